What follows belongs to an exercise in optimizing a design on an open flow for small area, a short achievable clock period and few clock cycles; a production flow would make more cautious choices.
At most, simulation tests tie the RTL to the original design; equivalence was not proved.
Runs are listed by start time; runs that overlapped did not see each other's results, and the first one shown may already differ from the original design.
The series may have gaps, and a smaller design here may also do less where the tests do not look.
Only the layout flow was run in runs 2 and 3; the RTL was not checked for function there.
Power is estimated from default activity; no workload was simulated.

File: design/flow/constraint.sdc
create_clock -name core_clock -period 28.0 [get_ports {clk}]
set_input_delay 5.6000 -clock core_clock [delete_from_list [all_inputs] [get_ports {clk}]]
set_output_delay 5.6000 -clock core_clock [all_outputs]
set_load 0.01 [all_outputs]
File: design/flow/run.sh
#!/bin/bash
# synth_recipe.tcl (not shown) runs the flow's synth.tcl, then flattens the netlist and writes it again
# the make line also repeats each setting of config.mk as NAME=value (left out here)
make -C /OpenROAD-flow-scripts/flow DESIGN_CONFIG=/design/flow/config.mk WORK_HOME=/design/flow/orfs CLKGATE_MAP_FILE= SYNTH_SCRIPT=/design/flow/synth_recipe.tcl finish
File: design/flow/design.v
`timescale 1ns/1ps
module full_adder 
  (
   i_bit1,
   i_bit2,
   i_carry,
   o_sum,
   o_carry
   );
  input  i_bit1;
  input  i_bit2;
  input  i_carry;
  output o_sum;
  output o_carry;
  wire   w_WIRE_1;
  wire   w_WIRE_2;
  wire   w_WIRE_3;
  assign w_WIRE_1 = i_bit1 ^ i_bit2;
  assign w_WIRE_2 = w_WIRE_1 & i_carry;
  assign w_WIRE_3 = i_bit1 & i_bit2;
  assign o_sum   = w_WIRE_1 ^ i_carry;
  assign o_carry = w_WIRE_2 | w_WIRE_3;
endmodule
module carry_lookahead_adder
  #(parameter WIDTH=32)
  (
   input [WIDTH-1:0] i_add1,
   input [WIDTH-1:0] i_add2,
   output [WIDTH:0]  o_result
   );
  wire [WIDTH:0]     w_C;
  wire [WIDTH-1:0]   w_G, w_P, w_SUM;
  genvar             ii;
  generate
    for (ii=0; ii<WIDTH; ii=ii+1) 
      begin
        full_adder full_adder_inst
            ( 
              .i_bit1(i_add1[ii]),
              .i_bit2(i_add2[ii]),
              .i_carry(w_C[ii]),
              .o_sum(w_SUM[ii]),
              .o_carry()
              );
      end
  endgenerate
  genvar             jj;
  generate
    for (jj=0; jj<WIDTH; jj=jj+1) 
      begin
        assign w_G[jj]   = i_add1[jj] & i_add2[jj];
        assign w_P[jj]   = i_add1[jj] | i_add2[jj];
        assign w_C[jj+1] = w_G[jj] | (w_P[jj] & w_C[jj]);
      end
  endgenerate
  assign w_C[0] = 1'b0;  
  assign o_result = {w_C[WIDTH], w_SUM};    
endmodule  
`timescale 1ns/1ps
module alu (
    input wire[4:0] i_alu_operator,
    input  wire[31:0] i_alu_operand_1,
    input  wire[31:0] i_alu_operand_2,
    output wire[31:0] o_alu_output,
    output wire o_alu_br_cond
);
wire [32:0] r_adder_out;
wire [32:0] r_substract_out;
wire [31:0] i_alu_operand_2_comp;
carry_lookahead_adder uut1
                (
                .i_add1(i_alu_operand_1),
                .i_add2(i_alu_operand_2),
                .o_result(r_adder_out)
                );
assign i_alu_operand_2_comp=((~i_alu_operand_2)+1);
carry_lookahead_adder  uut2
                (
                .i_add1(i_alu_operand_1),
                .i_add2(i_alu_operand_2_comp),
                .o_result(r_substract_out)
                );
wire[31:0] lsl_val;
wire[31:0] lru_val;
wire[31:0] lra_val;
wire[31:0] add_val;
wire[31:0] sub_val;
wire[31:0] and_val;
wire[31:0] or_val;
wire[31:0] xor_val;
wire[31:0] sltu_val;
wire[31:0] slt_val;
assign lsl_val = i_alu_operand_1 << i_alu_operand_2[4:0];
assign lru_val = i_alu_operand_1 >> i_alu_operand_2[4:0];
assign lra_val = $signed(i_alu_operand_1) >>> $signed(i_alu_operand_2[4:0]);
assign add_val = r_adder_out[31:0];
assign sub_val = r_substract_out[31:0];
assign and_val = i_alu_operand_1 & i_alu_operand_2;
assign or_val = i_alu_operand_1 | i_alu_operand_2;
assign xor_val = i_alu_operand_1 ^ i_alu_operand_2;
assign sltu_val = i_alu_operand_1 < i_alu_operand_2;
assign slt_val = $signed(i_alu_operand_1) < $signed(i_alu_operand_2);
assign o_alu_output = i_alu_operator == 5'b00000 ? i_alu_operand_1 :
                      i_alu_operator == 5'b00001             ? lsl_val         :
                      i_alu_operator == 5'b00010      ? lru_val         :
                      i_alu_operator == 5'b00011        ? lra_val         :
                      i_alu_operator == 5'b00100             ? add_val         :
                      i_alu_operator == 5'b00101             ? sub_val         :
                      i_alu_operator == 5'b00110             ? and_val         :
                      i_alu_operator == 5'b00111              ? or_val          :
                      i_alu_operator == 5'b01000             ? xor_val         :
                      i_alu_operator == 5'b01001      ? sltu_val         :
                      i_alu_operator == 5'b01010        ? slt_val        :
                      i_alu_operator == 5'b01011 ? i_alu_operand_2 :
                      32'b0;
assign o_alu_br_cond = i_alu_operator == 5'b01100 && sub_val==32'b0   ?  1'b1 :
                       i_alu_operator == 5'b01101 && sub_val!=32'b0   ?  1'b1 :
                       i_alu_operator == 5'b01110 && slt_val==32'b1  ?  1'b1 :
                       i_alu_operator == 5'b01111 && sltu_val==32'b1 ?  1'b1 :
                       i_alu_operator == 5'b10000 && slt_val==32'b0  ?  1'b1 :
                       i_alu_operator == 5'b10001 && sltu_val==32'b0 ?  1'b1 :
                       1'b0;
endmodule
`timescale 1ns / 1ps
module branch(
input wire i_branch_cond,
input wire[31:0] i_jump_br_addr,
input wire[1:0] i_br_type,
output wire o_is_branching,
output wire[31:0] o_branch_addr
);
wire[31:0] jalr_jump_addr;
assign jalr_jump_addr = {i_jump_br_addr[31:1],1'b0};
assign o_is_branching = i_br_type== 2'b00 ? 1'b0 :  
                                            i_br_type== 2'b01 ? 1'b1 : 
                                                               i_br_type== 2'b10 ?  1'b1 :  
                                                                                    i_br_type==2'b11 && i_branch_cond==1'b1 ? 1'b1:
                                                                                                                            1'b0;
assign o_branch_addr = 
                        i_br_type== 2'b01 ? i_jump_br_addr : 
                                            i_br_type== 2'b10 ? jalr_jump_addr :  
                                                                i_br_type==2'b11 && i_branch_cond==1 ?   i_jump_br_addr: 32'b0  ;
endmodule
`timescale 1ns / 1ps
module control(
input wire[31:0] instr_in,
output wire[4:0] ALU_OP,
output wire REG_write_en,
output wire[1:0] BR_type,
output wire RAM_write_en ,
output wire RAM_read_en ,
output wire[3:0] RAM_ram_type ,
output wire RAM_sign,
output wire MUX_op1_select,
output wire MUX_op2_select,
output wire MUX_br_ret_addr_select,
output wire MUX_br_Addr_sel,
output wire[1:0] MUX_writeback 
    );
    wire is_branch;
    wire is_jal;
    wire is_jalr;
    wire is_auipc;
    wire is_lui;
    wire is_load;
    wire is_store;
    wire is_system;
    wire is_op;
    wire is_op_imm;
    assign is_branch = instr_in[6] & instr_in[5] & ~instr_in[4] & ~instr_in[3] & ~instr_in[2] & instr_in[1] & instr_in[0];
    assign is_jal = instr_in[6] & instr_in[5] & ~instr_in[4] & instr_in[3] & instr_in[2]  & instr_in[1] & instr_in[0];
    assign is_jalr = instr_in[6] & instr_in[5] & ~instr_in[4] & ~instr_in[3] & instr_in[2]  & instr_in[1] & instr_in[0];
    assign is_auipc = ~instr_in[6] & ~instr_in[5] & instr_in[4] & ~instr_in[3] & instr_in[2]  & instr_in[1] & instr_in[0];
    assign is_lui = ~instr_in[6] & instr_in[5] & instr_in[4] & ~instr_in[3] & instr_in[2]  & instr_in[1] & instr_in[0];
    assign is_op = ~instr_in[6] & instr_in[5] & instr_in[4] & ~instr_in[3] & ~instr_in[2]  & instr_in[1] & instr_in[0];
    assign is_op_imm = ~instr_in[6] & ~instr_in[5] & instr_in[4] & ~instr_in[3] & ~instr_in[2]  & instr_in[1] & instr_in[0];
    assign is_load = ~instr_in[6] & ~instr_in[5] & ~instr_in[4] & ~instr_in[3] & ~instr_in[2]  & instr_in[1] & instr_in[0];
    assign is_store = ~instr_in[6] & instr_in[5] & ~instr_in[4] & ~instr_in[3] & ~instr_in[2]  & instr_in[1] & instr_in[0];
    wire[2:0] FN3;
    wire FN7_BIT30;
    assign FN3 =  instr_in[14:12];
    assign FN7_BIT30=instr_in[30];
    assign ALU_OP = is_load || is_store || is_auipc || is_jal || is_jalr || (is_op && FN3==3'b000 && FN7_BIT30==0) || (is_op_imm && FN3==3'b000) ? 5'b00100 :
                      is_op && FN3==3'b000 && FN7_BIT30==1                                                                                             ? 5'b00101 :
                      ( is_op && FN3==3'b001 ) || (is_op_imm && FN3==3'b001)                                                                             ? 5'b00001 :
                      (is_op && FN3==3'b010) || (is_op_imm && FN3==3'b010)                                                                               ? 5'b01010 :
                      (is_op && FN3==3'b011) || (is_op_imm && FN3==3'b011)                                                                             ? 5'b01001 :
                      (is_op && FN3==3'b100) || (is_op_imm && FN3==3'b100)                                                                               ? 5'b01000 :
                      (is_op && FN3==3'b110) || (is_op_imm && FN3==3'b110)                                                                                 ? 5'b00111 :
                      (is_op && FN3==3'b111) || (is_op_imm && FN3==3'b111)                                                                               ? 5'b00110 :
                      (is_op && FN3==3'b101 && FN7_BIT30==0)|| (is_op_imm && FN3==3'b101 && FN7_BIT30==0)                                        ? 5'b00010 :
                      (is_op && FN3==3'b101 && FN7_BIT30==1)|| (is_op_imm && FN3==3'b101 && FN7_BIT30==1)                                        ? 5'b00011 :
                       is_lui == 1                                                                                                                           ? 5'b01011:
                       is_branch && FN3==3'b000                                                                                                            ? 5'b01100 :
                       is_branch && FN3==3'b001                                                                                                            ? 5'b01101 :
                       is_branch && FN3==3'b100                                                                                                            ? 5'b01110 :
                       is_branch && FN3==3'b101                                                                                                            ? 5'b10000 :
                       is_branch && FN3==3'b110                                                                                                           ? 5'b01111 :
                       is_branch && FN3==3'b111                                                                                                           ? 5'b10001 :
                      5'b00000;
    assign REG_write_en = is_op || is_op_imm || is_lui || is_auipc || is_jal || is_jalr || is_load   ? 1'b1 :
                          1'b0 ;
    assign BR_type       =  is_jal      ?  2'b01 :
                            is_jalr     ?  2'b10:
                            is_branch   ?  2'b11  :
                            2'b00 ;
    assign RAM_write_en  = is_store ? 1'b1 :
                           1'b0 ;
    assign RAM_read_en  = is_load ? 1'b1 :
                           1'b0 ;
    assign RAM_ram_type = (is_load && FN3==3'b000)|| (is_load && FN3==3'b100) || (is_store && FN3==3'b000)  ?  4'b0001 :
                          (is_load && FN3==3'b001)|| (is_load && FN3==3'b101) || (is_store && FN3==3'b001)  ?  4'b0011 :
                          (is_load && FN3==3'b010)  || (is_store && FN3==3'b010)                         ?  4'b1111 :
                          4'b0000 ; 
    assign RAM_sign    = (is_load && FN3==3'b100) || (is_load && FN3==3'b101) ? 1'b0 : 
                          1'b1 ;
    assign MUX_op1_select = is_auipc || is_jal ?  1'b0 :
                            1'b1 ;
    assign MUX_op2_select = is_op || is_branch ? 1'b1 :
                            1'b0 ;
    assign MUX_br_ret_addr_select =  is_branch  ? 1'b1 :
                                     1'b0 ;
    assign MUX_br_Addr_sel =         is_branch  ? 1'b1 :
                                     1'b0 ;
    assign MUX_writeback = is_jal || is_jalr                         ? 2'b01:
                           is_op || is_op_imm ||  is_lui || is_auipc ? 2'b10 :
                           is_load                                   ?  2'b11 :
                                                                         2'b00 ;  
endmodule
`timescale 1ns / 1ps
`timescale 1ns / 1ps
module IMM_OP (
    input  [31:0] INSTR,
    output [31:0] IMM_OP
    );
    wire [31:0] i_type;
    wire [31:0] s_type;
    wire [31:0] b_type;
    wire [31:0] u_type;
    wire [31:0] j_type;
    wire [31:0] csr_type;
    wire is_branch;
    wire is_jal;
    wire is_jalr;
    wire is_auipc;
    wire is_lui;
    wire is_load;
    wire is_store;
    wire is_system;
    wire is_op;
    wire is_op_imm;
    wire [2:0] IMM_TYPE;
    assign is_branch = INSTR[6] & INSTR[5] & ~INSTR[4] & ~INSTR[3] & ~INSTR[2];
    assign is_jal = INSTR[6] & INSTR[5] & ~INSTR[4] & INSTR[3] & INSTR[2];
    assign is_jalr = INSTR[6] & INSTR[5] & ~INSTR[4] & ~INSTR[3] & INSTR[2];
    assign is_auipc = ~INSTR[6] & ~INSTR[5] & INSTR[4] & ~INSTR[3] & INSTR[2];
    assign is_lui = ~INSTR[6] & INSTR[5] & INSTR[4] & ~INSTR[3] & INSTR[2];
    assign is_op = ~INSTR[6] & INSTR[5] & INSTR[4] & ~INSTR[3] & ~INSTR[2];
    assign is_op_imm = ~INSTR[6] & ~INSTR[5] & INSTR[4] & ~INSTR[3] & ~INSTR[2];
    assign is_load = ~INSTR[6] & ~INSTR[5] & ~INSTR[4] & ~INSTR[3] & ~INSTR[2];
    assign is_store = ~INSTR[6] & INSTR[5] & ~INSTR[4] & ~INSTR[3] & ~INSTR[2];
    assign i_type = { {20{INSTR[31]}}, INSTR[31:20] };
    assign s_type = { {20{INSTR[31]}}, INSTR[31:25], INSTR[11:7] };
    assign b_type = { {19{INSTR[31]}}, INSTR[31], INSTR[7], INSTR[30:25], INSTR[11:8], 1'b0 };
    assign u_type = { INSTR[31:12], 12'h000 };
    assign j_type = { {11{INSTR[31]}}, INSTR[31], INSTR[19:12], INSTR[20], INSTR[30:21], 1'b0 };
    assign csr_type = { 27'b0, INSTR[19:15] };
    assign IMM_TYPE = {is_lui | is_auipc | is_jal , is_store | is_branch , is_op_imm | is_load | is_jalr | is_branch | is_jal } ;
assign IMM_OP = 3'b010 == IMM_TYPE ? s_type :
                3'b011 == IMM_TYPE ? b_type :
                3'b100 == IMM_TYPE ? u_type :
                3'b101 == IMM_TYPE ? j_type : 
                i_type ;  
endmodule
`timescale 1ns / 1ps
module pc(
input wire i_clk,
input wire i_rst_n,
input wire[2:0] trap,
input wire i_is_branch_true,
input wire[31:0] i_branch_addr,
output reg[31:0] o_r_pc
);
reg branch_address_misaligned;
always @(*)
begin
if (i_is_branch_true==1'b1 && i_branch_addr[1:0]!=2'b00)
    branch_address_misaligned <= 1'b1;
else
    branch_address_misaligned <= 1'b0;
end
wire[32:0] pc_plus4_addr;
wire[31:0] pc_nxt;
carry_lookahead_adder uut(.i_add1(o_r_pc),.i_add2(4),.o_result(pc_plus4_addr));
always@(posedge i_clk)
begin
if (i_rst_n == 0)
    o_r_pc<=32'b0;
else 
    o_r_pc<=pc_nxt;
end
assign pc_nxt = branch_address_misaligned==0 && i_is_branch_true==1 ?   i_branch_addr :
                branch_address_misaligned==1 ? 1020:
                trap==2'b001 ?  2050 :
                trap==2'b010 ?  2051 :
                trap==2'b011 ?  2052 :
                trap==3'b100 ? o_r_pc:
                pc_plus4_addr[31:0] ;
endmodule
`timescale 1ns / 1ps
module regs(
input i_clk,
input wire i_rst_n,
input wire[4:0] i_rs1_addr,
input wire[4:0] i_rs2_addr,
input wire[4:0] i_rd_addr,
input wire[31:0] i_rd_data,
input wire i_write_en,
output wire[31:0] o_rs1_data,
output wire[31:0] o_rs2_data
    );
    wire is_i_rs1_addr_zero;
    wire is_i_rs2_addr_zero;
    wire is_rd_fwd_rs1;
    wire is_rd_fwd_rs2;
    reg[31:0] reg_x[31:1];
    integer i;
    always@(posedge i_clk)
    begin
    if(i_rst_n==0)
    begin
    for(i=1;i<32;i=i+1)
                reg_x[i]<=32'b0;  
    end
    else if(i_write_en==1'b1 &&  i_rd_addr != 5'b00000)
    begin
            reg_x[i_rd_addr]<=i_rd_data;
    end        
    end
    assign is_i_rs1_addr_zero= i_rs1_addr==5'b00000;
    assign is_i_rs2_addr_zero= i_rs2_addr==5'b00000;
    assign o_rs1_data = is_i_rs1_addr_zero==1 ? 32'b0 :  reg_x[i_rs1_addr];
    assign o_rs2_data = is_i_rs2_addr_zero==1 ? 32'b0 : reg_x[i_rs2_addr];
endmodule
`timescale 1ns / 1ps
module ram_2 #(
    parameter w=32,
    parameter h=8,
    parameter l=4
    )(
    clk,
    ram_wdat,
    ram_we,
    ram_type,
    sign,
    ram_addr,
    ram_re,
    data_reg,
    o_memory_address_misaligned,
    wea,
    dina,
    bram_addr,
    data_read
    );
    input   wire          clk;
    input   wire   [w-1:0]  ram_wdat;
    input   wire          ram_we;
    input   wire  [l-1:0]   ram_type;
    input wire sign;
    input   wire   [w-1:0]  ram_addr;
    input   wire            ram_re;
    output  wire     [w-1:0] data_reg;
    output  wire o_memory_address_misaligned;
wire[31:0] ram_word_aligned_addr;
wire[1:0] ram_word__position;
assign ram_word_aligned_addr = {2'b00,ram_addr[31:2]};
assign ram_word__position=ram_addr[1:0];
output wire [3 : 0] wea;
output wire [31 : 0] dina; 
output wire [31:0] bram_addr;
input wire [31:0] data_read ;
assign bram_addr = ram_word_aligned_addr;
reg memory_address_misaligned ;
always @(*)
begin
if (    (ram_type==4'b0011 && ram_addr[0] != 1'b0 ) || (ram_type==4'b1111 && ram_addr[1:0] != 2'b00) ) 
        memory_address_misaligned<= 1'b1;
else 
        memory_address_misaligned<= 1'b0;
end
assign o_memory_address_misaligned = memory_address_misaligned ;
assign wea = memory_address_misaligned==1'b0 && ram_we && ram_type==4'b1111 ? 4'b1111 :
              memory_address_misaligned==1'b0 &&  ram_we && ram_type==4'b0011 && ram_word__position==2'b00 ? 4'b0011 :
             memory_address_misaligned==1'b0 &&  ram_we && ram_type==4'b0011 && ram_word__position==2'b10 ? 4'b1100 :
              memory_address_misaligned==1'b0 &&  ram_we &&  ram_type==4'b0001 && ram_word__position==2'b00 ? 4'b0001 : 
              memory_address_misaligned==1'b0 &&  ram_we &&  ram_type==4'b0001 && ram_word__position==2'b01 ? 4'b0010 :
              memory_address_misaligned==1'b0 &&  ram_we &&  ram_type==4'b0001 && ram_word__position==2'b10 ? 4'b0100 :
              memory_address_misaligned==1'b0 &&  ram_we &&  ram_type==4'b0001 && ram_word__position==2'b11 ? 4'b1000 : 4'b0000;
assign dina =memory_address_misaligned==1'b0 &&  ram_we && ram_type==4'b1111 ? ram_wdat :
              memory_address_misaligned==1'b0 &&  ram_we && ram_type==4'b0011 && ram_word__position==2'b00 ? ram_wdat :
              memory_address_misaligned==1'b0 &&  ram_we && ram_type==4'b0011 && ram_word__position==2'b10 ? {ram_wdat[2*h-1:0],16'b0} :
              memory_address_misaligned==1'b0 &&  ram_we &&  ram_type==4'b0001 && ram_word__position==2'b00 ? {24'b0,ram_wdat[h-1:0]} : 
              memory_address_misaligned==1'b0 &&  ram_we &&  ram_type==4'b0001 && ram_word__position==2'b01 ? {16'b0,ram_wdat[h-1:0],8'b0} :
              memory_address_misaligned==1'b0 &&  ram_we &&  ram_type==4'b0001 && ram_word__position==2'b10 ?{8'b0,ram_wdat[h-1:0],16'b0} :
              memory_address_misaligned==1'b0 &&  ram_we &&  ram_type==4'b0001 && ram_word__position==2'b11 ? {ram_wdat[h-1:0],24'b0} : 32'b0000;             
wire[h-1:0] data1;
wire[h-1:0] data2;
wire[h-1:0] data3;
wire[h-1:0] data4;
assign data1 = ram_type==4'b1111 || (ram_type==4'b0011 && ram_word__position==2'b00) || (ram_type==4'b0001 && ram_word__position==2'b00)  ? data_read[h-1:0] :
               ram_type==4'b0001 && ram_word__position==2'b01 ? data_read[2*h-1:h] :
               ram_type==4'b0011 && ram_word__position==2'b10 || (ram_type==4'b0001 && ram_word__position==2'b10)? data_read[3*h-1:2*h] :
               ram_type==4'b0001 && ram_word__position==2'b11 ? data_read[4*h-1:3*h]: 8'b00000000;
assign data2 =  ram_type==4'b1111 || (ram_type==4'b0011 && ram_word__position==2'b00)  ? data_read[2*h-1:h] :
                ram_type==4'b0011 && ram_word__position==2'b10  ? data_read[4*h-1:3*h] :  8'b00000000;
assign data3 =ram_type==4'b1111 ? data_read[3*h-1:2*h]:8'b00000000;
assign data4 =ram_type==4'b1111 ? data_read[4*h-1:3*h]:8'b00000000;
wire [w-1:0]signedbyte;
wire [w-1:0]unsignedbyte;
wire [w-1:0]signedhalfword;
wire [w-1:0]unsignedhalfword;
wire [w-1:0]signedthreequaters;
wire [w-1:0]unsignedthreequaters;
wire [w-1:0]fullword;
assign signedbyte={{24{data1[7]}},data1};
assign unsignedbyte={24'b0,data1};
assign signedhalfword={{16{data2[7]}},data2,data1};
assign unsignedhalfword={16'b0,data2,data1};
assign signedthreequaters={{8{data3[7]}},data3,data2,data1};
assign unsignedthreequaters={8'b0,data3,data2,data1};
assign fullword={data4,data3,data2,data1};
assign data_reg=(memory_address_misaligned==1'b0 && sign==1 && ram_type==4'b0001 && ram_re==1 )?signedbyte:
                (memory_address_misaligned==1'b0 && sign==0 && ram_type==4'b0001 && ram_re==1)?unsignedbyte:
                (memory_address_misaligned==1'b0 && sign==1 && ram_type==4'b0011 && ram_re==1)?signedhalfword:
                (memory_address_misaligned==1'b0 && sign==0 && ram_type==4'b0011 && ram_re==1)?unsignedhalfword:
                (memory_address_misaligned==1'b0 && ram_type==4'b1111 && ram_re==1)?fullword:
                 32'b0;
endmodule
`timescale 1ns / 1ps
module s_core(
input wire clk ,
input wire rst_n,
output wire[31:0] o_imem_addr,
input wire[31:0] i_imem_data,
output wire[31:0] o_dmem_addr,
output wire[3:0] o_dmem_we,
output wire[31:0] o_dmem_wdata,
input wire[31:0] i_dmem_rdata
);
wire[2:0] trap;
wire o_memory_address_misaligned;             
wire i_pc_is_branch_true; 
wire[31:0] i_pc_branch_addr;
wire[31:0] pc_out;
wire o_branch_address_misaligned;
pc uut_pc (clk,
        rst_n,
        trap,
        i_pc_is_branch_true,
        i_pc_branch_addr,
        pc_out
);
wire instrom_write_en; 
wire[31:0] instrom_pc_in;
wire[31:0] inst_mem_addr;
wire[31:0] inst_mem_data;
wire[31:0] inst_rom_out;
assign instrom_write_en=0;
assign inst_mem_data =0;
assign inst_mem_addr=0;
assign inst_rom_out = i_imem_data;
assign o_imem_addr = instrom_pc_in;
reg reg_load_handle;
wire wire_load_handle;
assign wire_load_handle = inst_rom_out[6:2] == 5'b00000 && reg_load_handle==0 ? 1'b1:0;
always @(posedge clk)
begin 
if(rst_n==0) 
        reg_load_handle<=0;
else
        reg_load_handle<=wire_load_handle;
end
assign trap = o_memory_address_misaligned==1 ? 2'b011:
              inst_rom_out[6:2] == 5'b11100 && inst_rom_out[14:12]==3'b000 && inst_rom_out[31:20]==12'b000000000000 ?2'b001 :
              inst_rom_out[6:2] == 5'b11100 && inst_rom_out[14:12]==3'b000 && inst_rom_out[31:20]==12'b000000000001 ?2'b010 :
               wire_load_handle==1 ? 3'b100 :3'b000;
wire[4:0] rs1_addr;
wire[4:0] rs2_addr;
wire[4:0]  rd_addr;
wire[31:0] rd_data;
wire reg_write_en; 
wire[31:0] rs1_data;
wire[31:0] rs2_data;
regs uut_reg (clk,
            rst_n,
            rs1_addr,
            rs2_addr,
            rd_addr,
            rd_data,
            reg_write_en & ~wire_load_handle,  
            rs1_data,
            rs2_data);
wire reg_rd_ctrl; 
wire [31:0 ] ALU_input_1;
wire [31:0 ] ALU_input_2;
wire[4:0] ALU_operator;
wire[31:0] ALU_out;
wire ALU_br_cond;
alu uut_alu(.i_alu_operator(ALU_operator),.i_alu_operand_1(ALU_input_1),.i_alu_operand_2(ALU_input_2),.o_alu_output(ALU_out),.o_alu_br_cond(ALU_br_cond));
wire[31:0] imm_out;
IMM_OP uut_imm_gen (inst_rom_out,imm_out);
wire[31:0] adder_in_1;
wire[32:0] cla_adder_out;
carry_lookahead_adder uut_adder(.i_add1(adder_in_1),.i_add2(pc_out),.o_result(cla_adder_out));
wire[31:0] adder_out;
assign adder_out=cla_adder_out[31:0];
wire[31:0] br_jump_addr ;
wire br_cond_in ;
wire[1:0] br_type ;   
wire br_is_branching ;
wire[31:0] br_addr ; 
branch uut_branch (br_cond_in , br_jump_addr , br_type ,br_is_branching, br_addr) ;
wire[31:0] ram_write_data_in;
wire ram_write_en ;  
wire[3:0] ram_type ; 
wire[31:0] ram_addr ;
wire ram_read_en ; 
wire[31:0] ram_data_out ;
wire ram_sign ; 
ram_2 uut_ram(
    clk,
    ram_write_data_in,
    ram_write_en,
    ram_type,
    ram_sign,
    ram_addr,
    ram_read_en,
    ram_data_out ,
    o_memory_address_misaligned,
    o_dmem_we,
    o_dmem_wdata,
    o_dmem_addr,
    i_dmem_rdata
    );
wire op1_select;
assign ALU_input_1 = op1_select==1 ? rs1_data : pc_out ;
wire op2_select;
assign ALU_input_2 = op2_select==1 ? rs2_data : imm_out ;
wire BR_OR_RETURN_select;
assign adder_in_1 = BR_OR_RETURN_select==1 ? imm_out : 32'h00000004 ; 
wire addr_sel;
assign br_jump_addr = addr_sel==1 ? adder_out : ALU_out;
wire[1:0] writeback_sel;
wire[31:0] rd_writeback;
assign rd_writeback = writeback_sel == 2'b01 ? adder_out    :
                      writeback_sel == 2'b10  ? ALU_out      :
                      writeback_sel == 2'b11 ? ram_data_out : 32'b0 ;
control uut_ctrl ( 
inst_rom_out,
ALU_operator,
reg_write_en,
br_type,
ram_write_en ,
ram_read_en ,
ram_type,
ram_sign,
op1_select,
op2_select,
BR_OR_RETURN_select,
addr_sel,
writeback_sel
 );
assign instrom_pc_in=pc_out;
assign rs1_addr=inst_rom_out[19:15];
assign rs2_addr=inst_rom_out[24:20];
assign rd_addr=inst_rom_out[11:7];  
assign rd_data =rd_writeback;  
assign br_cond_in = ALU_br_cond;
assign i_pc_is_branch_true = br_is_branching;
assign i_pc_branch_addr = br_addr; 
assign ram_write_data_in = rs2_data ; 
assign ram_addr = ALU_out ;
endmodule
File: design/flow/config.mk
export PLATFORM = sky130hd
export DESIGN_NAME = s_core
export DESIGN_NICKNAME = s_core
export VERILOG_FILES = /design/flow/design.v
export SDC_FILE = /design/flow/constraint.sdc
export NUM_CORES = 4
export LEC_CHECK = 0
export CAP_MARGIN = 20
export CORE_MARGIN = 2
export CORE_UTILIZATION = 40
export PLACE_DENSITY = 0.6
export SLEW_MARGIN = 20
==> reports/summary.txt, run 1 <==
Via density - 7.05
status - timing/DRC/antenna clean
final WL - 367000 um
DR WL/cell - 41.5 um
DR pass1 iterations - 7
mean area per synthesized cell - 11.2 um2
Clock Power Share - 34.4%
net load switching power - 0.00135 W
Die W - 422 um
total number of vias - 62500
WHS - 456 ps
Cell Pwr Density - 53.5 nW/um2
leak pwr - 28.7 nW
setup TNS - 0 ps
number of I/O pins - 166
Clock Tree Root - clkbuf_16
Post-synth EDFFs - 1024
Net Sw Frac - 31.6%
layout cell share with drive strength beyond 1 - 21.3%
WS Path Type - input port to output pin
crit path capture type - output pin
most used cell, CP - fa_2
area grow syn2layout - 14.8%
CP max stage delay - 540 ps
FILL cells - 16000
measured slew at the worst slew-check pin - 1410 ps
CP required - 22400 ps
crit path launch type - input port
flop-to-flop setup slack - 10070 ps
DP Area - 76100 um2
Max transition margin - 5.29%
Finished Layout Cells - 8853
ys async rst share - 0%
share of power burned in registers - 42.5%
clock latency on the worst-skew pair - 790 ps
Worst VDD drop - 0.0000532 V
initial antenna violation count - 33
RSZ-0062 raised after global routing - false
final period utilization - 97.9%
Routed Antenna Nets - 0
total of max-cap violations - 0
Clock Sinks - 1057
Pwr Total - 0.00428 W
Comb power frac - 23.1%
Most used DFF post-synth - edfxtp_1
flops & latches, synth - 1057
Remaining DRCs - 0
Detailed Place HPWL - 250000 um
IO Port Bufs - 163
GRT overflow - 0
final setup vio count - 0
# rows - 153
Post-layout nets - 6707
CTS Buffer Depth - 3
yosys warns - 4
GRT Util Overall - 40.2%
design area - 80000 um2
vias in the first global route - 59100
gate count after technology mapping - 6240
count of cell types in the netlist - 103
final hold vios - 0
Int Power - 0.00293 W
Worst Clk Skew - 63.8 ps
RD Place Congestion - 1.08
sequential fraction of the synthesis area - 45.0%
DR iter-0 viols - 10800
CP max FO - 6
H-Tree Depth - 3
Core Region - 174000 um2
first-pass GRT wire length - 494000 um
CTS tree - built
Cells after DPL - 8625
max-slew violation total from the final report - 0
Die Ht - 422 um
crit path time final - 27410 ps
fmax - 36.5 MHz
Initial Util - 40.2%
total CTS buffers - 110
Post-Syn Area - 69800 um2
Crit path max-delay family - adder cells
die area - 178000 um2
worst-path cell with the longest stage delay - a21oi_1
Hold Crit Class - flop to flop
arrival time worst endpoint - 21810 ps
worst path bufs/invs - 10
pin count of the biggest net entering global routing - 79
CTS clk-pin slew, worst paths - 90 ps
## cell usage after synthesis, types with 17 or more instances
library cell / count / area, um2
a21oi_1: 464 / 2320
a32oi_1: 17 / 149
edfxtp_1: 1024 / 30700
clkbuf_1: 386 / 1450
or2_2: 20 / 125
xnor2_1: 32 / 280
a221oi_1: 44 / 385
nor3_1: 168 / 841
inv_1: 123 / 462
o31ai_1: 18 / 135
and2_1: 26 / 163
o21ai_0: 210 / 1050
nand3_1: 74 / 370
mux2i_1: 378 / 3780
fa_1: 90 / 1800
a31oi_1: 45 / 282
nand4_1: 46 / 288
o21a_1: 21 / 158
mux2_2: 70 / 788
a22o_1: 55 / 482
o22ai_1: 60 / 375
o221ai_1: 40 / 350
dfxtp_1: 33 / 661
buf_4: 77 / 578
and3_1: 39 / 244
a221o_1: 27 / 270
nand2b_1: 25 / 156
nor2b_1: 24 / 150
o211ai_1: 82 / 616
inv_2: 21 / 78.8
nand2_1: 328 / 1230
nor4_1: 24 / 150
buf_2: 132 / 661
mux4_2: 349 / 7860
a211oi_1: 61 / 458
buf_6: 27 / 304
buf_1: 40 / 150
a211o_1: 24 / 210
a21o_1: 37 / 278
nor2_1: 909 / 3410
a22oi_1: 146 / 1100
ha_1: 127 / 1590
## routing by layer
metal,wire length (um),vias up,GRT usage (%)
met3,52600,1522,14.3
met4,36700,24,32.3
li1,-,24300,-
met2,156000,5556,58.9
met1,122000,31100,47.6
met5,159,-,0
## cell type report
class	count	area, um2	share of cell area (%)
antenna	12	30.0	0.0375
clock buffer	136	2870	3.59
clock inverter	68	606	0.757
inverter	148	558	0.697
multi-input combinational	4407	35700	44.6
sequential	1057	31400	39.2
tap	2325	2910	3.63
timing repair buffer	700	5950	7.43
## cell families after synthesis
| family | after synthesis | synth area share, % |
|---|---|---|
| DFF | 1057 | 45.0 |
| and+or+nand+nor | 1767 | 11.2 |
| xor gates and xnor gates | 36 | 0.452 |
| muxes | 797 | 17.8 |
| other | 1 | 0.00538 |
| adders and majority gates | 217 | 4.86 |
| buffers and inverters | 810 | 5.30 |
| AOI/OAI and AO/OA | 1555 | 15.3 |
## timing repair
item | in CTS | in global routing
resized for setup | 43 | 30
hold buffers | 0 | 0
setup endpoints to repair | 4 | 3
endpoints found under the hold margin | 0 | 0
setup buffers | 0 | 3
pin swaps | 6 | 11
## final timing paths
| kind | from | to | depth (start not counted) |
|---|---|---|---|
| worst min register to register | reg_load_handle | reg_load_handle | 1 |
| worst min-delay path | reg_load_handle | reg_load_handle | 1 |
| worst max-delay path | i_imem_data[24] | o_dmem_addr[29] | 51 |
| worst max register to register | uut_reg.reg_x[12][1] | uut_pc.o_r_pc[5] | 51 |
## registers in the layout, indices dropped and copies added (netlist names)
name,flops
uut_pc.o_r_pc,32
reg_load_handle,1
uut_reg.reg_x,1024
## through the flow
step | setup WS, ps | utilization (%)
3_3_place_gp | -1570 | 43.8
5_1_grt | 198 | 46.1
6_report | 594 | 46.1
2_1_floorplan | 30.6 | -
4_1_cts | 5.40 | 45.9
3_5_place_dp | -1510 | 43.8
## power groups by stage
stage	clock network, W	registers [W]	logic [W]
floorplan	0	0.00183	0.000500
global placement	0	0.00185	0.000927
detailed placement	0	0.00185	0.000927
CTS	0.00147	0.00182	0.000936
global route	0.00153	0.00182	0.00101
finish	0.00147	0.00182	0.000991
## cells in the final DEF (no fill, tap or decap), types with 25 or more instances in the layout
cell type / n
ha_1: 127
dfxtp_1: 33
fa_2: 35
clkbuf_1: 25
edfxtp_1: 1024
a21o_1: 36
fa_1: 55
clkinv_1: 32
nand3_1: 73
xnor2_1: 30
o221ai_1: 38
nand2_1: 270
mux2_2: 70
nand4_1: 46
a221o_1: 27
buf_4: 509
clkdlybuf4s50_1: 148
o22ai_1: 58
and2_1: 26
mux2i_1: 374
and3_1: 38
a22o_1: 55
nor2_1: 903
nor3_1: 160
nand2_2: 43
o211ai_1: 82
a21oi_1: 457
a221oi_1: 42
conb_1: 35
inv_1: 122
a22oi_1: 138
mux4_2: 349
clkbuf_16: 111
a211oi_1: 58
o21ai_0: 205
a31oi_1: 38
Testbench counts, summed over its fixed seeds: cycles 88,061.
==> run 2, diff against run 1 <==
==> design/flow/design.v (replaced) <==
module ks_add32(
input wire [31:0] i_a,
input wire [31:0] i_b,
input wire i_cin,
output wire [32:0] o_sum
);
wire [31:0] p0 = i_a ^ i_b;
wire [31:0] g0 = i_a & i_b;
wire [31:0] g [0:5];
wire [31:0] p [0:5];
assign g[0] = {g0[31:1], g0[0] | (p0[0] & i_cin)};
assign p[0] = p0;
genvar l, i;
generate
for (l = 0; l < 5; l = l + 1) begin : lvl
    for (i = 0; i < 32; i = i + 1) begin : b
        if (i >= (1 << l)) begin : comb
            assign g[l+1][i] = g[l][i] | (p[l][i] & g[l][i - (1 << l)]);
            assign p[l+1][i] = p[l][i] & p[l][i - (1 << l)];
        end else begin : pass
            assign g[l+1][i] = g[l][i];
            assign p[l+1][i] = p[l][i];
        end
    end
end
endgenerate
assign o_sum = {g[5][31], p0 ^ {g[5][30:0], i_cin}};
endmodule
`timescale 1ns / 1ps
module s_core(
input wire clk ,
input wire rst_n,
output wire[31:0] o_imem_addr,
input wire[31:0] i_imem_data,
output wire[31:0] o_dmem_addr,
output wire[3:0] o_dmem_we,
output wire[31:0] o_dmem_wdata,
input wire[31:0] i_dmem_rdata
);
reg [31:2] pc;           
reg [31:0] ir;           
reg [31:2] pcx;          
reg        vx;           
assign o_imem_addr = {pc, 2'b00};
wire [4:0] opc = ir[6:2];
wire [4:0] rd  = ir[11:7];
wire [4:0] rs1 = ir[19:15];
wire [4:0] rs2 = ir[24:20];
wire [2:0] f3  = ir[14:12];
wire is_lui   = opc == 5'b01101;
wire is_auipc = opc == 5'b00101;
wire is_jal   = opc == 5'b11011;
wire is_jalr  = opc == 5'b11001;
wire is_br    = opc == 5'b11000;
wire is_ld    = opc == 5'b00000;
wire is_st    = opc == 5'b01000;
wire is_opi   = opc == 5'b00100;
wire is_op    = opc == 5'b01100;
wire rs1_used = !(is_lui || is_auipc || is_jal);
wire rs2_used = is_op || is_st || is_br;
wire wr_rd    = !(is_st || is_br) && rd != 5'd0;
wire [31:0] imm_i = {{20{ir[31]}}, ir[31:20]};
wire [31:0] imm_s = {{20{ir[31]}}, ir[31:25], ir[11:7]};
wire [31:0] imm_b = {{20{ir[31]}}, ir[7], ir[30:25], ir[11:8], 1'b0};
wire [31:0] imm_u = {ir[31:12], 12'b0};
wire [31:0] imm_j = {{12{ir[31]}}, ir[19:12], ir[20], ir[30:21], 1'b0};
reg [31:0] rf [1:31];
wire [31:0] rf1 = (rs1 == 5'd0) ? 32'b0 : rf[rs1];
wire [31:0] rf2 = (rs2 == 5'd0) ? 32'b0 : rf[rs2];
reg       m_ldv;         
reg [4:0] m_rd;
reg [2:0] m_f3;
reg [1:0] m_off;
reg       w_ldv;         
reg [4:0] w_rd;
reg [2:0] w_f3;
reg [1:0] w_off;
reg        e0_v;
reg [4:0]  e0_rd;
reg [2:0]  e0_f3;
reg [1:0]  e0_off;
reg [31:0] e0_raw;
reg        e1_v;
reg [4:0]  e1_rd;
reg [31:0] e1_val;
reg [31:0] e0_val;
reg [31:0] e0_sh;
always @(*) begin
    e0_sh = e0_raw >> {e0_off, 3'b000};
    case (e0_f3[1:0])
        2'b00:   e0_val = {{24{~e0_f3[2] & e0_sh[7]}}, e0_sh[7:0]};
        2'b01:   e0_val = {{16{~e0_f3[2] & e0_sh[15]}}, e0_sh[15:0]};
        default: e0_val = e0_raw;
    endcase
end
wire f01 = e0_v && e0_rd == rs1;
wire f11 = e1_v && e1_rd == rs1;
wire f02 = e0_v && e0_rd == rs2;
wire f12 = e1_v && e1_rd == rs2;
wire [31:0] a = f01 ? e0_val : f11 ? e1_val : rf1;
wire [31:0] b = f02 ? e0_val : f12 ? e1_val : rf2;
wire hz1 = rs1_used && ((m_ldv && m_rd == rs1) || (w_ldv && w_rd == rs1));
wire hz2 = rs2_used && ((m_ldv && m_rd == rs2) || (w_ldv && w_rd == rs2));
wire full  = w_ldv && e0_v && e1_v;      
wire stall = vx && (hz1 || hz2 || (full && wr_rd));
wire go    = vx && !stall;               
wire x_we  = go && wr_rd;
wire e1_we = e1_v && !x_we;
wire e0_we = e0_v && !x_we && !e1_v;
wire e0_stay = e0_v && !e0_we && !(x_we && rd == e0_rd);
wire e1_stay = e1_v && !e1_we && !(x_we && rd == e1_rd);
wire ld_new  = w_ldv && !(x_we && rd == w_rd);
wire e0_mv   = ld_new && e0_stay && e0_rd != w_rd;     
wire e0_v_n  = ld_new || e0_stay;
wire e1_v_n  = e0_mv || (e1_stay && !(ld_new && e1_rd == w_rd));
wire use_imm = !(is_op || is_br);
wire [31:0] opb = !use_imm ? b : (is_st ? imm_s : imm_i);
wire sub = is_br || ((is_op || is_opi) && (f3 == 3'b010 || f3 == 3'b011)) || (is_op && f3 == 3'b000 && ir[30]);
wire [32:0] sum;
ks_add32 u_add(.i_a(a), .i_b(sub ? ~opb : opb), .i_cin(sub), .o_sum(sum));
wire ltu = ~sum[32];
wire lts = (a[31] ^ opb[31]) ? a[31] : sum[31];
wire eq  = a == b;
wire [4:0] shamt = opb[4:0];
wire [31:0] sll = a << shamt;
wire [31:0] srx = $signed({ir[30] & a[31], a}) >>> shamt;
reg [31:0] alu;
always @(*) begin
    case (f3)
        3'b000: alu = sum[31:0];
        3'b001: alu = sll;
        3'b010: alu = {31'b0, lts};
        3'b011: alu = {31'b0, ltu};
        3'b100: alu = a ^ opb;
        3'b101: alu = srx;
        3'b110: alu = a | opb;
        default: alu = a & opb;
    endcase
end
wire [31:0] pcimm = {pcx, 2'b00} + (is_br ? imm_b : is_jal ? imm_j : imm_u);
wire [31:0] res = is_lui ? imm_u :
                  is_auipc ? pcimm :
                  (is_jal || is_jalr) ? {pc, 2'b00} :    
                  alu;
reg bcond;
always @(*) begin
    case (f3)
        3'b000: bcond = eq;
        3'b001: bcond = !eq;
        3'b100: bcond = lts;
        3'b101: bcond = !lts;
        3'b110: bcond = ltu;
        default: bcond = !ltu;
    endcase
end
wire taken = go && (is_jal || is_jalr || (is_br && bcond));
wire [31:2] target = is_jalr ? sum[31:2] : pcimm[31:2];
wire [4:0]  wa = x_we ? rd : e1_v ? e1_rd : e0_rd;
wire [31:0] wd = x_we ? res : e1_v ? e1_val : e0_val;
always @(posedge clk) begin
    if (x_we || e0_v || e1_v)
        rf[wa] <= wd;
end
always @(posedge clk) begin
    if (!rst_n) begin
        pc <= 30'd0;
        vx <= 1'b0;
    end else if (taken) begin
        pc <= target;
        vx <= 1'b0;
    end else if (!stall) begin
        pc <= pc + 30'd1;
        vx <= 1'b1;
    end
end
always @(posedge clk) begin
    if (!stall) begin
        ir  <= i_imem_data;
        pcx <= pc;
    end
end
reg [29:0] m_addr;
reg [3:0]  m_we;
reg [31:0] m_wdata;
assign o_dmem_addr  = {2'b00, m_addr};
assign o_dmem_we    = m_we;
assign o_dmem_wdata = m_wdata;
always @(posedge clk) begin
    m_addr  <= sum[31:2];
    m_wdata <= f3[1] ? b : f3[0] ? {2{b[15:0]}} : {4{b[7:0]}};
    m_f3    <= f3;
    m_off   <= sum[1:0];
    m_rd    <= rd;
    w_rd    <= m_rd;
    w_f3    <= m_f3;
    w_off   <= m_off;
end
always @(posedge clk) begin
    if (!rst_n) begin
        m_we  <= 4'b0;
        m_ldv <= 1'b0;
        w_ldv <= 1'b0;
        e0_v  <= 1'b0;
        e1_v  <= 1'b0;
    end else begin
        m_we  <= (go && is_st) ? (f3[1] ? 4'b1111 :
                                  f3[0] ? (sum[1] ? 4'b1100 : 4'b0011) :
                                  (4'b0001 << sum[1:0])) : 4'b0000;
        m_ldv <= go && is_ld && rd != 5'd0;
        w_ldv <= m_ldv && !(x_we && rd == m_rd);
        e0_v  <= e0_v_n;
        e1_v  <= e1_v_n;
    end
end
always @(posedge clk) begin
    if (ld_new) begin
        e0_raw <= i_dmem_rdata;
        e0_rd  <= w_rd;
        e0_f3  <= w_f3;
        e0_off <= w_off;
    end
    if (e0_mv) begin
        e1_rd  <= e0_rd;
        e1_val <= e0_val;
    end
end
endmodule
==> design/flow/flow/run.sh (new file) <==
#!/bin/bash
# Standard ORFS layout (standard.sh, unchanged synthesis), with the
# repair_timing steps asked for extra setup margin so the resizer works on the
# critical paths instead of stopping at the (loose) clock constraint. The SDC
# is the standard flow's own, unchanged.
set -euo pipefail
cd "$(dirname "$0")/.."
MARGIN=$(cat flow/margin.txt)
bash standard.sh SETUP_SLACK_MARGIN=$MARGIN TNS_END_PERCENT=$(cat flow/tns.txt) finish > flow_make.log 2>&1
==> design/flow/flow/margin.txt (new file) <==
21
==> design/flow/flow/tns.txt (new file) <==
10
==> design/flow/standard.sh (new file) <==
#!/bin/bash
# synth_recipe.tcl (not shown) runs the flow's synth.tcl, then flattens the netlist and writes it again
# the make line also repeats each setting of config.mk as NAME=value (left out here)
make -C /OpenROAD-flow-scripts/flow DESIGN_CONFIG=/design/flow/config.mk WORK_HOME=/design/flow/orfs CLKGATE_MAP_FILE= SYNTH_SCRIPT=/design/flow/synth_recipe.tcl "${@:-finish}"
removed: design/flow/run.sh
==> run 2 against run 1 <==
Net effect: design area is 2.8% higher; largest power group unchanged; sequential share of layout area rose by 5.4 points; via count shrank 12%; sequential power grew 19%.
==> reports/summary.txt, run 2 <==
Routed Antenna Nets - 0 (unchanged)
leak pwr - 29.1 nW (+1.3%)
Via density - 6.80 (-3.7%)
setup TNS - 0 ps (unchanged)
worst path bufs/invs - 1 (-9)
Pwr Total - 0.00506 W (+18%)
crit path from - pc[16]
Post-synth EDFFs - 1131 (+10%)
final setup vio count - 0 (unchanged)
count of cell types in the netlist - 102 (-0.97%)
clock latency on the worst-skew pair - 840 ps (+50 ps)
CP required - 22400 ps (about the same)
Cell Pwr Density - 61.5 nW/um2 (+15%)
final hold vios - 0 (unchanged)
initial antenna violation count - 21 (-36%)
crit path launch type - flop
Remaining DRCs - 0 (unchanged)
total number of vias - 55000 (-12%)
Biggest register - rf
CP max FO - 2 (-4)
yosys warns - 2 (-2)
first-pass GRT wire length - 420000 um (-15%)
Clock Sinks - 1262 (+19%)
arrival time worst endpoint - 1700 ps (-20110 ps)
layout cell share with drive strength beyond 1 - 22.6% (+1.3 points)
commonest non-fill, non-tap cell in the layout - edfxtp_1
flop-to-flop setup slack - 20700 ps (+10630 ps)
top cell type's share of synthesized area - 48.6% (+4.5 points)
DP Worst Slack - 18010 ps (+19520 ps)
Die Ht - 422 um (about the same)
Largest register FFs - 992 (-3.1%)
Clock Tree Root - clkbuf_16
GRT Util Overall - 33.8% (-6.4 points)
Worst Reg-to-Reg Cells - 16 (-69%)
# rows - 153 (unchanged)
FF-to-FF End - rf[4][25]
final WL - 311000 um (-15%)
gate count after technology mapping - 5399 (-13%)
DR pass1 iterations - 8 (+1)
FILL cells - 15300 (-4.7%)
critical path, cell by cell - clkdlybuf4s50_1
pin count of the biggest net entering global routing - 60 (-24%)
Hold Crit Class - flop to flop
vias in the first global route - 51500 (-13%)
CTS Buffer Depth - 3 (unchanged)
Worst VDD drop - 0.0000444 V (-17%)
WP depth - 1 (-98%)
final period utilization - 26.1% (-72 points)
number of I/O pins - 166 (unchanged)
fin worst setup slack - 20700 ps (+20110 ps)
dominant cells by area after synthesis - edfxtp_1 (49%), mux4_2 (12%), mux2i_1 (4.9%)
sequential fraction of the synthesis area - 52.4% (+7.3 points)
Commonest cells post-synth - edfxtp_1 (1131), nand2_1 (397), mux4_2 (383)
fmax - 137 MHz (+280%)
share of power burned in registers - 42.7% (+0.2 points)
Crit path max-delay family - buffers and inverters
Post-layout nets - 5840 (-13%)
most frequent cells in the layout - edfxtp_1 (1131), nand2_1 (392), mux4_2 (383)
hold-fix buffers at CTS - 0 (unchanged)
total of max-cap violations - 0 (unchanged)
H-Tree Depth - 4 (+1)
Worst Clk Skew - 52.3 ps (-11.5 ps)
Critical Path Sink - o_imem_addr[16]
crit path time final - 7300 ps (-20110 ps)
mean area per synthesized cell - 12.9 um2 (+16%)
worst-path cell with the longest stage delay - clkdlybuf4s50_1
Int Power - 0.00353 W (+20%)
Post-Syn Area - 69900 um2 (+0.17%)
flops & latches, synth - 1262 (+19%)
cell taking the most area after synthesis - edfxtp_1
Comb power frac - 20.9% (-2.2 points)
WS Path Type - flop to output pin
die area - 178000 um2 (+0.17%)
RSZ-0062 raised after global routing - true
Die W - 422 um (about the same)
CTS tree - built
total CTS buffers - 142 (+29%)
Net Sw Frac - 30.3% (-1.3 points)
area grow syn2layout - 17.8%
Max transition margin - 13.6% (+8.3 points)
Detailed Place HPWL - 193000 um (-23%)
status - timing/DRC/antenna clean
Clock Power Share - 36.3% (+1.9 points)
measured slew at the worst slew-check pin - 1290 ps (-120 ps)
Core Region - 174000 um2 (unchanged)
max-slew violation total from the final report - 0 (unchanged)
DR iter-0 viols - 8900 (-18%)
RD Place Congestion - 1.04 (-3.2%)
most frequent cell after synthesis - edfxtp_1
crit path capture type - output pin
CP max stage delay - 530 ps (about the same)
GRT overflow - 0 (unchanged)
ys async rst share - 0% (unchanged)
Most used DFF post-synth - edfxtp_1
CTS clk-pin slew, worst paths - 60 ps (-30 ps)
net load switching power - 0.00153 W (+13%)
IO Port Bufs - 159 (-2.5%)
Initial Util - 40.2% (+0.068 points)
DR WL/cell - 38.4 um (-7.4%)
==> run 2: cell types whose count changed in the layout (fill, tap and decap cells not counted), moves of 103 or more <==
cell / delta
nor3_1: -103
buf_4: -242
nand2_1: +122
edfxtp_1: +107
nor2_1: -584
a21oi_1: -156
==> run 2: through the flow <==
stage               util, %  std cells  area, um2  hold WS, ps
finish                 47.4       8089      82300          310
CTS                    46.9       8045      81500          316
global placement       42.9       7692      74600          313
global route           47.4       8082      82300          328
detailed placement     43.0       7695      74600          315
floorplan                 -       5402      69900          310
==> run 2: final cells by class <==
| type | instances | area [um2] | area share, % |
|---|---|---|---|
| tap | 2325 | 2910 | 3.53 |
| sequential | 1262 | 36700 | 44.6 |
| clock buffer | 178 | 3760 | 4.57 |
| multi-input combinational | 3596 | 32000 | 38.9 |
| clock inverter | 76 | 748 | 0.909 |
| antenna | 8 | 20.0 | 0.0243 |
| timing repair buffer | 521 | 5710 | 6.94 |
| inverter | 123 | 467 | 0.567 |
==> run 2: kinds of logic (layout without fill, tap and decap cells) <==
kind of cell / Yosys count / in the layout / synth area share, %
buf+inv: 547 / 898 / 3.82
other cells: 1 / 12 / 0.00537
compound gates: 1261 / 1264 / 12.3
mux: 804 / 804 / 18.9
fa+ha+maj: 128 / 128 / 2.31
xor+xnor: 191 / 191 / 2.39
simple gates: 1205 / 1205 / 7.93
flops: 1262 / 1262 / 52.4
==> run 2: routing by layer <==
layer	GRT usage, %	part of all wire (%)	vias up
met5	1.02	0.049	-
met4	22.8	8.0	18
met3	9.66	12	978
met2	50.7	44	4285
met1	42.4	36	27800
li1	-	-	21900
==> run 2: power by group through the flow <==
| stage | registers [W] | logic (W) | clock network [W] |
|---|---|---|---|
| floorplan | 0.00221 | 0.000487 | 0 |
| global placement | 0.00221 | 0.000920 | 0 |
| detailed placement | 0.00221 | 0.000925 | 0 |
| CTS | 0.00216 | 0.000998 | 0.00186 |
| global route | 0.00217 | 0.00108 | 0.00193 |
| finish | 0.00216 | 0.00106 | 0.00184 |
==> run 2: repair_timing <==
action                                  in CTS  in global routing
hold endpoints to repair                     0                  0
endpoints found under the setup margin    1143                902
buffers inserted                            73                 25
resized for setup                          263                 70
cloned                                      23                  9
pin swaps                                   17                 14
==> run 2: worst min-delay path by stage <==
stage	startpoint	end	depth (start not counted)
final	m_f3[2]	w_f3[2]	0
after floorplan	m_f3[0]	w_f3[0]	0
after global placement	m_f3[0]	w_f3[0]	0
after CTS	m_f3[2]	w_f3[2]	0
after global routing	m_f3[2]	w_f3[2]	0
after detailed placement	m_f3[2]	w_f3[2]	0
==> run 3, diff against run 2 <==
--- a/design/flow/design.v
+++ b/design/flow/design.v
@@ -67,4 +67,12 @@
 reg [31:0] rf [1:31];
-wire [31:0] rf1 = (rs1 == 5'd0) ? 32'b0 : rf[rs1];
-wire [31:0] rf2 = (rs2 == 5'd0) ? 32'b0 : rf[rs2];
+reg [31:0] rf1, rf2;
+integer j;
+always @(*) begin
+    rf1 = 32'b0;
+    rf2 = 32'b0;
+    for (j = 1; j < 32; j = j + 1) begin
+        rf1 = rf1 | ({32{rs1 == j}} & rf[j]);
+        rf2 = rf2 | ({32{rs2 == j}} & rf[j]);
+    end
+end
 reg       m_ldv;         
@@ -77,40 +85,28 @@
 reg [1:0] w_off;
-reg        e0_v;
-reg [4:0]  e0_rd;
-reg [2:0]  e0_f3;
-reg [1:0]  e0_off;
-reg [31:0] e0_raw;
-reg        e1_v;
-reg [4:0]  e1_rd;
-reg [31:0] e1_val;
-reg [31:0] e0_val;
-reg [31:0] e0_sh;
-always @(*) begin
-    e0_sh = e0_raw >> {e0_off, 3'b000};
-    case (e0_f3[1:0])
-        2'b00:   e0_val = {{24{~e0_f3[2] & e0_sh[7]}}, e0_sh[7:0]};
-        2'b01:   e0_val = {{16{~e0_f3[2] & e0_sh[15]}}, e0_sh[15:0]};
-        default: e0_val = e0_raw;
+reg        lb_v;         
+reg [4:0]  lb_rd;
+reg [2:0]  lb_f3;
+reg [1:0]  lb_off;
+reg [31:0] lb_raw;
+reg [31:0] lb_val;
+reg [31:0] lb_sh;
+always @(*) begin
+    lb_sh = lb_raw >> {lb_off, 3'b000};
+    case (lb_f3[1:0])
+        2'b00:   lb_val = {{24{~lb_f3[2] & lb_sh[7]}}, lb_sh[7:0]};
+        2'b01:   lb_val = {{16{~lb_f3[2] & lb_sh[15]}}, lb_sh[15:0]};
+        default: lb_val = lb_raw;
     endcase
 end
-wire f01 = e0_v && e0_rd == rs1;
-wire f11 = e1_v && e1_rd == rs1;
-wire f02 = e0_v && e0_rd == rs2;
-wire f12 = e1_v && e1_rd == rs2;
-wire [31:0] a = f01 ? e0_val : f11 ? e1_val : rf1;
-wire [31:0] b = f02 ? e0_val : f12 ? e1_val : rf2;
+wire fw1 = lb_v && lb_rd == rs1;
+wire fw2 = lb_v && lb_rd == rs2;
+wire [31:0] a = fw1 ? lb_val : rf1;
+wire [31:0] b = fw2 ? lb_val : rf2;
 wire hz1 = rs1_used && ((m_ldv && m_rd == rs1) || (w_ldv && w_rd == rs1));
 wire hz2 = rs2_used && ((m_ldv && m_rd == rs2) || (w_ldv && w_rd == rs2));
-wire full  = w_ldv && e0_v && e1_v;      
-wire stall = vx && (hz1 || hz2 || (full && wr_rd));
+wire drain = lb_v && w_ldv;              
+wire stall = vx && (hz1 || hz2 || (drain && wr_rd));
 wire go    = vx && !stall;               
 wire x_we  = go && wr_rd;
-wire e1_we = e1_v && !x_we;
-wire e0_we = e0_v && !x_we && !e1_v;
-wire e0_stay = e0_v && !e0_we && !(x_we && rd == e0_rd);
-wire e1_stay = e1_v && !e1_we && !(x_we && rd == e1_rd);
-wire ld_new  = w_ldv && !(x_we && rd == w_rd);
-wire e0_mv   = ld_new && e0_stay && e0_rd != w_rd;     
-wire e0_v_n  = ld_new || e0_stay;
-wire e1_v_n  = e0_mv || (e1_stay && !(ld_new && e1_rd == w_rd));
+wire lb_we = lb_v && !x_we;
 wire use_imm = !(is_op || is_br);
@@ -124,4 +120,12 @@
 wire [4:0] shamt = opb[4:0];
-wire [31:0] sll = a << shamt;
-wire [31:0] srx = $signed({ir[30] & a[31], a}) >>> shamt;
+wire shl = ~f3[2];
+reg [31:0] a_rev, sh_rev;
+wire [31:0] sh_out;
+integer k;
+always @(*) for (k = 0; k < 32; k = k + 1) begin a_rev[k] = a[31-k]; sh_rev[k] = sh_out[31-k]; end
+wire [31:0] sh_in = shl ? a_rev : a;
+wire [32:0] sh_ext = {ir[30] & ~shl & a[31], sh_in};
+wire [32:0] sh_full = $signed(sh_ext) >>> shamt;
+assign sh_out = sh_full[31:0];
+wire [31:0] shres = shl ? sh_rev : sh_out;
 reg [31:0] alu;
@@ -130,3 +134,3 @@
         3'b000: alu = sum[31:0];
-        3'b001: alu = sll;
+        3'b001: alu = shres;
         3'b010: alu = {31'b0, lts};
@@ -134,3 +138,3 @@
         3'b100: alu = a ^ opb;
-        3'b101: alu = srx;
+        3'b101: alu = shres;
         3'b110: alu = a | opb;
@@ -157,6 +161,6 @@
 wire [31:2] target = is_jalr ? sum[31:2] : pcimm[31:2];
-wire [4:0]  wa = x_we ? rd : e1_v ? e1_rd : e0_rd;
-wire [31:0] wd = x_we ? res : e1_v ? e1_val : e0_val;
-always @(posedge clk) begin
-    if (x_we || e0_v || e1_v)
+wire [4:0]  wa = x_we ? rd : lb_rd;
+wire [31:0] wd = x_we ? res : lb_val;
+always @(posedge clk) begin
+    if (x_we || lb_we)
         rf[wa] <= wd;
@@ -202,4 +206,3 @@
         w_ldv <= 1'b0;
-        e0_v  <= 1'b0;
-        e1_v  <= 1'b0;
+        lb_v  <= 1'b0;
     end else begin
@@ -210,16 +213,14 @@
         w_ldv <= m_ldv && !(x_we && rd == m_rd);
-        e0_v  <= e0_v_n;
-        e1_v  <= e1_v_n;
-    end
-end
-always @(posedge clk) begin
-    if (ld_new) begin
-        e0_raw <= i_dmem_rdata;
-        e0_rd  <= w_rd;
-        e0_f3  <= w_f3;
-        e0_off <= w_off;
-    end
-    if (e0_mv) begin
-        e1_rd  <= e0_rd;
-        e1_val <= e0_val;
+        if (w_ldv && !(x_we && rd == w_rd))
+            lb_v <= 1'b1;
+        else if (lb_we || (x_we && rd == lb_rd))
+            lb_v <= 1'b0;
+    end
+end
+always @(posedge clk) begin
+    if (w_ldv) begin
+        lb_raw <= i_dmem_rdata;
+        lb_rd  <= w_rd;
+        lb_f3  <= w_f3;
+        lb_off <= w_off;
     end
==> run 3 against run 2 <==
Net effect: fmax is 0.48% lower; sequential power decreased by 4%; global-route usage rose by 9.8 points; clock-buffer cell count down 11; still clean; highest routed layer unchanged; first-iteration DRC count rose by 62%; critical endpoint is now pc[24]; largest cell class unchanged; die area is 9.8% lower; utilization grew 2.4 points; final cell count about the same; clock skew is 41 ps higher; setup slack worse by 35 ps; synthesized cell count rose by 0.93%; synthesized area shrank 9.9%.
==> reports/summary.txt, run 3 <==
status - timing/DRC/antenna clean
GRT overflow - 0 (unchanged)
worst path bufs/invs - 7 (+6)
leak pwr - 28.4 nW (-2.3%)
area grow syn2layout - 23.7%
initial antenna violation count - 34 (+62%)
count of cell types in the netlist - 106 (+3.9%)
Finished Layout Cells - 8086 (-0.037%)
Largest regs - rf: 992 flops, lb_raw: 32 flops, m_wdata: 32 flops
gate count after technology mapping - 5449 (+0.93%)
Remaining DRCs - 0 (unchanged)
Die Ht - 401 um (-5.0%)
crit path launch type - flop
DR pass1 iterations - 9 (+1)
Worst VDD drop - 0.0000706 V (+59%)
Detailed Place HPWL - 220000 um (+14%)
Hold Crit Class - flop to flop
fmax - 136 MHz (-0.48%)
Post-layout nets - 6068 (+3.9%)
H-Tree Depth - 4 (unchanged)
final setup vio count - 0 (unchanged)
CP max FO - 27 (+25)
crit path from - ir[17]
IO Port Bufs - 159 (unchanged)
commonest non-fill, non-tap cell in the layout - edfxtp_1
hold-fix buffers at CTS - 0 (unchanged)
die area - 161000 um2 (-9.8%)
dominant cells by area after synthesis - edfxtp_1 (52%), a22oi_1 (7.2%), dfxtp_1 (3.8%)
most used cell, CP - buf_6
worst r2r src - ir[17]
WP depth - 27 (+26)
layout cell share with drive strength beyond 1 - 20.0% (-2.7 points)
WS Path Type - flop to flop
Top Layer Used - met5
Max transition margin - 14.4% (+0.84 points)
Biggest register - rf
number of I/O pins - 166 (unchanged)
measured slew at the worst slew-check pin - 1270 ps (-16.8 ps)
Critical Path Sink - pc[24]
DR iter-0 viols - 14400 (+62%)
GRT Util Overall - 43.6% (+9.8 points)
final period utilization - 26.2% (+0.12 points)
total number of vias - 61900 (+13%)
total CTS buffers - 133 (-6.3%)
clock latency on the worst-skew pair - 830 ps (about the same)
Post-Syn Area - 63000 um2 (-9.9%)
DP Area - 68600 um2 (-8.1%)
first-pass GRT wire length - 479000 um (+14%)
Pwr Total - 0.00495 W (-2.2%)
CP max stage delay - 650 ps (+120 ps)
CTS tree - built
Via density - 7.65 (+13%)
Cells after DPL - 7558 (-1.8%)
sequential fraction of the synthesis area - 56.0% (+3.6 points)
RSZ-0062 raised after global routing - true
Core Region - 156000 um2 (-10%)
cell taking the most area after synthesis - edfxtp_1
CTS clk-pin slew, worst paths - 60 ps (about the same)
final hold vios - 0 (unchanged)
Largest register FFs - 992 (unchanged)
Initial Util - 40.3% (+0.062 points)
# rows - 145 (-5.2%)
Post-synth EDFFs - 1094 (-3.3%)
Crit path max-delay family - compound AO/OA/AOI/OAI gates
fin util - 49.8% (+2.4 points)
Commonest cells post-synth - edfxtp_1 (1094), a22oi_1 (603), nand2_1 (364)
Most used DFF post-synth - edfxtp_1
crit path capture type - flop
Die W - 401 um (-5.0%)
arrival time worst endpoint - 8000 ps (+6300 ps)
DR WL/cell - 45.7 um (+19%)
final WL - 369000 um (+19%)
worst-path cell with the longest stage delay - or3b_2
top cell type's share of synthesized area - 52.2% (+3.6 points)
vias in the first global route - 55100 (+6.9%)
Met3 Wirelength - 63600 um (+65%)
CP required - 28670 ps (+6270 ps)
CTS Buffer Depth - 3 (unchanged)
ys async rst share - 0% (unchanged)
metal2 WL - 143000 um (+4.5%)
Worst Clk Skew - 93.3 ps (+41.0 ps)
flops & latches, synth - 1214 (-3.8%)
most frequent cell after synthesis - edfxtp_1
Worst Reg-to-Reg Cells - 27 (+11)
RD Place Congestion - 1.02 (-2.4%)
total of max-cap violations - 0 (unchanged)
FILL cells - 13600 (-11%)
yosys warns - 2 (unchanged)
Clock Tree Root - clkbuf_16
crit path time final - 7330 ps (+34.8 ps)
WL met1 - 120000 um (+7.9%)
flop-to-flop setup slack - 20670 ps (-30 ps)
most frequent cells in the layout - edfxtp_1 (1094), a22oi_1 (602), buf_4 (361)
Clock Sinks - 1214 (-3.8%)
mean area per synthesized cell - 11.6 um2 (-11%)
max-slew violation total from the final report - 0 (unchanged)
Cell Pwr Density - 63.6 nW/um2 (+3.4%)
Routed Antenna Nets - 0 (unchanged)
design area - 77900 um2 (-5.4%)
setup TNS - 0 ps (unchanged)
pin count of the biggest net entering global routing - 69 (+15%)
FF-to-FF End - pc[24]
-- run 3: cell types whose count changed after synthesis, sizes merged, moves of 48 or more --
cell	previous run	this run
a22oi	101	603
mux4	400	32
and3	45	269
mux2i	339	125
a21oi	323	214
a22o	17	103
nand3	118	187
nand4	40	107
a2111oi	21	82
buf	194	146
-- run 3: metrics by stage --
| stage | setup slack (ps) | hold WS, ps |
|---|---|---|
| 3_3_place_gp | 17900 | 313 |
| 6_report | 20670 | 325 |
| 3_5_place_dp | 17940 | 312 |
| 2_1_floorplan | 20690 | 310 |
| 5_1_grt | 20730 | 336 |
| 4_1_cts | 20730 | 325 |
-- run 3: worst min path at each step --
| stage | depth (start not counted) | from | endpoint |
|---|---|---|---|
| 3_3_place_gp | 0 | m_f3[2] | w_f3[2] |
| 6_report | 0 | m_f3[2] | w_f3[2] |
| 3_5_place_dp | 0 | m_f3[2] | w_f3[2] |
| 2_1_floorplan | 0 | m_f3[0] | w_f3[0] |
| 4_1_cts | 0 | m_f3[2] | w_f3[2] |
| 5_1_grt | 0 | m_f3[2] | w_f3[2] |
-- run 3: timing repair --
action                                   CTS  global route
gates cloned                              11            23
endpoints found under the setup margin  1141          1057
buffers inserted                          94           112
pin swaps                                 46            77
gates resized for setup                  390           238
-- run 3: kinds of logic after synthesis --
group	count (synthesis)	synth area share (%)
compound gates	1640	19.0
simple gates	1576	12.8
flops	1214	56.0
buf+inv	530	3.55
mux	191	3.79
xor+xnor	170	2.37
fa+ha+maj	127	2.55
other cells	1	0.00596
-- run 3: power breakdown --
group          switching, W  internal [W]  total [W]
Combinational      0.000718      0.000350    0.00107
Clock              0.000798       0.00100    0.00180
Sequential        0.0000253       0.00206    0.00208
Total               0.00154       0.00341    0.00495
-- run 3: cell type report --
type,count,area (um2),share of cell area [%]
well taps,2058,2570,3.31
diodes,46,115,0.148
repair inverters,1,5.00,0.00643
clock buffers,167,3550,4.56
repair buffers,681,7000,9.00
inverters,131,505,0.649
flip-flops and latches,1214,35400,45.4
clock inverters,75,850,1.09
multi-input cells,3713,27900,35.8
-- run 3: per-layer routing --
| layer | track usage (%) | vias to the layer above |
|---|---|---|
| met5 | 0.922 | - |
| met4 | 36.9 | 28 |
| met3 | 21.4 | 2428 |
| met2 | 59.4 | 7319 |
| met1 | 50.9 | 29500 |
| li1 | - | 22600 |
==> run 4, diff against run 3 <==
--- a/design/flow/design.v
+++ b/design/flow/design.v
@@ -41,3 +41,2 @@
 reg [31:0] ir;           
-reg [31:2] pcx;          
 reg        vx;           
@@ -67,2 +66,3 @@
 reg [31:0] rf [1:31];
+reg [31:1] sel1, sel2;
 reg [31:0] rf1, rf2;
@@ -73,4 +73,4 @@
     for (j = 1; j < 32; j = j + 1) begin
-        rf1 = rf1 | ({32{rs1 == j}} & rf[j]);
-        rf2 = rf2 | ({32{rs2 == j}} & rf[j]);
+        rf1 = rf1 | ({32{sel1[j]}} & rf[j]);
+        rf2 = rf2 | ({32{sel2[j]}} & rf[j]);
     end
@@ -87,13 +87,11 @@
 reg [4:0]  lb_rd;
-reg [2:0]  lb_f3;
-reg [1:0]  lb_off;
-reg [31:0] lb_raw;
 reg [31:0] lb_val;
-reg [31:0] lb_sh;
-always @(*) begin
-    lb_sh = lb_raw >> {lb_off, 3'b000};
-    case (lb_f3[1:0])
-        2'b00:   lb_val = {{24{~lb_f3[2] & lb_sh[7]}}, lb_sh[7:0]};
-        2'b01:   lb_val = {{16{~lb_f3[2] & lb_sh[15]}}, lb_sh[15:0]};
-        default: lb_val = lb_raw;
+reg [31:0] w_val;
+reg [31:0] w_sh;
+always @(*) begin
+    w_sh = i_dmem_rdata >> {w_off, 3'b000};
+    case (w_f3[1:0])
+        2'b00:   w_val = {{24{~w_f3[2] & w_sh[7]}}, w_sh[7:0]};
+        2'b01:   w_val = {{16{~w_f3[2] & w_sh[15]}}, w_sh[15:0]};
+        default: w_val = i_dmem_rdata;
     endcase
@@ -143,6 +141,7 @@
 end
-wire [31:0] pcimm = {pcx, 2'b00} + (is_br ? imm_b : is_jal ? imm_j : imm_u);
+wire [31:0] immx  = is_br ? imm_b : is_jal ? imm_j : imm_u;
+wire [31:0] pcimm = {pc, 2'b00} + (immx - 32'd4);
 wire [31:0] res = is_lui ? imm_u :
                   is_auipc ? pcimm :
-                  (is_jal || is_jalr) ? {pc, 2'b00} :    
+                  (is_jal || is_jalr) ? {pc, 2'b00} :
                   alu;
@@ -179,2 +178,3 @@
 end
+integer q;
 always @(posedge clk) begin
@@ -182,3 +182,6 @@
         ir  <= i_imem_data;
-        pcx <= pc;
+        for (q = 1; q < 32; q = q + 1) begin
+            sel1[q] <= i_imem_data[19:15] == q;
+            sel2[q] <= i_imem_data[24:20] == q;
+        end
     end
@@ -221,6 +224,4 @@
     if (w_ldv) begin
-        lb_raw <= i_dmem_rdata;
+        lb_val <= w_val;
         lb_rd  <= w_rd;
-        lb_f3  <= w_f3;
-        lb_off <= w_off;
     end
==> design/flow/flow/run.sh (replaced) <==
#!/bin/bash
# Standard ORFS layout (standard.sh, unchanged synthesis), with the
# repair_timing steps asked for extra setup margin so the resizer works on the
# critical paths instead of stopping at the (loose) clock constraint, and the
# port buffers made plain buffers instead of the delay cell buffer_ports picks.
# The SDC is the standard flow's own, unchanged.
set -euo pipefail
cd "$(dirname "$0")/.."
MARGIN=$(cat flow/margin.txt)
bash standard.sh SETUP_SLACK_MARGIN=$MARGIN TNS_END_PERCENT=$(cat flow/tns.txt) \
  "BUFFER_PORTS_ARGS=-buffer_cell sky130_fd_sc_hd__buf_2" finish > flow_make.log 2>&1
==> design/flow/flow/margin.txt (replaced) <==
21.2
--- a/design/flow/config.mk
+++ b/design/flow/config.mk
@@ -10,2 +10,4 @@
 export CORE_UTILIZATION = 40
+export CTS_CLUSTER_DIAMETER = 60
+export CTS_CLUSTER_SIZE = 30
 export PLACE_DENSITY = 0.6
==> run 4 against run 3 <==
Net effect: now fails the layout checks on max-capacitance violations, max-slew violations; non-clock buffer count decreased by 182; combinational power down 6%; final cell count shrank 5.3%; sequential share of layout area increased by 5.4 points; power is 5.4% lower; synthesized cell count down 3.1%; critical path depth shrank 6; clock-buffer cell count shrank 62; synthesized area down 1.7%; clock power shrank 15%; design area shrank 8.6%; largest cell class unchanged; largest power group unchanged.
==> reports/summary.txt, run 4 <==
most frequent cell after synthesis - edfxtp_1
Core Region - 154000 um2 (-1.5%)
Most used DFF post-synth - edfxtp_1
Via density - 7.58 (-0.93%)
IO Port Bufs - 159 (unchanged)
violated checks - max-capacitance violations, max-slew violations
Biggest register - rf
GRT overflow - 0 (unchanged)
ys async rst share - 0% (unchanged)
Largest register FFs - 992 (unchanged)
Max transition margin - -62.7% (-77 points)
final period utilization - 25.4% (-0.76 points)
Worst Clk Skew - 58.5 ps (-34.9 ps)
Initial Util - 40.2% (-0.066 points)
initial antenna violation count - 16 (-53%)
most frequent cells in the layout - edfxtp_1 (1121), a22oi_1 (818), nand2_1 (339)
H-Tree Depth - 3 (-1)
number of I/O pins - 166 (unchanged)
arrival time worst endpoint - 7590 ps (-410 ps)
setup TNS - 0 ps (unchanged)
total of max-cap violations - 2 (+2)
mean area per synthesized cell - 11.7 um2 (+1.5%)
Hold Crit Class - flop to flop
max-slew violation total from the final report - 9 (+9)
die area - 158000 um2 (-1.6%)
Cells after DPL - 7398 (-2.1%)
CP max FO - 19 (-30%)
pin count of the biggest net entering global routing - 75 (+8.7%)
Die W - 397 um (-0.82%)
count of cell types in the netlist - 84 (-21%)
hold-fix buffers at CTS - 0 (unchanged)
Finished Layout Cells - 7657 (-5.3%)
Clock Tree Root - clkbuf_16
Post-synth EDFFs - 1121 (+2.5%)
total CTS buffers - 95 (-29%)
clock latency on the worst-skew pair - 790 ps (-40 ps)
Clock Sinks - 1241 (+2.2%)
RSZ-0062 raised after global routing - true
CTS clk-pin slew, worst paths - 90 ps (+30 ps)
Post-Syn Area - 61900 um2 (-1.7%)
Detailed Place HPWL - 202000 um (-7.9%)
critical path, cell by cell - buf_4 -> buf_4 -> a22oi_1 -> nand4_1 -> nor2_1 -> a31oi_1 -> buf_4 -> o21a_1 -> buf_4 -> inv_1 -> xnor2_1 -> ha_1 -> and3_1 -> and3b_1 -> o2111ai_1 -> nand3_2 -> o31ai_1 -> a311oi_1 -> xor2_1 -> a22oi_2 -> a31oi_4
crit path launch type - flop
Routed Antenna Nets - 0 (unchanged)
Die Ht - 397 um (-0.82%)
FILL cells - 13900 (+2.4%)
Largest regs - rf: 992 flops, lb_val: 32 flops, m_wdata: 32 flops
Remaining DRCs - 0 (unchanged)
DR pass1 iterations - 14 (+5)
Commonest cells post-synth - edfxtp_1 (1121), a22oi_1 (819), nand2_1 (340)
sequential fraction of the synthesis area - 58.3% (+2.3 points)
fmax - 140 MHz (+3.0%)
layout cell share with drive strength beyond 1 - 15.9% (-4.1 points)
cell taking the most area after synthesis - edfxtp_1
CTS Buffer Depth - 3 (unchanged)
DR WL/cell - 44.4 um (-2.8%)
crit path capture type - flop
Cell Pwr Density - 65.8 nW/um2 (+3.4%)
status - failed layout checks
flops & latches, synth - 1241 (+2.2%)
leak pwr - 24.6 nW (-13%)
area grow syn2layout - 15.0%
WS Path Type - flop to flop
CP required - 28470 ps (-200 ps)
final WL - 340000 um (-8.0%)
gate count after technology mapping - 5281 (-3.1%)
yosys warns - 2 (unchanged)
final setup vio count - 0 (unchanged)
RD Place Congestion - 1.05 (+3.1%)
crit path time final - 7120 ps (-213 ps)
first-pass GRT wire length - 444000 um (-7.4%)
measured slew at the worst slew-check pin - 2420 ps (+1150 ps)
DR iter-0 viols - 14100 (-2.1%)
CTS tree - built
Post-layout nets - 5728 (-5.6%)
CP max stage delay - 740 ps (+90 ps)
Worst VDD drop - 0.0000559 V (-21%)
# rows - 144 (-0.69%)
dominant cells by area after synthesis - edfxtp_1 (54%), a22oi_1 (9.9%), dfxtp_1 (3.9%)
fin util - 46.3% (-3.6 points)
top cell type's share of synthesized area - 54.4% (+2.2 points)
most used cell, CP - buf_4
vias in the first global route - 52500 (-4.6%)
worst-path cell with the longest stage delay - a31oi_4
commonest non-fill, non-tap cell in the layout - edfxtp_1
final hold vios - 0 (unchanged)
total number of vias - 58000 (-6.2%)
GRT Util Overall - 41.1% (-2.5 points)
==> run 4: cell count changes after synthesis, moves of 41 or more <==
cell / before / now
nor3_1: 61 / 155
and3_1: 269 / 24
clkbuf_1: 253 / 294
a2111oi_0: 79 / 7
a31oi_1: 45 / 102
buf_2: 87 / 25
inv_1: 123 / 188
nand4_1: 107 / 171
nand3_1: 187 / 116
a22oi_1: 603 / 819
a22o_1: 103 / 48
a222oi_1: 8 / 64
==> run 4: where the power goes <==
group	leakage [nW]	total, W	internal (W)	switching (W)
logic	11.6	0.00101	0.000298	0.000716
clock network	1.67	0.00153	0.000735	0.000796
registers	11.4	0.00214	0.00210	0.0000353
total	24.6	0.00468	0.00314	0.00155
==> run 4: logic make-up (layout without fill, tap and decap cells) <==
group | count (synthesis) | in the layout | synth area share (%)
AND/OR/NAND/NOR | 1262 | 1263 | 9.71
adder cells (fa/ha/maj) | 155 | 155 | 3.16
flip-flops | 1241 | 1241 | 58.3
other | 1 | 29 | 0.00606
multiplexers | 175 | 175 | 2.96
XOR/XNOR | 162 | 162 | 2.34
AO/OA/AOI/OAI | 1712 | 1718 | 19.9
buffers and inverters | 573 | 870 | 3.65
==> run 4: cell type report <==
| type | instances | area (um2) | area share, % |
|---|---|---|---|
| repair buffers | 499 | 3590 | 5.04 |
| well taps | 2044 | 2560 | 3.59 |
| clock buffers | 105 | 2540 | 3.57 |
| diodes | 25 | 62.6 | 0.0879 |
| multi-input cells | 3477 | 24600 | 34.6 |
| inverters | 193 | 743 | 1.04 |
| flip-flops and latches | 1241 | 36200 | 50.8 |
| clock inverters | 73 | 925 | 1.30 |
==> run 4: worst max-delay path, delay by kind of cell, from the launching register on <==
family	cells	cell delay (ps)
AO/OA/AOI/OAI	8	2480
buffers and inverters	5	1790
AND/OR/NAND/NOR	5	870
XOR/XNOR	2	870
adder cells (fa/ha/maj)	1	390
flip-flops	1	330
==> run 4: routing by layer <==
layer / routed length [um] / GRT usage, %
met3: 60900 / 20.4
met1: 106000 / 47.0
met2: 135000 / 57.9
met4: 37400 / 32.6
met5: 498 / 0.847
==> run 4: worst paths after layout <==
path	from	end	slack, ps	depth (start not counted)
worst max-delay path	sel2[19]	rf[12][17]	20880	21
worst min-delay path	m_f3[1]	w_f3[1]	330	0
worst max register to register	sel2[19]	rf[12][17]	20880	21
worst min register to register	m_f3[1]	w_f3[1]	330	0
==> run 4: timing repair <==
item	4_1_cts	5_1_grt
setup buffers	22	24
endpoints found under the setup margin	995	876
pin swaps	13	19
gates resized for setup	97	73
hold endpoints to repair	0	0
gates cloned	4	6
==> run 4: metrics by stage <==
stage	cell area [um2]	setup slack (ps)	hold slack, ps	total power [W]
floorplan	62000	20930	310	0.00265
global placement	66400	19360	311	0.00307
detailed placement	66400	19350	316	0.00308
CTS	70500	21010	333	0.00458
global route	71100	21040	338	0.00475
finish	71200	20880	331	0.00468
Testbench counts for the RTL of run 4, summed over its fixed seeds: cycles 88,639.
==> run 5, diff against run 4 <==
--- a/design/flow/design.v
+++ b/design/flow/design.v
@@ -98,4 +98,3 @@
 end
-wire fw1 = lb_v && lb_rd == rs1;
-wire fw2 = lb_v && lb_rd == rs2;
+reg fw1, fw2;
 wire [31:0] a = fw1 ? lb_val : rf1;
@@ -209,3 +208,2 @@
         w_ldv <= 1'b0;
-        lb_v  <= 1'b0;
     end else begin
@@ -216,7 +214,13 @@
         w_ldv <= m_ldv && !(x_we && rd == m_rd);
-        if (w_ldv && !(x_we && rd == w_rd))
-            lb_v <= 1'b1;
-        else if (lb_we || (x_we && rd == lb_rd))
-            lb_v <= 1'b0;
-    end
+    end
+end
+wire       lb_v_n  = rst_n && ((w_ldv && !(x_we && rd == w_rd)) ||
+                               (lb_v && !lb_we && !(x_we && rd == lb_rd)));
+wire [4:0] lb_rd_n = w_ldv ? w_rd : lb_rd;
+wire [4:0] rs1_n   = stall ? rs1 : i_imem_data[19:15];
+wire [4:0] rs2_n   = stall ? rs2 : i_imem_data[24:20];
+always @(posedge clk) begin
+    lb_v <= lb_v_n;
+    fw1  <= lb_v_n && lb_rd_n == rs1_n;
+    fw2  <= lb_v_n && lb_rd_n == rs2_n;
 end
--- a/design/flow/config.mk
+++ b/design/flow/config.mk
@@ -10,4 +10,4 @@
 export CORE_UTILIZATION = 40
-export CTS_CLUSTER_DIAMETER = 60
-export CTS_CLUSTER_SIZE = 30
+export CTS_CLUSTER_DIAMETER = 80
+export CTS_CLUSTER_SIZE = 20
 export PLACE_DENSITY = 0.6
==> run 5 against run 4 <==
Net effect: still fails the layout checks on max-capacitance violations, max-slew violations; synthesized area increased by 0.64%; worst hold slack gained 7.3 ps; clock-buffer cell count decreased by 5; die area up 0.63%; via count decreased by 1.5%; clock skew shrank 15 ps; utilization fell by 0.77 points; routed wire length is 0.78% lower; largest power group unchanged; sequential share of layout area grew 0.59 points; first-iteration DRC count decreased by 7.3%.
==> reports/summary.txt, run 5 <==
# rows - 144 (unchanged)
Remaining DRCs - 0 (unchanged)
pin count of the biggest net entering global routing - 77 (+2.7%)
GRT overflow - 0 (unchanged)
Core Region - 154000 um2 (+0.35%)
WL met1 - 108000 um (+1.9%)
CP max FO - 31 (+12)
WS Path Type - flop to flop
total number of vias - 57200 (-1.5%)
Largest register FFs - 992 (unchanged)
Die Ht - 399 um (+0.32%)
Via density - 7.67 (+1.2%)
die area - 159000 um2 (+0.63%)
Worst VDD drop - 0.0000431 V (-23%)
count of cell types in the netlist - 96 (+14%)
H-Tree Depth - 3 (unchanged)
final WL - 337000 um (-0.78%)
CP max stage delay - 880 ps (+140 ps)
mean area per synthesized cell - 12.0 um2 (+2.2%)
Commonest cells post-synth - edfxtp_1 (1116), a22oi_1 (341), a221oi_1 (326)
Cell Pwr Density - 62.5 nW/um2 (-5.0%)
dominant cells by area after synthesis - edfxtp_1 (54%), a221oi_1 (4.6%), a22o_1 (4.4%)
yosys warns - 2 (unchanged)
Routed Antenna Nets - 0 (unchanged)
Finished Layout Cells - 7456 (-2.6%)
total CTS buffers - 80 (-16%)
gate count after technology mapping - 5198 (-1.6%)
sequential fraction of the synthesis area - 57.9% (-0.39 points)
area grow syn2layout - 12.8%
Max transition margin - -4.85% (+58 points)
Worst Clk Skew - 43.6 ps (-14.8 ps)
Post-layout nets - 5567 (-2.8%)
arrival time worst endpoint - 7480 ps (-110 ps)
number of I/O pins - 166 (unchanged)
Post-synth EDFFs - 1116 (-0.45%)
Clock Sinks - 1243 (+0.16%)
leak pwr - 24.3 nW (-1.2%)
Die W - 399 um (+0.32%)
Cells after DPL - 7274 (-1.7%)
cell taking the most area after synthesis - edfxtp_1
CTS clk-pin slew, worst paths - 90 ps (about the same)
layout cell share with drive strength beyond 1 - 14.7% (-1.2 points)
worst-path cell with the longest stage delay - o32a_1
vias in the first global route - 51600 (-1.7%)
DR WL/cell - 45.2 um (+1.9%)
Met3 Wirelength - 59600 um (-2.1%)
flops & latches, synth - 1243 (+0.16%)
CP required - 28420 ps (-50 ps)
fmax - 142 MHz (+0.85%)
Hold Crit Class - flop to flop
Top Layer Used - met5
Detailed Place HPWL - 204000 um (+0.87%)
Initial Util - 40.4% (+0.12 points)
Clock Tree Root - clkbuf_16
crit path time final - 7060 ps (-59.7 ps)
Largest regs - rf: 992 flops, lb_val: 32 flops, m_wdata: 32 flops
initial antenna violation count - 14 (-2)
violated checks - max-capacitance violations, max-slew violations
DR iter-0 viols - 13100 (-7.3%)
DR pass1 iterations - 21 (+7)
top cell type's share of synthesized area - 53.8% (-0.59 points)
status - failed layout checks
IO Port Bufs - 159 (unchanged)
first-pass GRT wire length - 443000 um (-0.15%)
critical path, cell by cell - buf_4 -> buf_4 -> a22o_1 -> a221oi_1 -> nand3_1 -> o32a_1 -> mux2i_1 -> and4_1 -> a311oi_1 -> inv_1 -> mux2_2 -> o21ai_0 -> inv_1 -> o22ai_1 -> a21oi_1 -> o21ai_4
Most used DFF post-synth - edfxtp_1
crit path launch type - flop
most frequent cells in the layout - edfxtp_1 (1116), a22oi_1 (341), a221oi_1 (323)
Post-Syn Area - 62300 um2 (+0.64%)
hold-fix buffers at CTS - 0 (unchanged)
final period utilization - 25.2% (-0.21 points)
metal2 WL - 132000 um (-2.3%)
max-slew violation total from the final report - 3 (-6)
RSZ-0062 raised after global routing - true
crit path capture type - flop
setup TNS - 0 ps (unchanged)
measured slew at the worst slew-check pin - 1560 ps (-859 ps)
commonest non-fill, non-tap cell in the layout - edfxtp_1
total of max-cap violations - 1 (-1)
clock latency on the worst-skew pair - 760 ps (-30 ps)
worst path bufs/invs - 4 (-1)
RD Place Congestion - 1.06 (+0.50%)
Crit path max-delay family - compound AO/OA/AOI/OAI gates
final hold vios - 0 (unchanged)
ys async rst share - 0% (unchanged)
Pwr Total - 0.00439 W (-6.3%)
CTS tree - built
CTS Buffer Depth - 3 (unchanged)
GRT Util Overall - 40.9% (-0.17 points)
final setup vio count - 0 (unchanged)
Biggest register - rf
most frequent cell after synthesis - edfxtp_1
## run 5: repair_timing
item	4_1_cts	5_1_grt
cloned	4	3
pin swaps	8	14
setup endpoints to repair	1030	814
setup buffers	15	12
resized for setup	72	126
## run 5: layout make-up
cell class                 count  area, um2
clock buffer                 100       2140
multi-input combinational   3381      25000
tap                         2044       2560
antenna                       24       60.1
clock inverter                24        318
fill                       13900      84200
inverter                     196        776
sequential                  1243      36100
timing repair buffer         444       3340
## run 5: cell families after synthesis
logic type	Yosys count	share of synthesized area [%]
other	1	0.00602
buffers and inverters	581	3.75
XOR/XNOR	168	2.36
AO/OA/AOI/OAI	1825	22.0
flip-flops	1243	57.9
multiplexers	139	2.39
adder cells (fa/ha/maj)	155	3.14
AND/OR/NAND/NOR	1086	8.49
## run 5: worst reg2reg max path, stage by stage (launching register included)
cell,delay (ps)
edfxtp_1,340
buf_4,510
buf_4,620
a22o_1,270
a221oi_1,60
nand3_1,130
o32a_1,890
mux2i_1,270
and4_1,290
a311oi_1,650
inv_1,220
mux2_2,330
o21ai_0,500
inv_1,90
o22ai_1,520
a21oi_1,320
o21ai_4,730
## run 5: stage by stage
stage	hold slack (ps)	instance area [um2]	utilization, %	setup slack (ps)
floorplan	310	62300	-	20930
global placement	314	66500	43.1	19810
detailed placement	315	66500	43.1	19720
CTS	339	69500	45.0	20830
global route	351	70200	45.5	20970
finish	338	70300	45.5	20940
## run 5: routing by layer
layer	track usage, %	up-vias
met5	1.21	-
met2	56.4	6410
met1	47.8	27500
met3	20.0	2016
li1	-	21200
met4	32.9	32
## run 5: final timing paths
path,startpoint,end,slack (ps),depth (start not counted)
setup reg to reg,sel1[11],rf[17][10],20940,16
hold reg to reg,m_f3[2],w_f3[2],340,0
setup / recovery,sel1[11],rf[17][10],20940,16
hold / removal,m_f3[2],w_f3[2],340,0
## run 5: power by group
part	total, W	internal [W]	switching [W]
sequential	0.00214	0.00211	0.0000383
combinational	0.000993	0.000288	0.000705
clock	0.00125	0.000568	0.000686
Testbench counts for the RTL of run 5, summed over its fixed seeds: cycles 88,639.
==> run 6, diff against run 5 <==
==> design/flow/flow/run.sh (replaced) <==
#!/bin/bash
# Standard ORFS layout (standard.sh, unchanged synthesis), with the
# repair_timing steps asked for extra setup margin so the resizer works on the
# critical paths instead of stopping at the (loose) clock constraint, the port
# buffers made plain buffers instead of the delay cell buffer_ports picks, and
# no gate cloning (clones overloaded their drivers once antenna diodes were
# added). The SDC is the standard flow's own, unchanged. ORFS writes each step's log under
# orfs/logs; make's own output goes to flow_make.log.
set -euo pipefail
cd "$(dirname "$0")/.."
MARGIN=$(cat flow/margin.txt)
bash standard.sh SETUP_SLACK_MARGIN=$MARGIN TNS_END_PERCENT=$(cat flow/tns.txt) SKIP_GATE_CLONING=1 \
  "BUFFER_PORTS_ARGS=-buffer_cell sky130_fd_sc_hd__buf_2" finish > flow_make.log 2>&1
--- a/design/flow/config.mk
+++ b/design/flow/config.mk
@@ -7,3 +7,3 @@
 export LEC_CHECK = 0
-export CAP_MARGIN = 20
+export CAP_MARGIN = 30
 export CORE_MARGIN = 2
@@ -13,2 +13,2 @@
 export PLACE_DENSITY = 0.6
-export SLEW_MARGIN = 20
+export SLEW_MARGIN = 30
==> run 6 against run 5 <==
Net effect: critical endpoint is now rf[19][15]; utilization rose by 0.40 points; fmax rose by 1.2%; clock skew fell by 4.9 ps; the run now finishes clean; clock power barely moved.
==> reports/summary.txt, run 6 <==
net load switching power - 0.00144 W (+0.84%)
total of max-cap violations - 0 (-1)
Clock Tree Root - clkbuf_16
Detailed Place HPWL - 205000 um (+0.76%)
mean area per synthesized cell - 12.0 um2 (unchanged)
vias in the first global route - 51800 (+0.30%)
Clock Sinks - 1243 (unchanged)
crit path time final - 6980 ps (-81.6 ps)
flops & latches, synth - 1243 (unchanged)
Post-Syn Area - 62300 um2 (unchanged)
Comb power frac - 22.7% (about the same)
final setup vio count - 0 (unchanged)
Max transition margin - 21.1% (+26 points)
first-pass GRT wire length - 444000 um (+0.13%)
critical path, cell by cell - buf_4 -> buf_6 -> a221oi_1 -> nand4_1 -> o32a_1 -> buf_6 -> a211oi_2 -> a211oi_2 -> buf_6 -> clkinv_1 -> buf_12 -> xnor2_1 -> ha_1 -> o21ai_0 -> inv_1 -> a21oi_1 -> o311ai_0 -> a31oi_1 -> xnor2_2 -> a221oi_1 -> a2111oi_0 -> a211o_2
count of cell types in the netlist - 96 (unchanged)
Cell Pwr Density - 62.2 nW/um2 (-0.50%)
arrival time worst endpoint - 7440 ps (-40 ps)
Routed Antenna Nets - 0 (unchanged)
number of I/O pins - 166 (unchanged)
measured slew at the worst slew-check pin - 1170 ps (-381 ps)
RSZ-0062 raised after global routing - true
CP required - 28470 ps (+50 ps)
yosys warns - 2 (unchanged)
# rows - 144 (unchanged)
Die Ht - 399 um (unchanged)
gate count after technology mapping - 5198 (unchanged)
CP max stage delay - 700 ps (-180 ps)
Worst VDD drop - 0.0000433 V (+0.68%)
Clock Power Share - 28.8% (+0.2 points)
worst-path cell with the longest stage delay - a2111oi_0
Via density - 7.71 (+0.56%)
most used cell, CP - buf_6
area grow syn2layout - 13.7%
die area - 159000 um2 (unchanged)
Die W - 399 um (unchanged)
top cell type's share of synthesized area - 53.8% (unchanged)
share of power burned in registers - 48.5% (-0.3 points)
Net Sw Frac - 32.7% (+0.15 points)
Core Region - 154000 um2 (unchanged)
IO Port Bufs - 159 (unchanged)
Largest regs - rf: 992 flops, lb_val: 32 flops, m_wdata: 32 flops
final hold vios - 0 (unchanged)
H-Tree Depth - 3 (unchanged)
total CTS buffers - 80 (unchanged)
Hold Crit Class - flop to flop
Remaining DRCs - 0 (unchanged)
clock latency on the worst-skew pair - 760 ps (about the same)
WS Path Type - flop to flop
Worst Clk Skew - 38.8 ps (-4.87 ps)
crit path launch type - flop
Largest register FFs - 992 (unchanged)
Initial Util - 40.4% (unchanged)
CTS Buffer Depth - 3 (unchanged)
final WL - 337000 um (about the same)
most frequent cell after synthesis - edfxtp_1
DR pass1 iterations - 13 (-38%)
design area - 70900 um2 (+0.88%)
Commonest cells post-synth - edfxtp_1 (1116), a22oi_1 (341), a221oi_1 (326)
fmax - 143 MHz (+1.2%)
CP max FO - 31 (unchanged)
Post-synth EDFFs - 1116 (unchanged)
CTS clk-pin slew, worst paths - 90 ps (about the same)
layout cell share with drive strength beyond 1 - 15.6% (+0.92 points)
Most used DFF post-synth - edfxtp_1
Biggest register - rf
max-slew violation total from the final report - 0 (-3)
cell taking the most area after synthesis - edfxtp_1
status - timing/DRC/antenna clean
GRT overflow - 0 (unchanged)
sequential fraction of the synthesis area - 57.9% (unchanged)
Int Power - 0.00297 W (+0.15%)
most frequent cells in the layout - edfxtp_1 (1116), a22oi_1 (341), a221oi_1 (321)
Post-layout nets - 5600 (+0.59%)
leak pwr - 24.6 nW (+1.2%)
WHS - 335 ps (-3.17 ps)
setup TNS - 0 ps (unchanged)
ys async rst share - 0% (unchanged)
hold-fix buffers at CTS - 0 (unchanged)
DP Area - 66700 um2 (+0.30%)
commonest non-fill, non-tap cell in the layout - edfxtp_1
pin count of the biggest net entering global routing - 77 (unchanged)
RD Place Congestion - 1.06 (unchanged)
DR WL/cell - 45.0 um (-0.57%)
GRT Util Overall - 40.9% (about the same)
final period utilization - 24.9% (-0.29 points)
initial antenna violation count - 24 (+10)
crit path capture type - flop
total number of vias - 57800 (+1.0%)
CTS tree - built
dominant cells by area after synthesis - edfxtp_1 (54%), a221oi_1 (4.6%), a22o_1 (4.4%)
DR iter-0 viols - 13100 (-0.015%)
## run 6: cell counts after synthesis
No cell type changed its count.
## run 6: cell type report
cell class	count	area [um2]
antenna	26	65.1
clock buffer	97	2090
clock inverter	28	402
fill	13900	83500
inverter	196	768
multi-input combinational	3377	25000
sequential	1243	36200
tap	2044	2560
timing repair buffer	481	3840
## run 6: path summary, 6_finish.rpt
| check | from | slack [ps] | cells past startpoint | to |
|---|---|---|---|---|
| setup / recovery | sel2[22] | 21020 | 22 | rf[19][15] |
| hold / removal | m_f3[1] | 340 | 0 | w_f3[1] |
| setup reg to reg | sel2[22] | 21020 | 22 | rf[19][15] |
| hold reg to reg | m_f3[1] | 340 | 0 | w_f3[1] |
## run 6: critical path, delay by kind of cell, from the launching register on
kind / cells / cell delay, ps
AOI/OAI and AO/OA: 11 / 3160
xor gates and xnor gates: 2 / 660
adders and majority gates: 1 / 380
buffers and inverters: 7 / 1920
DFF: 1 / 330
and+or+nand+nor: 1 / 130
## run 6: repair_timing
action	in CTS	in global routing
gates resized for setup	117	136
setup endpoints to repair	1032	815
pin swaps	5	17
setup buffers	37	22
## run 6: logic make-up after synthesis
logic type                 share of synthesized area (%)
xor gates and xnor gates                            2.36
DFF                                                 57.9
muxes                                               2.39
buffers and inverters                               3.75
other                                            0.00602
AOI/OAI and AO/OA                                   22.0
and+or+nand+nor                                     8.49
adders and majority gates                           3.14
## run 6: stage by stage
| step | utilization [%] | total power [W] | setup slack [ps] | instances |
|---|---|---|---|---|
| after floorplan | - | 0.00265 | 20930 | 5201 |
| after global placement | 43.1 | 0.00307 | 19810 | 7273 |
| after detailed placement | 43.2 | 0.00308 | 19730 | 7280 |
| after CTS | 45.2 | 0.00431 | 21090 | 7442 |
| after global routing | 45.9 | 0.00446 | 21080 | 7467 |
| final | 45.9 | 0.00441 | 21020 | 7492 |
## run 6: layer usage
metal | GRT usage, % | vias up | wire length (um) | part of all wire [%]
li1 | - | 21300 | - | -
met1 | 48.4 | 28000 | 109000 | 32
met2 | 56.5 | 6457 | 132000 | 39
met3 | 19.2 | 2032 | 58300 | 17
met4 | 32.9 | 24 | 36700 | 11
met5 | 1.06 | - | 560 | 0.17
## run 6: power groups by stage
stage,Clock [W],Sequential [W],Combinational (W)
final,0.00127,0.00214,0.000999
after global placement,0,0.00218,0.000886
after global routing,0.00131,0.00214,0.00101
after floorplan,0,0.00219,0.000467
after detailed placement,0,0.00218,0.000894
after CTS,0.00126,0.00214,0.000912
==> run 7, diff against run 6 <==
--- a/design/flow/design.v
+++ b/design/flow/design.v
@@ -87,14 +87,17 @@
 reg [4:0]  lb_rd;
+reg [2:0]  lb_f3;
+reg [1:0]  lb_off;
+reg [31:0] lb_raw;
 reg [31:0] lb_val;
-reg [31:0] w_val;
-reg [31:0] w_sh;
-always @(*) begin
-    w_sh = i_dmem_rdata >> {w_off, 3'b000};
-    case (w_f3[1:0])
-        2'b00:   w_val = {{24{~w_f3[2] & w_sh[7]}}, w_sh[7:0]};
-        2'b01:   w_val = {{16{~w_f3[2] & w_sh[15]}}, w_sh[15:0]};
-        default: w_val = i_dmem_rdata;
+reg [31:0] lb_sh;
+always @(*) begin
+    lb_sh = lb_raw >> {lb_off, 3'b000};
+    case (lb_f3[1:0])
+        2'b00:   lb_val = {{24{~lb_f3[2] & lb_sh[7]}}, lb_sh[7:0]};
+        2'b01:   lb_val = {{16{~lb_f3[2] & lb_sh[15]}}, lb_sh[15:0]};
+        default: lb_val = lb_raw;
     endcase
 end
-reg fw1, fw2;
+wire fw1 = lb_v && lb_rd == rs1;
+wire fw2 = lb_v && lb_rd == rs2;
 wire [31:0] a = fw1 ? lb_val : rf1;
@@ -208,2 +211,3 @@
         w_ldv <= 1'b0;
+        lb_v  <= 1'b0;
     end else begin
@@ -214,13 +218,7 @@
         w_ldv <= m_ldv && !(x_we && rd == m_rd);
-    end
-end
-wire       lb_v_n  = rst_n && ((w_ldv && !(x_we && rd == w_rd)) ||
-                               (lb_v && !lb_we && !(x_we && rd == lb_rd)));
-wire [4:0] lb_rd_n = w_ldv ? w_rd : lb_rd;
-wire [4:0] rs1_n   = stall ? rs1 : i_imem_data[19:15];
-wire [4:0] rs2_n   = stall ? rs2 : i_imem_data[24:20];
-always @(posedge clk) begin
-    lb_v <= lb_v_n;
-    fw1  <= lb_v_n && lb_rd_n == rs1_n;
-    fw2  <= lb_v_n && lb_rd_n == rs2_n;
+        if (w_ldv && !(x_we && rd == w_rd))
+            lb_v <= 1'b1;
+        else if (lb_we || (x_we && rd == lb_rd))
+            lb_v <= 1'b0;
+    end
 end
@@ -228,4 +226,6 @@
     if (w_ldv) begin
-        lb_val <= w_val;
+        lb_raw <= i_dmem_rdata;
         lb_rd  <= w_rd;
+        lb_f3  <= w_f3;
+        lb_off <= w_off;
     end
==> design/flow/flow/run.sh (replaced) <==
#!/bin/bash
# Standard ORFS layout (standard.sh, unchanged synthesis), with the
# repair_timing steps asked for extra setup margin so the resizer works on the
# critical paths instead of stopping at the (loose) clock constraint, and the
# port buffers made plain buffers instead of the delay cell buffer_ports picks.
# The SDC is the standard flow's own, unchanged.
set -euo pipefail
cd "$(dirname "$0")/.."
MARGIN=$(cat flow/margin.txt)
bash standard.sh SETUP_SLACK_MARGIN=$MARGIN TNS_END_PERCENT=$(cat flow/tns.txt) \
  "BUFFER_PORTS_ARGS=-buffer_cell sky130_fd_sc_hd__buf_2" finish > flow_make.log 2>&1
==> design/flow/flow/margin.txt (replaced) <==
21
--- a/design/flow/config.mk
+++ b/design/flow/config.mk
@@ -7,8 +7,8 @@
 export LEC_CHECK = 0
-export CAP_MARGIN = 30
+export CAP_MARGIN = 20
 export CORE_MARGIN = 2
 export CORE_UTILIZATION = 40
-export CTS_CLUSTER_DIAMETER = 80
-export CTS_CLUSTER_SIZE = 20
+export CTS_CLUSTER_DIAMETER = 60
+export CTS_CLUSTER_SIZE = 30
 export PLACE_DENSITY = 0.6
-export SLEW_MARGIN = 30
+export SLEW_MARGIN = 20
==> run 7 against run 6 <==
Net effect: utilization grew 0.12 points; critical path type is now input port to flop; worst hold slack worse by 3.5 ps; sequential share of layout area fell by 1.2 points; power grew 6.4%; synthesized cell count is 2.1% higher; design area rose by 2.5%; routed wire length up 0.17%; non-clock buffer count up 21; final cell count grew 2.5%; sequential power is essentially flat; fmax shrank 3.5%; critical path depth decreased by 15.
==> reports/summary.txt, run 7 <==
status - timing/DRC/antenna clean
Pwr Total - 0.00469 W (+6.4%)
fin worst setup slack - 20770 ps (-257 ps)
first-pass GRT wire length - 447000 um (+0.72%)
Core Region - 158000 um2 (+2.2%)
sequential fraction of the synthesis area - 57.2% (-0.70 points)
CTS clk-pin slew, worst paths - 80 ps (about the same)
total of max-cap violations - 0 (unchanged)
leak pwr - 25.3 nW (+2.6%)
max-slew violation total from the final report - 0 (unchanged)
DR pass1 iterations - 13 (unchanged)
Cell Pwr Density - 64.6 nW/um2 (+3.8%)
fmax - 138 MHz (-3.5%)
count of cell types in the netlist - 96 (unchanged)
share of power burned in registers - 45.6% (-2.9 points)
CP max FO - 50 (+61%)
RD Place Congestion - 1.07 (+1.7%)
Worst Hold Launch - m_off[0]
DR WL/cell - 43.9 um (-2.3%)
final period utilization - 25.8% (+0.92 points)
flops & latches, synth - 1246 (+0.24%)
crit path capture type - flop
# rows - 146 (+1.4%)
WS Path Type - input port to flop
final WL - 337000 um (+0.17%)
measured slew at the worst slew-check pin - 1360 ps (+184 ps)
GRT Util Overall - 40.0% (-0.91 points)
H-Tree Depth - 3 (unchanged)
CTS Buffer Depth - 3 (unchanged)
Clock Tree Root - clkbuf_16
clock latency on the worst-skew pair - 810 ps (+50 ps)
number of I/O pins - 166 (unchanged)
cell taking the most area after synthesis - edfxtp_1
commonest non-fill, non-tap cell in the layout - edfxtp_1
Remaining DRCs - 0 (unchanged)
layout cell share with drive strength beyond 1 - 16.0% (+0.32 points)
most frequent cells in the layout - edfxtp_1 (1126), a221oi_1 (363), a22o_1 (356)
dominant cells by area after synthesis - edfxtp_1 (53%), a221oi_1 (5.1%), a22o_1 (4.9%)
ys async rst share - 0% (unchanged)
Post-synth EDFFs - 1126 (+0.90%)
area grow syn2layout - 14.6%
DP Worst Slack - 18960 ps (-770 ps)
Worst VDD drop - 0.0000740 V (+71%)
arrival time worst endpoint - 7800 ps (+360 ps)
Initial Util - 40.1% (-0.21 points)
pin count of the biggest net entering global routing - 75 (-2.6%)
die area - 162000 um2 (+1.7%)
Biggest register - rf
Commonest cells post-synth - edfxtp_1 (1126), a221oi_1 (366), a22o_1 (358)
final setup vio count - 0 (unchanged)
final hold vios - 0 (unchanged)
Max transition margin - 8.48% (-13 points)
IO Port Bufs - 159 (unchanged)
net load switching power - 0.00155 W (+7.7%)
Largest regs - rf: 992 flops, lb_raw: 32 flops, m_wdata: 32 flops
crit path time final - 7230 ps (+257 ps)
worst r2r src - sel2[23]
Via density - 7.60 (-1.5%)
Comb power frac - 21.3% (-1.4 points)
crit path launch type - input port
CP required - 28560 ps (+90 ps)
Worst Clk Skew - 95.9 ps (+57.2 ps)
GRT overflow - 0 (unchanged)
yosys warns - 2 (unchanged)
vias in the first global route - 53200 (+2.7%)
Die Ht - 402 um (+0.83%)
top cell type's share of synthesized area - 53.4% (-0.41 points)
Post-Syn Area - 63400 um2 (+1.7%)
most frequent cell after synthesis - edfxtp_1
Detailed Place HPWL - 207000 um (+0.85%)
design area - 72600 um2 (+2.5%)
total CTS buffers - 96 (+20%)
CTS tree - built
Clock Power Share - 33.0% (+4.2 points)
initial antenna violation count - 10 (-58%)
crit path from - rst_n
mean area per synthesized cell - 11.9 um2 (-0.39%)
Post-layout nets - 5728 (+2.3%)
DR iter-0 viols - 12300 (-5.8%)
gate count after technology mapping - 5306 (+2.1%)
DP Area - 67600 um2 (+1.4%)
hold-fix buffers at CTS - 0 (unchanged)
Int Power - 0.00314 W (+5.8%)
flop-to-flop setup slack - 20770 ps (-260 ps)
RSZ-0062 raised after global routing - true
Largest register FFs - 992 (unchanged)
Net Sw Frac - 33.1% (+0.41 points)
Routed Antenna Nets - 0 (unchanged)
setup TNS - 0 ps (unchanged)
Most used DFF post-synth - edfxtp_1
Die W - 402 um (+0.83%)
Hold Crit Class - flop to flop
Clock Sinks - 1246 (+0.24%)
total number of vias - 58400 (+1.0%)
## run 7: logic make-up (layout without fill, tap and decap cells)
family                     after synthesis  after routing  share of synthesized area (%)
muxes                                  114            114                           2.23
and+or+nand+nor                       1188           1188                           9.36
buffers and inverters                  601            881                           3.76
xor gates and xnor gates               146            146                           2.02
other                                    1             24                        0.00592
adders and majority gates              155            155                           3.08
DFF                                   1246           1246                           57.2
AOI/OAI and AO/OA                     1855           1856                           22.4
## run 7: critical path: stages
cell and delay, ps:
buf_2 80, buf_4 430, clkinv_1 170, buf_4 250
nor3_1 260, nand2_1 410, a21oi_1 550
## run 7: worst paths after layout
check                                  to  cells past startpoint
worst min-delay path             w_off[0]                      0
worst min register to register   w_off[0]                      0
worst max-delay path              m_we[1]                      7
worst max register to register  rf[18][0]                     23
## run 7: cell type report
type	instances	area, um2
clock buffer	101	2420
antenna	20	50.0
tap	2072	2590
sequential	1246	36200
timing repair buffer	502	3670
multi-input combinational	3463	25800
fill	14500	85200
clock inverter	80	1150
inverter	198	769
## run 7: metal layers
layer	share of wire [%]	track usage [%]	wire length, um
met3	16	17.0	55600
met5	0.0089	0	30
met4	11	33.6	36100
met1	32	46.5	109000
met2	41	56.9	137000
## run 7: timing repair
action,in CTS,in global routing
pin swaps,7,8
setup endpoints to repair,991,680
cloned,1,3
hold endpoints to repair,0,0
setup buffers,41,31
gates resized for setup,59,83
## run 7: through the flow
stage	hold WS, ps	util, %	std cells
CTS	332	45.5	7625
global route	337	46.0	7664
finish	332	46.0	7682
floorplan	310	-	5309
detailed placement	312	42.9	7402
global placement	312	42.9	7401
## run 7: power by group through the flow
stage | clock network [W] | registers [W] | logic (W)
after floorplan | 0 | 0.00219 | 0.000456
after detailed placement | 0 | 0.00219 | 0.000896
final | 0.00155 | 0.00214 | 0.00100
after CTS | 0.00154 | 0.00214 | 0.000923
after global routing | 0.00161 | 0.00214 | 0.00101
after global placement | 0 | 0.00218 | 0.000893
Testbench counts for the RTL of run 7, summed over its fixed seeds: cycles 88,639.
==> run 8, diff against run 7 <==
--- a/design/flow/design.v
+++ b/design/flow/design.v
@@ -87,17 +87,14 @@
 reg [4:0]  lb_rd;
-reg [2:0]  lb_f3;
-reg [1:0]  lb_off;
-reg [31:0] lb_raw;
 reg [31:0] lb_val;
-reg [31:0] lb_sh;
-always @(*) begin
-    lb_sh = lb_raw >> {lb_off, 3'b000};
-    case (lb_f3[1:0])
-        2'b00:   lb_val = {{24{~lb_f3[2] & lb_sh[7]}}, lb_sh[7:0]};
-        2'b01:   lb_val = {{16{~lb_f3[2] & lb_sh[15]}}, lb_sh[15:0]};
-        default: lb_val = lb_raw;
+reg [31:0] w_val;
+reg [31:0] w_sh;
+always @(*) begin
+    w_sh = i_dmem_rdata >> {w_off, 3'b000};
+    case (w_f3[1:0])
+        2'b00:   w_val = {{24{~w_f3[2] & w_sh[7]}}, w_sh[7:0]};
+        2'b01:   w_val = {{16{~w_f3[2] & w_sh[15]}}, w_sh[15:0]};
+        default: w_val = i_dmem_rdata;
     endcase
 end
-wire fw1 = lb_v && lb_rd == rs1;
-wire fw2 = lb_v && lb_rd == rs2;
+reg fw1, fw2;
 wire [31:0] a = fw1 ? lb_val : rf1;
@@ -211,3 +208,2 @@
         w_ldv <= 1'b0;
-        lb_v  <= 1'b0;
     end else begin
@@ -218,7 +214,13 @@
         w_ldv <= m_ldv && !(x_we && rd == m_rd);
-        if (w_ldv && !(x_we && rd == w_rd))
-            lb_v <= 1'b1;
-        else if (lb_we || (x_we && rd == lb_rd))
-            lb_v <= 1'b0;
-    end
+    end
+end
+wire       lb_v_n  = rst_n && ((w_ldv && !(x_we && rd == w_rd)) ||
+                               (lb_v && !lb_we && !(x_we && rd == lb_rd)));
+wire [4:0] lb_rd_n = w_ldv ? w_rd : lb_rd;
+wire [4:0] rs1_n   = stall ? rs1 : i_imem_data[19:15];
+wire [4:0] rs2_n   = stall ? rs2 : i_imem_data[24:20];
+always @(posedge clk) begin
+    lb_v <= lb_v_n;
+    fw1  <= lb_v_n && lb_rd_n == rs1_n;
+    fw2  <= lb_v_n && lb_rd_n == rs2_n;
 end
@@ -226,6 +228,4 @@
     if (w_ldv) begin
-        lb_raw <= i_dmem_rdata;
+        lb_val <= w_val;
         lb_rd  <= w_rd;
-        lb_f3  <= w_f3;
-        lb_off <= w_off;
     end
==> design/flow/flow/run.sh (replaced) <==
#!/bin/bash
# Standard ORFS layout (standard.sh, unchanged synthesis), with the
# repair_timing steps asked for extra setup margin so the resizer works on the
# critical paths instead of stopping at the (loose) clock constraint, the port
# buffers made plain buffers instead of the delay cell buffer_ports picks, and
# no gate cloning (clones overloaded their drivers once antenna diodes were
# added). The SDC is the standard flow's own, unchanged. ORFS writes each step's log under
# orfs/logs; make's own output goes to flow_make.log.
set -euo pipefail
cd "$(dirname "$0")/.."
MARGIN=$(cat flow/margin.txt)
bash standard.sh SETUP_SLACK_MARGIN=$MARGIN TNS_END_PERCENT=$(cat flow/tns.txt) SKIP_GATE_CLONING=1 \
  "BUFFER_PORTS_ARGS=-buffer_cell sky130_fd_sc_hd__buf_2" finish > flow_make.log 2>&1
==> design/flow/flow/margin.txt (replaced) <==
21.2
--- a/design/flow/config.mk
+++ b/design/flow/config.mk
@@ -10,4 +10,4 @@
 export CORE_UTILIZATION = 40
-export CTS_CLUSTER_DIAMETER = 60
-export CTS_CLUSTER_SIZE = 30
+export CTS_CLUSTER_DIAMETER = 80
+export CTS_CLUSTER_SIZE = 20
 export PLACE_DENSITY = 0.6
==> run 8 against run 7 <==
Net effect: design area shrank 3.6%; clock skew shrank 51 ps; combinational power is essentially flat; critical path depth grew 9; clock power shrank 19%; clock-buffer cell count shrank 1; via count shrank 1.9%; non-clock buffer count shrank 59; global-route usage grew 0.67 points; highest routed layer unchanged; power shrank 6.8%; final cell count shrank 3.0%.
==> reports/summary.txt, run 8 <==
Largest regs - rf: 992 flops, lb_val: 32 flops, m_wdata: 32 flops
dominant cells by area after synthesis - edfxtp_1 (54%), a221oi_1 (4.6%), a22o_1 (4.4%)
crit path time final - 7130 ps (-103 ps)
FF-to-FF End - rf[17][10]
CP required - 28410 ps (-150 ps)
DR WL/cell - 45.0 um (+2.5%)
gate count after technology mapping - 5198 (-2.0%)
hold depth - 0 (unchanged)
CP max stage delay - 770 ps (+220 ps)
top cell type's share of synthesized area - 53.8% (+0.41 points)
Clock Tree Root - clkbuf_16
hold-fix buffers at CTS - 0 (unchanged)
RSZ-0062 raised after global routing - true
Cell Pwr Density - 62.4 nW/um2 (-3.3%)
mean area per synthesized cell - 12.0 um2 (+0.39%)
Largest register FFs - 992 (unchanged)
CTS clk-pin slew, worst paths - 90 ps (about the same)
arrival time worst endpoint - 7540 ps (-260 ps)
Hold Crit Endpoint - w_f3[0]
vias in the first global route - 51400 (-3.3%)
Post-Syn Area - 62300 um2 (-1.7%)
final period utilization - 25.5% (-0.37 points)
Remaining DRCs - 0 (unchanged)
Worst VDD drop - 0.0000426 V (-42%)
GRT overflow - 0 (unchanged)
IO Port Bufs - 159 (unchanged)
Most used DFF post-synth - edfxtp_1
fmax - 140 MHz (+1.4%)
Biggest register - rf
RD Place Congestion - 1.06 (-1.6%)
final hold vios - 0 (unchanged)
first-pass GRT wire length - 441000 um (-1.3%)
crit path capture type - flop
area grow syn2layout - 12.4%
Hold Crit Class - flop to flop
leak pwr - 24.3 nW (-4.1%)
Worst Hold Launch - m_f3[0]
Core Region - 154000 um2 (-2.2%)
most frequent cell after synthesis - edfxtp_1
flop-to-flop setup slack - 20870 ps (+100 ps)
CTS Buffer Depth - 3 (unchanged)
WS Path Type - flop to flop
pin count of the biggest net entering global routing - 77 (+2.7%)
sequential fraction of the synthesis area - 57.9% (+0.70 points)
Crit path max-delay family - compound AO/OA/AOI/OAI gates
total CTS buffers - 80 (-17%)
measured slew at the worst slew-check pin - 1260 ps (-97.8 ps)
setup TNS - 0 ps (unchanged)
status - timing/DRC/antenna clean
fin worst setup slack - 20870 ps (+103 ps)
Worst Clk Skew - 44.9 ps (-51.1 ps)
critical path, cell by cell - buf_4 -> buf_4 -> a22o_1 -> a221oi_1 -> nand4_1 -> o32a_1 -> and3_1 -> o211ai_1 -> a311oi_1 -> inv_1 -> mux2_2 -> o21ai_0 -> inv_1 -> o22ai_1 -> a21oi_1 -> o21ai_4
ys async rst share - 0% (unchanged)
Clock Sinks - 1243 (-0.24%)
Worst Reg-to-Reg Cells - 16 (-30%)
register area - 36100 um2 (-0.24%)
Post-layout nets - 5562 (-2.9%)
FILL cells - 13900 (-3.7%)
fin util - 45.3% (-0.68 points)
Die W - 399 um (-0.82%)
final setup vio count - 0 (unchanged)
Routed Antenna Nets - 0 (unchanged)
area of the multi-input gates - 24800 um2 (-3.9%)
total of max-cap violations - 0 (unchanged)
max-slew violation total from the final report - 0 (unchanged)
GRT Util Overall - 40.7% (+0.67 points)
count of cell types in the netlist - 96 (unchanged)
CTS tree - built
worst-path cell with the longest stage delay - a311oi_1
clock latency on the worst-skew pair - 760 ps (-50 ps)
CP max FO - 31 (-38%)
Detailed Place HPWL - 204000 um (-1.6%)
total number of vias - 57200 (-1.9%)
flops & latches, synth - 1243 (-0.24%)
commonest non-fill, non-tap cell in the layout - edfxtp_1
yosys warns - 2 (unchanged)
Via density - 7.68 (+1.1%)
# rows - 144 (-1.4%)
Max transition margin - 15.3% (+6.9 points)
Initial Util - 40.4% (+0.21 points)
final WL - 335000 um (-0.60%)
H-Tree Depth - 3 (unchanged)
worst r2r src - sel1[18]
cell taking the most area after synthesis - edfxtp_1
DR pass1 iterations - 17 (+4)
Die Ht - 399 um (-0.82%)
layout cell share with drive strength beyond 1 - 14.5% (-1.5 points)
die area - 159000 um2 (-1.6%)
Commonest cells post-synth - edfxtp_1 (1116), a22oi_1 (341), a221oi_1 (326)
crit path launch type - flop
number of I/O pins - 166 (unchanged)
DR iter-0 viols - 13000 (+5.7%)
most frequent cells in the layout - edfxtp_1 (1116), a22oi_1 (341), a221oi_1 (323)
initial antenna violation count - 20 (+10)
Post-synth EDFFs - 1116 (-0.89%)
DP Worst Slack - 19720 ps (+760 ps)
worst path bufs/invs - 4 (unchanged)
==> run 8: report_power, final <==
group | internal [W] | switching (W)
Sequential | 0.00210 | 0.0000379
Clock | 0.000568 | 0.000682
Combinational | 0.000282 | 0.000696
==> run 8: worst max-delay path by stage <==
stage	start	to	slack [ps]	cells after the start
2_1_floorplan	i_dmem_rdata[31]	lb_val[21]	20930	7
3_3_place_gp	sel2[12]	pc[4]	19810	26
3_5_place_dp	sel2[12]	pc[4]	19720	26
4_1_cts	pc[31]	o_imem_addr[31]	21000	1
5_1_grt	sel2[9]	pc[4]	21000	28
6_report	sel1[18]	rf[17][10]	20870	16
==> run 8: layout make-up <==
cell class | count | share of cell area, %
Antenna cell | 26 | 0.0929
Tap cell | 2044 | 3.65
Sequential cell | 1243 | 51.6
Timing Repair Buffer | 443 | 4.67
Inverter | 196 | 1.08
Multi-Input combinational cell | 3377 | 35.4
Clock inverter | 24 | 0.454
Clock buffer | 100 | 3.06
==> run 8: stage by stage <==
step | hold WS, ps | cell area [um2] | power [W] | std cells
after floorplan | 310 | 62300 | 0.00265 | 5201
after global placement | 314 | 66500 | 0.00307 | 7273
after detailed placement | 315 | 66500 | 0.00307 | 7274
after CTS | 339 | 69400 | 0.00428 | 7414
after global routing | 351 | 70000 | 0.00444 | 7431
final | 346 | 70000 | 0.00437 | 7453
==> run 8: kinds of logic after synthesis <==
kind of cell             share of synthesized area [%]
adder cells (fa/ha/maj)                           3.14
AND/OR/NAND/NOR                                   8.49
XOR/XNOR                                          2.36
buffers and inverters                             3.75
other                                          0.00602
multiplexers                                      2.39
AO/OA/AOI/OAI                                     22.0
flip-flops                                        57.9
==> run 8: what timing repair did <==
action	CTS	global route
gates resized for setup	86	92
buffers inserted	16	12
pin swaps	5	14
gates cloned	0	0
endpoints found under the setup margin	1030	906
==> run 8: routing by layer <==
layer  wire (um)  up-vias  global-route usage [%]
met5         439        -                    1.09
met1      107000    27500                    47.8
li1            -    21200                       -
met4       35700       22                    32.4
met3       60300     2017                    19.5
met2      132000     6482                    56.3
Testbench counts for the RTL of run 8, summed over its fixed seeds: cycles 88,639.
==> run 9, diff against run 8 <==
--- a/design/flow/design.v
+++ b/design/flow/design.v
@@ -106,2 +106,4 @@
 wire go    = vx && !stall;               
+wire [4:0] rs1_n   = stall ? rs1 : i_imem_data[19:15];
+wire [4:0] rs2_n   = stall ? rs2 : i_imem_data[24:20];
 wire x_we  = go && wr_rd;
@@ -177,10 +179,11 @@
 end
+always @(posedge clk) begin
+    if (!stall)
+        ir  <= i_imem_data;
+end
 integer q;
 always @(posedge clk) begin
-    if (!stall) begin
-        ir  <= i_imem_data;
-        for (q = 1; q < 32; q = q + 1) begin
-            sel1[q] <= i_imem_data[19:15] == q;
-            sel2[q] <= i_imem_data[24:20] == q;
-        end
+    for (q = 1; q < 32; q = q + 1) begin
+        sel1[q] <= rs1_n == q;
+        sel2[q] <= rs2_n == q;
     end
@@ -219,4 +222,2 @@
 wire [4:0] lb_rd_n = w_ldv ? w_rd : lb_rd;
-wire [4:0] rs1_n   = stall ? rs1 : i_imem_data[19:15];
-wire [4:0] rs2_n   = stall ? rs2 : i_imem_data[24:20];
 always @(posedge clk) begin
--- a/design/flow/config.mk
+++ b/design/flow/config.mk
@@ -7,3 +7,3 @@
 export LEC_CHECK = 0
-export CAP_MARGIN = 20
+export CAP_MARGIN = 30
 export CORE_MARGIN = 2
@@ -13,2 +13,2 @@
 export PLACE_DENSITY = 0.6
-export SLEW_MARGIN = 20
+export SLEW_MARGIN = 30
==> run 9 against run 8 <==
Net effect: combinational power is 3.2% lower; highest routed layer unchanged; worst hold slack worse by 12 ps; critical path depth is 6 higher; still clean on timing, DRC and antenna; first-iteration DRC count is 6.8% lower; setup slack better by 34 ps; clock skew is 43 ps higher; via count is 2.5% lower; utilization is 0.42 points lower; synthesized area is 0.96% lower; non-clock buffer count is 65 lower; largest cell class unchanged.
==> reports/summary.txt, run 9 <==
total CTS buffers - 82 (+2.5%)
flops & latches, synth - 1243 (unchanged)
Commonest cells post-synth - edfxtp_1 (1054), a22oi_1 (351), a221oi_1 (333)
commonest non-fill, non-tap cell in the layout - edfxtp_1
Routed Antenna Nets - 0 (unchanged)
final setup vio count - 0 (unchanged)
gate count after technology mapping - 5110 (-1.7%)
Clock Power Share - 29.5% (+0.9 points)
DP Area - 65700 um2 (-1.3%)
Clock Tree Root - clkbuf_16
initial antenna violation count - 24 (+20%)
crit path launch type - flop
area of the multi-input gates - 24800 um2 (about the same)
DR iter-0 viols - 12200 (-6.8%)
Worst Reg-to-Reg Cells - 22 (+6)
status - timing/DRC/antenna clean
cell taking the most area after synthesis - edfxtp_1
worst r2r src - sel2[14]
Worst Hold Launch - m_f3[1]
ys async rst share - 0% (unchanged)
final WL - 325000 um (-3.0%)
share of power burned in registers - 48.9% (about the same)
Via density - 7.63 (-0.70%)
Max transition margin - 23.9% (+8.5 points)
final hold vios - 0 (unchanged)
CP max FO - 37 (+19%)
Largest regs - rf: 992 flops, lb_val: 32 flops, m_wdata: 32 flops
IO Port Bufs - 159 (unchanged)
Hold Crit Class - flop to flop
most frequent cell after synthesis - edfxtp_1
flop-to-flop setup slack - 20900 ps (+30 ps)
mean area per synthesized cell - 12.1 um2 (+0.74%)
leak pwr - 23.8 nW (-1.8%)
Most used DFF post-synth - edfxtp_1
crit path capture type - flop
Post-synth EDFFs - 1054 (-5.6%)
mux cell area share after synthesis - 3.27% (+0.88 points)
crit path from - sel2[14]
sequential fraction of the synthesis area - 57.4% (-0.44 points)
Post-layout nets - 5424 (-2.5%)
Detailed Place HPWL - 193000 um (-5.4%)
Synth Area in XOR/XNOR - 2.31% (-0.048 points)
Post-Synth Adder-Cell Area - 3.17% (+0.030 points)
FF-to-FF End - rf[8][31]
dominant cells by area after synthesis - edfxtp_1 (51%), dfxtp_1 (6.1%), a221oi_1 (4.7%)
FILL cells - 14000 (+0.63%)
Initial Util - 40.2% (-0.20 points)
number of I/O pins - 166 (unchanged)
Synth Area in Compound Gates - 22.0% (+0.027 points)
register area - 35600 um2 (-1.6%)
CTS Buffer Depth - 3 (unchanged)
DR WL/cell - 44.4 um (-1.2%)
Die W - 397 um (-0.48%)
GRT overflow - 0 (unchanged)
Core Region - 154000 um2 (-0.47%)
max-slew violation total from the final report - 0 (unchanged)
Worst Clk Skew - 87.8 ps (+42.9 ps)
Worst VDD drop - 0.0000442 V (+3.8%)
Cell Pwr Density - 63.4 nW/um2 (+1.5%)
die area - 157000 um2 (-0.95%)
total number of vias - 55800 (-2.5%)
CTS clk-pin slew, worst paths - 80 ps (about the same)
# rows - 144 (unchanged)
H-Tree Depth - 3 (unchanged)
yosys warns - 2 (unchanged)
Net Sw Frac - 32.2% (-0.17 points)
measured slew at the worst slew-check pin - 1140 ps (-119 ps)
largest family of logic cells by synthesized area - compound AO/OA/AOI/OAI gates
clock latency on the worst-skew pair - 770 ps (about the same)
most frequent cells in the layout - edfxtp_1 (1054), a22oi_1 (351), a221oi_1 (329)
crit path time final - 7100 ps (-33.5 ps)
Biggest register - rf
final period utilization - 25.4% (-0.12 points)
net load switching power - 0.00141 W (-0.43%)
first-pass GRT wire length - 431000 um (-2.2%)
Clock Sinks - 1243 (unchanged)
fin util - 44.9% (-0.42 points)
Comb power frac - 21.7% (-0.7 points)
Largest register FFs - 992 (unchanged)
setup TNS - 0 ps (unchanged)
count of cell types in the netlist - 98 (+2.1%)
GRT Util Overall - 39.8% (-0.89 points)
top cell type's share of synthesized area - 51.3% (-2.5 points)
RSZ-0062 raised after global routing - true
Critical Path Sink - rf[8][31]
fmax - 141 MHz (+0.47%)
DR pass1 iterations - 11 (-6)
arrival time worst endpoint - 7610 ps (+70 ps)
total of max-cap violations - 0 (unchanged)
pin count of the biggest net entering global routing - 64 (-17%)
Remaining DRCs - 0 (unchanged)
Int Power - 0.00296 W (+0.33%)
vias in the first global route - 50800 (-1.2%)
layout cell share with drive strength beyond 1 - 14.5% (+0.026 points)
Die Ht - 397 um (-0.48%)
Post-Syn Area - 61700 um2 (-0.96%)
area grow syn2layout - 11.9%
CTS tree - built
Post-Synth Simple-Gate Area - 8.02% (-0.47 points)
WS Path Type - flop to flop
CP required - 28510 ps (+100 ps)
RD Place Congestion - 0.996 (-5.6%)
design area - 69000 um2 (-1.4%)
==> run 9: metrics by stage <==
stage | power [W] | hold slack [ps] | cells | setup WS (ps)
after CTS | 0.00430 | 337 | 7292 | 20900
after detailed placement | 0.00304 | 316 | 7148 | 19730
final | 0.00437 | 334 | 7319 | 20900
after global placement | 0.00304 | 311 | 7146 | 19510
after floorplan | 0.00264 | 310 | 5113 | 20930
after global routing | 0.00445 | 346 | 7300 | 20970
==> run 9: layout make-up <==
class	count	share of cell area, %
clock buffers	105	3.14
flip-flops and latches	1243	51.5
multi-input cells	3294	35.9
well taps	2044	3.70
diodes	19	0.0689
inverters	204	1.13
clock inverters	32	0.669
repair buffers	378	3.89
==> run 9: logic make-up (layout without fill, tap and decap cells) <==
| kind of cell | Yosys count | after routing |
|---|---|---|
| AOI/OAI and AO/OA | 1790 | 1790 |
| DFF | 1243 | 1243 |
| and+or+nand+nor | 990 | 990 |
| buffers and inverters | 576 | 719 |
| muxes | 192 | 192 |
| xor gates and xnor gates | 163 | 163 |
| adders and majority gates | 155 | 155 |
| other | 1 | 23 |
==> run 9: power groups by stage <==
stage	registers, W	clock network (W)	logic [W]
3_3_place_gp	0.00218	0	0.000864
6_report	0.00214	0.00129	0.000947
3_5_place_dp	0.00218	0	0.000865
4_1_cts	0.00213	0.00128	0.000886
5_1_grt	0.00214	0.00135	0.000964
2_1_floorplan	0.00217	0	0.000466
==> run 9: layer usage <==
metal	vias to the layer above	global-route usage (%)	routed length (um)
li1	20800	-	-
met4	29	29.3	32200
met5	-	0	447
met2	6193	56.3	130000
met3	1909	18.9	56500
met1	26900	46.8	106000
==> run 9: worst min-delay path by stage <==
| stage | depth (start not counted) | to |
|---|---|---|
| after CTS | 0 | w_f3[1] |
| final | 0 | w_f3[1] |
| after floorplan | 0 | w_f3[0] |
| after global routing | 0 | w_f3[1] |
| after detailed placement | 0 | w_off[0] |
| after global placement | 0 | w_off[0] |
==> run 9: repair_timing <==
item,in CTS,in global routing
pin swaps,5,3
endpoints found under the setup margin,814,802
setup buffers,7,5
resized for setup,61,58
hold buffers,0,0
==> run 9: worst max-delay path: stages, from the launching register on <==
cell	delay (ps)
dfxtp_2	780
buf_4	670
a221oi_1	200
nand4_1	160
o32a_1	150
buf_4	250
nand2_1	100
o21ai_2	70
buf_4	380
inv_2	50
clkbuf_8	260
xnor2_1	180
ha_1	420
and3_1	210
nand3_1	150
nor4_4	260
nor3_2	140
or4_1	690
nand2_1	220
xor2_4	410
a221o_1	240
nand3_1	270
nand3_4	470
Testbench counts for the RTL of run 9, summed over its fixed seeds: cycles 88,639.

## separate check: timing with driven ports
How much do the figures lean on ideal ports? The routed layouts below were timed once more, with nothing changed but the port constraints. Step 1, drivers: a clkbuf_16 drives clk and a buf_2 each remaining input, both assumed. Step 2 also shifts input and output timing later by t, the mid clock arrival at the registers, as if the neighbouring blocks saw the same clock. Slacks: ideal ports / drivers / drivers and shift; pairs: ideal ports / drivers.
| run | t, ns | slack for setup (ns) | latest minus earliest clock arrival (ns) | slew at the worst register clock pin (ns) | worst data-port slew with drivers (ns) |
|---|---|---|---|---|---|
| run 1 | 0.832 | 0.594 / 0.464 / 0.464 | 0.065 / 0.065 | 0.09 / 0.09 | 0.15 |
| run 2 | 0.893 | 20.703 / 20.619 / 20.435 | 0.053 / 0.052 | 0.08 / 0.08 | 0.09 |
| run 3 | 0.867 | 20.668 / 20.668 / 20.222 | 0.093 / 0.094 | 0.07 / 0.07 | 0.07 |
| run 4 | 0.847 | 20.881 / 20.881 / 20.290 | 0.059 / 0.058 | 0.10 / 0.10 | 0.05 |
| run 5 | 0.822 | 20.941 / 20.886 / 20.243 | 0.044 / 0.044 | 0.09 / 0.09 | 0.05 |
| run 6 | 0.827 | 21.022 / 21.022 / 20.527 | 0.039 / 0.039 | 0.09 / 0.09 | 0.06 |
| run 7 | 0.844 | 20.766 / 20.690 / 19.969 | 0.097 / 0.096 | 0.10 / 0.10 | 0.14 |
| run 8 | 0.816 | 20.868 / 20.868 / 20.295 | 0.045 / 0.045 | 0.09 / 0.09 | 0.05 |
| run 9 | 0.803 | 20.902 / 20.902 / 20.492 | 0.089 / 0.089 | 0.09 / 0.09 | 0.07 |
For run 7, which loses most, drivers alone change the setup slack by -0.076 ns; drivers and shift together by -0.797 ns.
